Context: an optimization exercise on an open-source flow, tuned for small area. The choices shown serve that exercise and are no tape-out recipe. Where RTL was checked, it was by simulation tests only, not by an equivalence proof against the original. Runs are listed by start time; runs that overlapped did not see each other's results, and the first one shown may already differ from the original design. The series may have gaps, and a smaller design here may also do less where the tests do not look. Function not checked in run 1: the RTL went through the layout flow alone. Power figures rest on the tool's default switching activity, not on a simulated workload.

<file path="design/flow/design.v">
`timescale 1ns / 1ns
module flash_driver#(
    parameter                                   BLOCK_SIZE         = 64*1024,     
    parameter                                   PAGE_SIZE          = 256   ,     
    parameter                                   BLCOK_WIDTH        = $clog2(BLOCK_SIZE) 
)
(
    input                                       clk                 ,
    input                                       rst                 ,
    output reg                                  spi_cs              ,
    output                                      spi_sdo             ,
    input                                       spi_sdi             ,
    input                                       flash_start         ,
    input                                       flash_wr_rd         , 
    input              [BLCOK_WIDTH-1: 0]       flash_length        , 
    input              [23: 0]                  flash_addr          , 
    input              [7: 0]                   flash_wr_data       ,
    output reg                                  flash_wr_req        , 
    output reg         [7: 0]                   flash_rd_data       ,
    output reg                                  flash_rd_vld        ,
    output                                      flash_busy
);
    localparam                                  WR_EN_CMD          = 8'h06 ; 
    localparam                                  RD_STATUS_CMD      = 8'h05 ; 
    localparam                                  RD_DATA_CMD        = 8'h03 ; 
    localparam                                  PP_WR_CMD          = 8'h02 ; 
    localparam                                  BERASE_CMD         = 8'hd8 ; 
    localparam                                  IDLE               = 6'b000000;
    localparam                                  RD_STATUS          = 6'b000001;
    localparam                                  WR_EN              = 6'b000010;
    localparam                                  BERASE             = 6'b000100;
    localparam                                  PP_WR              = 6'b001000;
    localparam                                  RD_DATA            = 6'b010000;
    localparam                                  END                = 6'b100000;
    reg                [5: 0]                   cur_state           ;
    reg                [5: 0]                   next_state          ;
    reg                [23: 0]                  flash_addr_d0       ;
    reg                [23: 0]                  flash_wr_addr       ;
    reg                [BLCOK_WIDTH-1: 0]       flash_length_d0     ;
    reg                [3: 0]                   bit_cnt             ;
    reg                [BLCOK_WIDTH: 0]       byte_cnt            ;
    reg                [31: 0]                  wr_data             ;
    reg                                         wr_busy             ;
    reg                                         rd_busy             ;
    reg                                         block_erase_done    ; 
    reg                                         flash_wr_req_r      ;
    reg                [BLCOK_WIDTH-1: 0]       wr_length           ;
    reg                                         spi_cs_down         ;
    always @(posedge clk )
        begin
            if(flash_start) begin
                flash_addr_d0 <= flash_addr;
                flash_length_d0 <= flash_length;
        end
            else begin
                flash_addr_d0 <= flash_addr_d0;
                flash_length_d0 <= flash_length_d0;
        end
        end
    always @(posedge clk )
        begin
            if(rst) begin
                bit_cnt <= 0;
        end
            else if(bit_cnt == 7) begin
                bit_cnt <= 0;
        end
            else if(spi_cs) begin
                bit_cnt <= 0;
        end
            else begin
                bit_cnt <= bit_cnt +1;
        end
        end
    always @(posedge clk )
        begin
            if(rst) begin
                byte_cnt <= 0;
        end
            else if(cur_state != next_state) begin
                byte_cnt <= 0;
        end
            else if(bit_cnt == 7) begin
                byte_cnt <= byte_cnt +1;
        end
            else begin
                byte_cnt <= byte_cnt;
        end
        end
    assign                                      spi_sdo            = wr_data[31];
    always @(posedge clk )
        begin
            if(rst) begin
                wr_busy <= 0;
                rd_busy <= 0;
        end
        else if(cur_state == IDLE) begin
                wr_busy <= 0;
                rd_busy <= 0;
        end
            else if(flash_wr_rd) begin
                wr_busy <= 0;
                rd_busy <= 1;
        end
            else if(~flash_wr_rd) begin
                wr_busy <= 1;
                rd_busy <= 0;
        end
            else begin
                wr_busy <= wr_busy;
                rd_busy <= rd_busy;
        end
        end
    assign                                      flash_busy         = (cur_state != IDLE);
    always @(posedge clk )
        begin
            if(rst)
                cur_state <= IDLE;
            else
                cur_state <= next_state;
        end
    always @( * ) begin
            case(cur_state)
                IDLE:
        begin
            if(flash_start)
                next_state = RD_STATUS        ;
            else
                next_state = IDLE;
        end
                RD_STATUS:
        begin
            if(byte_cnt >= 1 && bit_cnt == 7 && ~spi_sdi && wr_busy) begin
                next_state = WR_EN;
        end
            else if(byte_cnt >= 1 && bit_cnt == 7 && ~spi_sdi && rd_busy) begin
                next_state = RD_DATA;
        end
            else
                next_state = cur_state;
        end
                WR_EN:
        begin
            if(bit_cnt == 7 && ~block_erase_done) begin
                next_state = BERASE;
        end
            else if(bit_cnt == 7 && block_erase_done) begin
                next_state = PP_WR;
        end
            else
                next_state = cur_state;
        end
                BERASE:
        begin
            if(byte_cnt == 3 && bit_cnt == 7) begin
                next_state = RD_STATUS;
        end
            else
                next_state = cur_state;
        end
                PP_WR:
        begin
            if(byte_cnt == wr_length + 3 && bit_cnt == 7) begin
                next_state = END;
        end
            else if(byte_cnt == PAGE_SIZE +3 && bit_cnt == 7) begin
                next_state = RD_STATUS;
        end
            else
                next_state = cur_state;
        end
                RD_DATA:
        begin
            if(byte_cnt == flash_length_d0 +3 && bit_cnt == 7) begin
                next_state = END;
        end
            else
                next_state = cur_state;
        end
                END:
        begin
                next_state = IDLE;
        end
                default: next_state = IDLE;
        endcase
        end
    always @(posedge clk) begin
            if(cur_state != next_state)
                spi_cs_down <= 1;
            else
                spi_cs_down <= 0;
        end
    always @(posedge clk) begin
            if(rst)
                spi_cs <= 1;
            else if(cur_state == IDLE || cur_state == END)
                spi_cs <= 1;
            else if(cur_state != next_state)
                spi_cs <= 1;
            else if(spi_cs_down)
                spi_cs <= 0;
        end
    always @(posedge clk )
        begin
            if(rst) begin
                block_erase_done <= 0;
        end
            else if(cur_state == BERASE && byte_cnt==3 && bit_cnt == 7) begin
                block_erase_done <= 1;
        end
            else if(cur_state == IDLE || cur_state == END) begin
                block_erase_done <= 0;
        end
            else begin
                block_erase_done <= block_erase_done;
        end
        end
    always @(posedge clk )
        begin
            if(rst) begin
                wr_length <= 0;
                flash_wr_addr <= 0;
        end
            else if(flash_start) begin
                wr_length <= flash_length;
                flash_wr_addr <= flash_addr;
        end
            else if(cur_state == PP_WR && byte_cnt == PAGE_SIZE +3 && bit_cnt == 7) begin
                wr_length <= wr_length -PAGE_SIZE;
                flash_wr_addr <= flash_wr_addr + PAGE_SIZE;
        end
            else begin
                wr_length <= wr_length;
                flash_wr_addr <= flash_wr_addr;
        end
        end
    always @(posedge clk )
        begin
            if(rst) begin
                wr_data <= 0;
        end
            else if(cur_state == RD_STATUS && spi_cs) begin
                wr_data <= {RD_STATUS_CMD,24'b0};
        end
            else if(cur_state == WR_EN && spi_cs) begin
                wr_data <= {WR_EN_CMD,24'b0};
        end
            else if(cur_state == BERASE && spi_cs) begin
                wr_data <= {BERASE_CMD,flash_addr_d0};
        end
            else if(cur_state == PP_WR && spi_cs) begin
                wr_data <= {PP_WR_CMD,flash_wr_addr};
        end
            else if(cur_state == RD_DATA && spi_cs) begin
                wr_data <= {RD_DATA_CMD,flash_addr_d0};
        end
            else if(flash_wr_req_r) begin
                wr_data <= {flash_wr_data,24'b0};
        end
            else if(~spi_cs)begin
                wr_data <= wr_data<<1;
        end
            else
                wr_data <= wr_data;
        end
    always @(posedge clk )
        begin
            if(rst) begin
                flash_wr_req <= 0;
        end
            else if(cur_state == PP_WR && byte_cnt >=3 && bit_cnt == 5
                                        && byte_cnt != PAGE_SIZE+3 && byte_cnt != wr_length +3) begin
                flash_wr_req <= 1;
        end
            else begin
                flash_wr_req <= 0;
        end
        end
    always @(posedge clk )
        begin
                flash_wr_req_r <= flash_wr_req;
        end
    always @(posedge clk) begin
            if(~spi_cs)
                flash_rd_data <= {flash_rd_data[6:0],spi_sdi};
            else
                flash_rd_data <= flash_rd_data;
        end
    always @(posedge clk) begin
            if(cur_state == RD_DATA && bit_cnt == 7 && byte_cnt > 3)
                flash_rd_vld <= 1'b1;
            else
                flash_rd_vld <= 0;
        end
endmodule
</file>
<file path="design/flow/run.sh">
#!/bin/bash
# synth_recipe.tcl (not shown) runs the flow's synth.tcl, then flattens the netlist and writes it again
# the make line also repeats each setting of config.mk as NAME=value (left out here)
make -C /OpenROAD-flow-scripts/flow DESIGN_CONFIG=/design/flow/config.mk WORK_HOME=/design/flow/orfs CLKGATE_MAP_FILE= SYNTH_SCRIPT=/design/flow/synth_recipe.tcl finish
</file>
<file path="design/flow/config.mk">
export PLATFORM = sky130hd
export DESIGN_NAME = flash_driver
export DESIGN_NICKNAME = flash_driver
export VERILOG_FILES = /design/flow/design.v
export SDC_FILE = /design/flow/constraint.sdc
export NUM_CORES = 4
export LEC_CHECK = 0
export CAP_MARGIN = 20
export CORE_MARGIN = 2
export CORE_UTILIZATION = 40
export SLEW_MARGIN = 20
</file>
<file path="design/flow/constraint.sdc">
create_clock -name core_clock -period 10.0 [get_ports {clk}]
set_input_delay 2.0000 -clock core_clock [delete_from_list [all_inputs] [get_ports {clk}]]
set_output_delay 2.0000 -clock core_clock [all_outputs]
set_load 0.01 [all_outputs]
</file>
==> results of run 1 <==
-- state kept, by name, summed over array words and instances, names as in the netlist --
| name | cells |
|---|---|
| bit_cnt | 4 |
| block_erase_done | 1 |
| byte_cnt | 17 |
| cur_state | 6 |
| flash_addr_d0 | 24 |
| flash_length_d0 | 16 |
| flash_rd_data | 8 |
| flash_rd_vld | 1 |
| flash_wr_addr | 24 |
| flash_wr_req | 1 |
| flash_wr_req_r | 1 |
| rd_busy | 1 |
| spi_cs | 1 |
| spi_cs_down | 1 |
| wr_busy | 1 |
| wr_data | 32 |
| wr_length | 16 |
-- synth_stat cells (21+ instances only) --
cell type,n,area [sq um]
sky130_fd_sc_hd__xor2_1,32,280.3
sky130_fd_sc_hd__o21ai_0,22,110.1
sky130_fd_sc_hd__nor2_1,137,514.2
sky130_fd_sc_hd__clkbuf_1,29,108.9
sky130_fd_sc_hd__nand4_1,21,131.4
sky130_fd_sc_hd__nor4_1,21,131.4
sky130_fd_sc_hd__mux2i_1,27,270.3
sky130_fd_sc_hd__a211oi_1,30,225.2
sky130_fd_sc_hd__xnor2_1,43,376.6
sky130_fd_sc_hd__nand2_1,75,281.5
sky130_fd_sc_hd__edfxtp_1,48,1441
sky130_fd_sc_hd__a21oi_1,27,135.1
sky130_fd_sc_hd__nor3_1,52,260.3
sky130_fd_sc_hd__a22oi_1,26,195.2
sky130_fd_sc_hd__inv_1,28,105.1
sky130_fd_sc_hd__dfxtp_1,107,2142
-- worst max path at each step --
stage	from	end	slack [ps]	cells past startpoint
after floorplan	spi_sdi	spi_cs	6510	7
after global placement	spi_sdi	spi_cs	5580	7
after detailed placement	spi_sdi	spi_cs	5570	7
after CTS	cur_state[3]	flash_busy	5840	4
after global routing	cur_state[3]	flash_busy	5720	4
final	cur_state[3]	flash_busy	5860	4
-- per-layer routing --
layer	vias to the layer above	wire, microns
li1	3481	-
met4	0	284
met5	-	0
met1	3395	10760
met3	21	841
met2	156	9578
-- final cells by class --
cell class                 count  area share
timing repair buffer          73     0.07300
multi-input combinational    699      0.4584
sequential                   155      0.3617
clock buffer                  19     0.04799
clock inverter                13     0.01351
inverter                      28     0.01061
tap                          275     0.03473
-- metrics by stage --
| step | instance area, sq um | setup slack [ps] | cells | utilization |
|---|---|---|---|---|
| final | 9907 | 5858 | 1262 | 0.4698 |
| after global routing | 9907 | 5721 | 1262 | 0.4698 |
| after CTS | 9872 | 5845 | 1261 | 0.4681 |
| after detailed placement | 9263 | 5572 | 1229 | 0.4392 |
| after global placement | 9263 | 5583 | 1229 | 0.4392 |
| after floorplan | 8627 | 6512 | 953 | - |
-- cell families (layout without fill, tap and decap cells) --
kind of cell,count (synthesis),after routing,synth area share
AO/OA/AOI/OAI,165,165,0.1391
XOR/XNOR,75,75,0.07614
adder cells (fa/ha/maj),9,9,0.01305
buffers and inverters,99,133,0.05903
flip-flops,155,155,0.4154
multiplexers,28,28,0.03263
AND/OR/NAND/NOR,422,422,0.2647
-- critical path, stage by stage, from the launching register on --
cell                              delay (ps)
sky130_fd_sc_hd__dfxtp_1                 390
sky130_fd_sc_hd__or3_1                   470
sky130_fd_sc_hd__nor2b_1                 300
sky130_fd_sc_hd__inv_1                    70
sky130_fd_sc_hd__clkdlybuf4s50_1         480
-- power groups by stage --
| stage | Sequential (uW) | Combinational, uW | Clock [uW] |
|---|---|---|---|
| after floorplan | 711 | 98.9 | 0 |
| after global placement | 724 | 137 | 0 |
| after detailed placement | 724 | 139 | 0 |
| after CTS | 710 | 139 | 678 |
| after global routing | 715 | 154 | 703 |
| final | 711 | 139 | 664 |
==> out/summary.md, run 1 <==
The flow ran to the end and the layout has no timing, DRC or antenna violations. Entering global routing, the biggest net connects 75 pins. The tools report the remaining max-slew budget at the tightest pin as 0.2862. Setup repair after global routing left no endpoint under its margin. The ratio of final minimum period to clock period is 0.4142, and the count of maximum capacitance violations is 0.

The tools report the number of cells produced by synthesis as 953. For the power after layout, the log shows 1513 uW. Fill cells in the final layout number 2029. The synthesized netlist contains 90 unique library cells. Cell internal power was estimated by the tool at 1108 uW. The number of hold violations in the final report was 0; the peak ir drop on the vdd network was 0.09939 mV. The logs give 0.470 for the sequential group share of total power and 155 for the total number of clock tree sinks. The tools report the startpoint of the most critical register-to-register path as wr_length[0].

In the final layout, flip-flops and latches occupy 3583 sq um. Data on the critical path is required at its endpoint by 8000 ps. Setup violations remaining at the end of the flow were counted as 0.

The worst path in the final design needs a cycle of 4142 ps, including I/O delays and setup. Buffers placed on the I/O ports in this run total 65. The count of antenna-violating nets left after detailed routing is 0, and the number of cells traversed by the worst register-to-register path is 9. The tools report the leakage power total as 0.003492 uW. After global routing, the most crowded layer is met2.

The first global-routing pass estimated 35220 microns of wire. The logs give 0 ps for the total negative slack for setup checks and 241.4 MHz for the maximum clock rate. Counting along the longest clock path gives a buffer depth of 2. For the routing usage on met1, the log shows 0.2798.

In this run the core area contains 53 standard-cell rows. At the later pin of the worst-skew pair, clock insertion delay measures 430 ps. Worst hold margin: 359.9 ps. The launch point of the worst hold path is flash_wr_req.

The final max-slew violation count was 0; the reg-to-reg setup timing slack was 6350 ps. The portion of total power attributed to the clock network is 0.438, and the transition time at the pin with the least slew margin is 1070 ps. The tools report the net count of the finished layout as 1036. The initial antenna violation count is 0, and the total track usage is 0.1946.

The number of vias in the routed layout came out at 7053. The most common flop cell mapped by yosys was sky130_fd_sc_hd__dfxtp_1. In this run the standard cell core region covers 21090 sq um. In this run the horizontal extent of the chip is 150.9 microns.

For the data arrival time of the critical path, the log shows 2140 ps. The tools report the critical path capture point type as an output pin. Mean cell area of the mapped netlist: 9.052 sq um. The clock root buffer master is sky130_fd_sc_hd__clkbuf_16.

Along the worst path, the maximum fanout reaches 8. For this run, design rule violations remaining after detail routing come to 0. Dividing total power by cell area gives a power density of 152.8 nW/um^2. Clock skew on the completed layout was measured at 12.55 ps.

The hold path depth came out at 0. The type of element launching the critical path is a flip-flop. The library cell used most frequently in the layout, excluding fill and tap cells, is sky130_fd_sc_hd__nor2_1.

In the layout the commonest cells are sky130_fd_sc_hd__nor2_1 (137), sky130_fd_sc_hd__dfxtp_1 (107), sky130_fd_sc_hd__nand2_1 (75). Routability-driven placement finished with a final weighted congestion of 0.8654. The share of the yosys chip area belonging to registers came out at 0.4154. Terminating pin of the worst hold path: flash_wr_req_r. For the met3 usage in global routing, the log shows 0.02801. After global routing the overflow that remains totals 0. Counting flops with a built-in enable in the synthesized netlist gives 48.

The H-tree level count came out at 4. Synthesis inferred 155 register bits. By startpoint and endpoint, the worst setup path is classified as reg -> out. The summed instance area of the synthesized netlist was 8627 sq um.

The detail-routed net length per standard cell was 17.00 microns; the die area was 22760 sq um. Buffers added to address setup during post-CTS repair amount to 0. The logs give 524 for the violation count after the first detailed-route iteration and 0.092 for the relative contribution of combinational cells to total power. Hold repair after CTS inserted 0 buffers.

The first-pass iteration count of the detailed router came out at 5. The fraction of layout cells with a size suffix above 1 is 0.08409. Via count of the first global-routing pass: 6617.

Switching fraction of total power: 0.2679. The CTS buffer count is 17, and the number of top-level pins is 66. For the number of instances resized during post-cts repair, the log shows 0.

The met2 routing resource usage after global routing is 0.3064, and the switching power summed over all nets is 405.5 uW. The initial core utilization came out at 0.4091. The layout overhead on the synthesized area works out to 14.84%. Net count after synthesis: 1015. For the count of synthesis-stage warnings from yosys, the log shows 1. The tightest min-delay check is of the reg -> reg type. The wire length after detailed routing is 21460 microns, and the clock-pin slew on the worst setup and hold paths is 70 ps.

Capture point of the worst reg-to-reg path: byte_cnt[1]. The vertical extent of the die was 150.9 microns. The share of synthesized flip-flops with an asynchronous set or reset is 0. The total inserted antenna cells came out at 0. TritonCTS built the clock tree. The area of the multi-input gates is 4542 sq um. The wire-length estimate of the detail-placed layout is 14300 microns. Dividing the detail-routed via count by the number of cells gives 5.589.
==> run 2: changes to the inputs <==
==> design/flow/design.v (replaced) <==
`timescale 1ns / 1ns
module flash_driver#(
    parameter                                   BLOCK_SIZE         = 64*1024,
    parameter                                   PAGE_SIZE          = 256   ,
    parameter                                   BLCOK_WIDTH        = $clog2(BLOCK_SIZE)
)
(
    input                                       clk                 ,
    input                                       rst                 ,
    output reg                                  spi_cs              ,
    output                                      spi_sdo             ,
    input                                       spi_sdi             ,
    input                                       flash_start         ,
    input                                       flash_wr_rd         , 
    input              [BLCOK_WIDTH-1: 0]       flash_length        ,
    input              [23: 0]                  flash_addr          ,
    input              [7: 0]                   flash_wr_data       ,
    output reg                                  flash_wr_req        ,
    output reg         [7: 0]                   flash_rd_data       ,
    output reg                                  flash_rd_vld        ,
    output                                      flash_busy
);
    localparam [2:0] IDLE   = 3'd0,
                     STAT   = 3'd1,
                     WREN   = 3'd2,
                     BERASE = 3'd3,
                     PP     = 3'd4,
                     RD     = 3'd5,
                     FIN    = 3'd6;
    reg  [2:0]  st;
    reg  [2:0]  nst;
    reg         erased;      
    reg  [2:0]  bcnt;        
    reg  [2:0]  ph;          
    reg  [23:0] a;
    reg  [15:0] len;
    wire s_idle = (st == IDLE);
    wire s_stat = (st == STAT);
    wire s_wren = (st == WREN);
    wire s_ber  = (st == BERASE);
    wire s_pp   = (st == PP);
    wire s_rd   = (st == RD);
    wire s_fin  = (st == FIN);
    wire bit7   = (bcnt == 3'd7);
    wire p0     = (ph == 3'd0);
    wire p3     = (ph == 3'd3);
    wire pdat   = ph[2];
    wire paddr  = ~ph[2] & (ph[1:0] != 2'd0);
    wire p3d    = p3 | pdat;
    wire eq     = (a[15:0] == len);
    wire pgend  = (a[7:0] == 8'd0);
    assign flash_busy = ~s_idle;
    always @(*) begin
        nst = st;
        case (st)
            IDLE:   if (flash_start) nst = STAT;
            STAT:   if (bit7 && !p0 && !spi_sdi) nst = flash_wr_rd ? RD : WREN;
            WREN:   if (bit7) nst = erased ? PP : BERASE;
            BERASE: if (bit7 && p3) nst = STAT;
            PP:     if (bit7 && p3d && eq) nst = FIN;
                    else if (bit7 && pdat && pgend) nst = STAT;
            RD:     if (bit7 && p3d && eq) nst = FIN;
            FIN:    nst = IDLE;
            default: nst = IDLE;
        endcase
    end
    always @(posedge clk) begin
        if (rst) st <= IDLE;
        else     st <= nst;
    end
    always @(posedge clk) begin
        spi_cs <= rst | s_idle | s_fin | (nst != st);
    end
    always @(posedge clk) begin
        erased <= ~s_idle & (erased | s_ber);
    end
    always @(posedge clk) begin
        if (spi_cs) begin
            bcnt <= 3'd0;
            ph   <= 3'd0;
        end else begin
            bcnt <= bcnt + 3'd1;
            if (bit7 && !ph[2]) ph <= ph + 3'd1;
        end
    end
    wire shift_hi = ~spi_cs & paddr & (s_ber | s_pp | s_rd) & (s_rd | ~p3);
    wire shift_lo = ~spi_cs & paddr & s_rd;
    wire inc      = ~spi_cs & pdat & (bcnt == 3'd0) & (s_pp | s_rd);
    always @(posedge clk) begin
        if (flash_start) begin
            a   <= flash_addr;
            len <= flash_length;
        end else begin
            if (shift_hi) a[23:8] <= {a[22:8], s_rd ? a[7] : a[23]};
            if (shift_lo) a[7:0]  <= {a[6:0], 1'b0};
            if (inc)      a[15:0] <= a[15:0] + 16'd1;
        end
    end
    always @(posedge clk) begin
        if (s_pp && bit7) flash_rd_data <= flash_wr_data;
        else              flash_rd_data <= {flash_rd_data[6:0], spi_sdi};
    end
    always @(posedge clk) begin
        flash_wr_req <= ~rst & s_pp & (bcnt == 3'd5) & p3d & ~eq & (p3 | ~pgend);
        flash_rd_vld <= s_rd & pdat & bit7;
    end
    reg cmd_bit;
    always @(*) begin
        case (st)
            STAT:    cmd_bit = (bcnt == 3'd5) | (bcnt == 3'd7);                     
            WREN:    cmd_bit = (bcnt == 3'd5) | (bcnt == 3'd6);                     
            BERASE:  cmd_bit = (bcnt == 3'd0) | (bcnt == 3'd1) | (bcnt == 3'd3)
                             | (bcnt == 3'd4);                                       
            PP:      cmd_bit = (bcnt == 3'd6);                                       
            RD:      cmd_bit = (bcnt == 3'd6) | (bcnt == 3'd7);                     
            default: cmd_bit = 1'b0;
        endcase
    end
    assign spi_sdo = p0    ? cmd_bit :
                     paddr ? (a[23] & (s_ber | s_pp | s_rd) & (s_rd | ~p3)) :
                             (flash_rd_data[7] & s_pp);
endmodule
==> run 2 against run 1 <==
Effect of this change: largest power group unchanged; first-iteration DRC count fell by 73%; sequential power fell by 58%; non-clock buffer count fell by 5; utilization rose by 4.0 points; synthesized cell count fell by 65%; sequential cell count fell by 94; worst hold slack improved by 120 ps; synthesized area fell by 59%; largest cell class unchanged; fmax fell by 13%; clock-buffer cell count fell by 7; combinational power fell by 53%.
==> out/summary.md, run 2 <==
The tools report the first-pass iteration count of the detailed router as 4. Registers take 1622 sq um. After the first detailed-routing iteration, the DRC count stood at 141.

Setup repair after global routing left no endpoint under its margin. The number of inserted filler cells in the final layout is 805, and the ratio of final minimum period to clock period is 0.4753. The post-synthesis xor/xnor area fraction came out at 0.04995. Kind of cell with the highest combined delay on the critical path: simple AND/OR/NAND/NOR gates. VDD sags by at most 0.06123 mV. The synthesized-area fraction occupied by ao, oa, aoi and oai cells is 0.1459, and the deepest clock path buffer count is 2. The initial core utilization was 0.4081; the half-perimeter wire length after detailed placement was 5334 microns.

The number of clock buffers added by TritonCTS is 9. On the final layout, the worst hold slack is 484.0 ps. For the clock insertion delay at the later pin of the skew report, the log shows 340 ps.

The repair_antennas step left the layout with diodes totalling 0. The count of synthesis-stage warnings from yosys is 1. Number of top-level pins: 66. The critical path in this run is classified as reg -> out. Leaving out fill and tap cells, the most frequent cell in the layout is sky130_fd_sc_hd__clkdlybuf4s50_1. The mean cell area of the mapped netlist works out to 10.44 sq um. TritonCTS built the clock tree.

The floorplan step set the die width to 97.64 microns. The share of synthesized flip-flops with an asynchronous set or reset was 0. The tools report the die area as 9533 sq um.

Summed over all layers, the global routing overflow is 0. In the final layout, the registers with the most flip-flops are a (24), len (16), flash_rd_data (8). The count of maximum capacitance violations came out at 0.

The number of hold violations in the final report was 0; the summed instance area of the synthesized netlist was 3507 sq um. The share of Yosys cell area claimed by the top area cell type came out at 0.3425. The tools report the type of element launching the critical path as a flip-flop.

The design draws 603.8 uW. The worst hold path belongs to the class reg -> reg. Once the clock tree was built, the setup fixing pass inserted 0 buffers. The logs give 4158 sq um for the placed standard-cell area and 2625 for the number of vias in the routed layout. The worst path buffer plus inverter count was 1; the ratio of total power to cell area was 137.9 nW/um^2. The number of hold buffers added after CTS was 0. Summed over all failing endpoints, the final setup total negative slack is 0 ps.

The maximum net fanout on the critical path works out to 21. The register with the most flip-flops in the layout has 24 of them. STA classifies the critical path endpoint as an output pin. Area share of fa/ha/maj cells after synthesis: 0.03924.

In the post-synthesis netlist, the biggest area contributors are sky130_fd_sc_hd__edfxtp_1 (34%), sky130_fd_sc_hd__dfxtp_1 (12%), sky130_fd_sc_hd__mux2_2 (5.1%), sky130_fd_sc_hd__xor2_1 (4.5%), sky130_fd_sc_hd__ha_1 (3.9%). By count the netlist is led by sky130_fd_sc_hd__edfxtp_1 (40), sky130_fd_sc_hd__nand2_1 (24), sky130_fd_sc_hd__nor2_1 (22), sky130_fd_sc_hd__dfxtp_1 (21), sky130_fd_sc_hd__a21oi_1 (20). Data on the critical path arrives at its endpoint at 2750 ps. Buffers placed on the I/O ports in this run total 65. The initial antenna violation count is 0.

The leading area contributor after synthesis is sky130_fd_sc_hd__edfxtp_1. In this run the vertical extent of the chip is 97.64 microns. Library cell contributing the largest single delay on the critical path: sky130_fd_sc_hd__dfxtp_1. From synthesis to final layout, the design area changed by 24.87%. The number of cells produced by synthesis is 336, and the final max-slew violation count is 0.

The final layout contains 454 nets. The run gives 0.4624 as the share of the yosys chip area belonging to registers. After synthesis, the largest family of logic cells by area is simple AND/OR/NAND/NOR gates.

The via count of the first global-routing pass is 2579, and the count of antenna-violating nets left after detailed routing is 0. The signal on the critical path passes through nand3b_1 > a21oi_1 > nor2_1 > or4b_2 > nand3_1 > clkdlybuf4s50_1. Setup slack closes at 5247 ps. For the wire length of the first global-routing pass, the log shows 12460 microns. The clock arrives with 8.426 ps of skew. The number of gates resized after CTS was 0. The remaining max-slew budget at the tightest pin is 0.5492, and the detail-routed net length per standard cell is 14.86 microns.

Worst setup slack after placement: 5648 ps. The area of the multi-input gates is 1669 sq um, and the transition time at the pin with the least slew margin is 675.2 ps. At the end of routability-driven placement, the weighted congestion stood at 0.8030.

Clock-pin slew was measured on the worst setup and hold paths at 80 ps. Row generation in the floorplan step produced 34 rows. With fillers left out, the area of the finished cells amounts to 4379 sq um. In this design, the stage delay of the slowest critical-path cell is 760 ps. The multiplexer area fraction after synthesis came out at 0.08027.

The area of the core region came out at 8593 sq um. The number of different library cells in the post-synthesis netlist is 58, and the detailed-route DRC error count is 0. The library cells used most frequently in the layout, excluding fill and tap cells, are sky130_fd_sc_hd__clkdlybuf4s50_1 (64), sky130_fd_sc_hd__edfxtp_1 (40), sky130_fd_sc_hd__nand2_1 (24). The flow ran to the end and the layout has no timing, DRC or antenna violations.

The tools report the total number of clock tree sinks as 61. In this run the static leakage power is 0.001592 uW. Derived from the worst setup path, the maximum achievable clock frequency is 210.4 MHz. Flop and latch count out of synthesis: 61. The clock tree synthesis step divided the H-tree into 3 levels.

The register with the most flip-flops in the final layout is a. The total track usage is 0.1631. Among all flip-flop cells after synthesis, the most frequent one is sky130_fd_sc_hd__edfxtp_1. The synthesized design contains 40 enable-type register cells. Entering global routing, the biggest net connects 56 pins. The net count after synthesis is 400. The simple-gate share of the synthesized area was 0.1605; the count of endpoints failing setup in the final report was 0. The clock period minus worst slack is 4753 ps, and the required time at the worst-slack endpoint is 8000 ps. In the post-synthesis netlist, the cell with the most instances is sky130_fd_sc_hd__edfxtp_1.

The tree is rooted in a sky130_fd_sc_hd__clkbuf_8. Wires add up to 7475 microns. Dividing the detail-routed via count by the number of cells gives 5.219. The fraction of layout cells with a size suffix above 1 came out at 0.1241.
run 2: changes by cell type in the layout (fill, tap and decap cells not counted), moves of 18 or more:
cell,previous run,this run
sky130_fd_sc_hd__nor2_1,137,22
sky130_fd_sc_hd__dfxtp_1,107,21
sky130_fd_sc_hd__nand2_1,75,24
sky130_fd_sc_hd__nor3_1,52,2
sky130_fd_sc_hd__xnor2_1,43,2
sky130_fd_sc_hd__a211oi_1,30,4
sky130_fd_sc_hd__a22oi_1,26,0
sky130_fd_sc_hd__mux2i_1,27,9
sky130_fd_sc_hd__nand4_1,21,3
run 2: worst register-to-register path: cells and delay by family (launching register included):
family	cells	cell delay, ps
simple gates	2	1000
flops	1	620
compound gates	2	520
run 2: path summary, 6_finish.rpt:
path | start | endpoint | slack [ps] | cells past startpoint
max reg2reg | st[2] | a[4] | 7580 | 4
min reg2reg | flash_rd_data[5] | flash_rd_data[6] | 480 | 1
min | flash_rd_data[5] | flash_rd_data[6] | 480 | 1
max | st[0] | spi_sdo | 5250 | 6
run 2: cell families (layout without fill, tap and decap cells):
group	count (synthesis)	count (layout)
xor+xnor	20	20
flops	61	61
buf+inv	42	101
fa+ha+maj	11	11
simple gates	101	101
compound gates	75	75
mux	26	26
run 2: final cells by class:
class                   count  share of cell area
inverters                  17             0.01457
well taps                 108             0.03086
multi-input cells         233              0.3811
flip-flops and latches     61              0.3703
clock buffers              12             0.04286
repair buffers             68              0.1526
clock inverters             4            0.007714
run 2: power breakdown:
part	switching, uW	total, uW	internal (uW)
sequential	16.0	302	286
clock	107	236	129
combinational	25.5	65.6	40.1
run 2: routing by layer:
metal	vias to the layer above	track usage	part of all wire
met5	-	0	0
met2	69	0.2504	0.46
met4	0	0.05449	0.012
met1	1215	0.2260	0.48
li1	1332	-	-
met3	9	0.04029	0.044
run 2: stage by stage:
step,util,cells
floorplan,-,336
global placement,0.4838,487
detailed placement,0.4838,487
CTS,0.5096,503
global route,0.5096,503
finish,0.5096,503
==> run 3: changes to the inputs <==
--- a/design/flow/design.v
+++ b/design/flow/design.v
@@ -15,7 +15,7 @@
     input              [BLCOK_WIDTH-1: 0]       flash_length        ,
     input              [23: 0]                  flash_addr          ,
     input              [7: 0]                   flash_wr_data       ,
-    output reg                                  flash_wr_req        ,
+    output                                      flash_wr_req        ,
     output reg         [7: 0]                   flash_rd_data       ,
     output reg                                  flash_rd_vld        ,
     output                                      flash_busy
@@ -47,7 +47,9 @@
     wire pdat   = ph[2];
     wire paddr  = ~ph[2] & (ph[1:0] != 2'd0);
     wire p3d    = p3 | pdat;
-    wire eq     = (a[15:0] == len);
+    reg         eqf;         
+    reg         cy;          
+    wire eq     = eqf;
     wire pgend  = (a[7:0] == 8'd0);
     assign flash_busy = ~s_idle;
     always @(*) begin
@@ -69,7 +71,9 @@
         else     st <= nst;
     end
     always @(posedge clk) begin
-        spi_cs <= rst | s_idle | s_fin | (nst != st);
+        spi_cs <= rst | s_idle | s_fin
+                | (bit7 & ((s_stat & ~p0 & ~spi_sdi) | s_wren | (s_ber & p3)
+                           | ((s_pp | s_rd) & p3d & eq) | (s_pp & pdat & pgend)));
     end
     always @(posedge clk) begin
         erased <= ~s_idle & (erased | s_ber);
@@ -85,7 +89,23 @@
     end
     wire shift_hi = ~spi_cs & paddr & (s_ber | s_pp | s_rd) & (s_rd | ~p3);
     wire shift_lo = ~spi_cs & paddr & s_rd;
-    wire inc      = ~spi_cs & pdat & (bcnt == 3'd0) & (s_pp | s_rd);
+    wire rot      = ~spi_cs & pdat & ~bcnt[2] & (s_pp | s_rd);
+    wire       first = (bcnt[1:0] == 2'd0);
+    wire [4:0] sum   = {1'b0, a[3:0]} + {4'd0, first | cy};
+    reg  [3:0] lnib;
+    always @(*) begin
+        case (bcnt[1:0])
+            2'd0: lnib = len[3:0];
+            2'd1: lnib = len[7:4];
+            2'd2: lnib = len[11:8];
+            default: lnib = len[15:12];
+        endcase
+    end
+    wire [3:0] cmpv = pdat ? sum[3:0] : 4'd0;
+    always @(posedge clk) begin
+        cy <= sum[4];
+        if (!bcnt[2]) eqf <= (first | eqf) & (cmpv == lnib);
+    end
     always @(posedge clk) begin
         if (flash_start) begin
             a   <= flash_addr;
@@ -93,7 +113,7 @@
         end else begin
             if (shift_hi) a[23:8] <= {a[22:8], s_rd ? a[7] : a[23]};
             if (shift_lo) a[7:0]  <= {a[6:0], 1'b0};
-            if (inc)      a[15:0] <= a[15:0] + 16'd1;
+            if (rot)      a[15:0] <= {sum[3:0], a[15:4]};
         end
     end
     always @(posedge clk) begin
@@ -101,9 +121,9 @@
         else              flash_rd_data <= {flash_rd_data[6:0], spi_sdi};
     end
     always @(posedge clk) begin
-        flash_wr_req <= ~rst & s_pp & (bcnt == 3'd5) & p3d & ~eq & (p3 | ~pgend);
         flash_rd_vld <= s_rd & pdat & bit7;
     end
+    assign flash_wr_req = s_pp & (bcnt == 3'd6) & p3d & ~eq & (p3 | ~pgend);
     reg cmd_bit;
     always @(*) begin
         case (st)
==> design/flow/flow/run.sh (new file) <==
#!/bin/bash
# Standard synthesis and layout, with small port buffers and a small clock tree
# (clkbuf_4 buffers, no dummy loads). Each step's output goes to its own log here.
set -euo pipefail
bash standard.sh synth > synth.log 2>&1
bash standard.sh \
  "BUFFER_PORTS_ARGS=-buffer_cell sky130_fd_sc_hd__buf_1" \
  "CTS_ARGS=-repair_clock_nets -dont_use_dummy_load -sink_clustering_enable -buf_list sky130_fd_sc_hd__clkbuf_4" \
  finish > layout.log 2>&1
==> design/flow/standard.sh (new file) <==
#!/bin/bash
# synth_recipe.tcl (not shown) runs the flow's synth.tcl, then flattens the netlist and writes it again
# the make line also repeats each setting of config.mk as NAME=value (left out here)
make -C /OpenROAD-flow-scripts/flow DESIGN_CONFIG=/design/flow/config.mk WORK_HOME=/design/flow/orfs CLKGATE_MAP_FILE= SYNTH_SCRIPT=/design/flow/synth_recipe.tcl "${@:-finish}"
removed: design/flow/run.sh
==> run 3 against run 2 <==
Effect of this change: synthesized area is 9.3% lower; cell count fell by 12%; sequential share of layout area increased by 9.4 points; total power grew 0.75%; critical path type unchanged; largest cell class is now registers; largest power group unchanged.
==> out/summary.md, run 3 <==
The net count of the finished layout is 411, and the synthesized-area fraction occupied by ao, oa, aoi and oai cells is 0.1133. The mean cell area of the mapped netlist was 11.32 sq um. Hold repair after CTS inserted 0 buffers. At the worst endpoint, the required time is 8000 ps. The detail-routed net length per standard cell is 14.12 microns, and the design internal power is 413.0 uW. For the final database, setup skew stands at 38.51 ps.

The area of the multi-input gates was 1395 sq um. For this run, the detailed router's first-pass iteration total came to 4. The flop and latch count out of synthesis works out to 62. Cell with the most instances after synthesis: sky130_fd_sc_hd__edfxtp_1. In this run the most critical hold path is launched from flash_rd_data[0]. Share of Yosys cell area claimed by the top area cell type: 0.3869. The signal on the critical path passes through nor3b_2 > nand3_1 > nor4_1 > buf_1. The final max-slew violation count was 0. The number of nets in the synthesized netlist is 347. The total track usage came out at 0.1505. The post-synthesis xor/xnor area fraction was 0.01652; the wire length of the first global-routing pass was 9998 microns. Across all register-to-register paths, the minimum setup slack is 7610 ps. The clock period minus worst slack is 4129 ps. For the initial core utilization, the log shows 0.4118.

Most common library cell in the layout ignoring fill and taps: sky130_fd_sc_hd__buf_1. The largest registers in the layout are a (24), len (16), flash_rd_data (8). Summing over every cut layer, the via total after detailed routing is 2264.

The worst register-to-register path ends at eqf. The flow ran to the end and the layout has no timing, DRC or antenna violations. For this design, the sink count on the clock tree is 62.

Ratio of total power to cell area: 171.1 nW/um^2. The tools report the die area as 8684 sq um. The worst setup path is captured at an output pin. The count of synthesis-stage warnings from yosys was 1.

The area share of fa/ha/maj cells after synthesis was 0.05112. The count of cells in the finished layout, fillers not included, comes to 445. Across the run, the number of max-cap violations was 0. The tools report the maximum clock rate as 242.2 MHz. The sequential group share of total power is 0.554. Data on the critical path arrives at its endpoint at 2130 ps. The repair_antennas step left the layout with diodes totalling 0.

Setup repair after global routing left no endpoint under its margin. The relative contribution of combinational cells to total power came out at 0.247. The count of endpoints failing setup in the final report was 0; the transition time at the pin with the least slew margin was 590.4 ps. The maximum net fanout on the critical path is 17. The tree is rooted in a sky130_fd_sc_hd__clkbuf_4. The worst path buffer plus inverter count is 1, and the layout overhead on the synthesized area is 11.76%. The vertical extent of the die is 93.19 microns, and the detailed-route DRC error count is 0.

The run gives 2076 as the via count of the first global-routing pass. The main combinational cell family by area after synthesis is simple AND/OR/NAND/NOR gates. The H-tree generated during clock tree synthesis spans 3 levels. The global placer's final weighted congestion was 0.8453; the longest individual stage delay on the worst path was 660 ps. The number of inserted filler cells in the final layout was 757.

The overall die width is 93.19 microns. The commonest cells after synthesis are sky130_fd_sc_hd__edfxtp_1 (41), sky130_fd_sc_hd__nand2_1 (28), sky130_fd_sc_hd__dfxtp_1 (21), sky130_fd_sc_hd__o21ai_1 (21), sky130_fd_sc_hd__mux2i_1 (19). Grouping stages by cell kind, the critical path spends the most delay in simple AND/OR/NAND/NOR gates. The number of cells produced by synthesis was 281. The count of nets left with antenna violations once routing finished came out at 0. Port buffering added 65 buffers. The ratio of final minimum period to clock period was 0.4129; the pin count of the biggest net entering global routing was 61. VDD sags by at most 0.07964 mV. Once placement completed, the tool counted placed cells totaling 436. The row count is 32. Of all cell types, the one taking the most synthesized area is sky130_fd_sc_hd__edfxtp_1. Registers take 1652 sq um. TritonCTS built the clock tree. The hold path depth is 1. The fraction of layout cells with a size suffix above 1 was 0.09913; the wire length after detailed routing was 6283 microns. Counting cells, the worst reg-to-reg path comes to 9.

The remaining max-slew budget at the tightest pin is 0.6064. In this run the worst hold path is classified as reg -> reg. The tools report the initial antenna violation count as 0. The type of the worst setup path is reg -> out. Number of hold violations in the final report: 0. The logs give 6381 ps for the worst setup slack after placement and 0 for the remaining global-route overflow.

The CTS buffer count was 9; the share of synthesized flip-flops with an asynchronous set or reset was 0. Once detailed placement completed, the half-perimeter wirelength came to 4563 microns. The clock insertion delay at the later pin of the skew report came out at 410 ps. The simple-gate share of the synthesized area was 0.1412. After layout, the worst setup slack is 5871 ps.

Summed over all nets, the switching power comes to 195.3 uW. In this run the count of I/O pins placed on the die edge is 66. After clock tree synthesis, the clock-pin slew on the worst setup and hold paths is 100 ps. The library cell contributing the largest single delay on the critical path was sky130_fd_sc_hd__dfxtp_1. The core region is 7727 sq um. No sink is reached through more buffers than the 2 on the longest clock path. More flip-flops sit in one register than any other, and that register is a. The number of instances resized during post-cts repair was 0. The most used flip-flop cell after synthesis is sky130_fd_sc_hd__edfxtp_1. The total negative slack for setup checks was 0 ps.

The synthesized netlist occupies a cell area of 3182 sq um. Leaving out fill and tap cells, the most frequent cells in the layout are sky130_fd_sc_hd__buf_1 (64), sky130_fd_sc_hd__edfxtp_1 (41), sky130_fd_sc_hd__nand2_1 (28). Multiplexer area fraction after synthesis: 0.1164.

The number of synthesized flops with an enable pin is 41, and the switching fraction of total power is 0.3210. The path with the worst hold slack has its endpoint at flash_rd_data[1]. The synthesized netlist contains 54 unique library cells. The portion of total power attributed to the clock network came out at 0.199. The type of element launching the critical path is a flip-flop.

In this run the static leakage power is 0.001380 uW. The flip-flop count of the largest register after layout works out to 24. Yosys attributes the largest share of cell area to sky130_fd_sc_hd__edfxtp_1 (39%), sky130_fd_sc_hd__dfxtp_1 (13%), sky130_fd_sc_hd__mux2i_1 (6.0%), sky130_fd_sc_hd__ha_1 (5.1%), sky130_fd_sc_hd__nand2_1 (3.3%). The number of setup buffers added after CTS is 0.

The startpoint identified for the worst register-to-register timing path is bcnt[0]. For the share of the yosys chip area belonging to registers, the log shows 0.5191. The mean number of vias per cell was 5.088.

The run gives 139 as the violation count after the first detailed-route iteration.
run 3: cell count changes after synthesis, moves of 5 or more:
| cell | previous run | this run |
|---|---|---|
| sky130_fd_sc_hd__o21ai_1 | 1 | 21 |
| sky130_fd_sc_hd__nor2_1 | 22 | 7 |
| sky130_fd_sc_hd__xor2_1 | 18 | 3 |
| sky130_fd_sc_hd__a21oi_1 | 20 | 10 |
| sky130_fd_sc_hd__buf_4 | 10 | 0 |
| sky130_fd_sc_hd__mux2i_1 | 9 | 19 |
| sky130_fd_sc_hd__mux2_2 | 16 | 8 |
| sky130_fd_sc_hd__mux2_1 | 1 | 8 |
| sky130_fd_sc_hd__nand3_1 | 12 | 5 |
| sky130_fd_sc_hd__o21ai_0 | 15 | 8 |
| sky130_fd_sc_hd__a31oi_1 | 7 | 1 |
| sky130_fd_sc_hd__nor4_1 | 7 | 2 |
run 3: cells by family (layout without fill, tap and decap cells):
logic type                 count (synthesis)  after routing
adders and majority gates                 13             13
DFF                                       62             62
and+or+nand+nor                           80             80
xor gates and xnor gates                   6              6
AOI/OAI and AO/OA                         57             57
muxes                                     35             35
buffers and inverters                     28             90
run 3: routing by layer:
layer / GRT usage / part of all wire / up-vias
met2: 0.2192 / 0.45 / 64
met3: 0.04754 / 0.046 / 10
met4: 0.05392 / 0.011 / 0
li1: - / - / 1150
met5: 0 / 0 / -
met1: 0.2110 / 0.49 / 1040
run 3: per-stage QoR:
stage / hold slack [ps] / area (sq um) / util / total power (uW)
6_report: 448.2 / 3556 / 0.4602 / 608.3
2_1_floorplan: 454.0 / 3182 / - / 445.9
3_3_place_gp: 443.2 / 3488 / 0.4514 / 491.1
4_1_cts: 444.3 / 3556 / 0.4602 / 614.2
3_5_place_dp: 448.7 / 3488 / 0.4514 / 493.9
5_1_grt: 452.5 / 3556 / 0.4602 / 648.5
run 3: cell type report:
class | instances | area share
multi-input combinational | 191 | 0.3923
timing repair buffer | 66 | 0.07108
sequential | 62 | 0.4645
tap | 102 | 0.03589
inverter | 15 | 0.01724
clock buffer | 9 | 0.01900
run 3: how the worst max path moves through the flow:
| stage | startpoint | to | depth (start not counted) |
|---|---|---|---|
| 6_report | st[2] | flash_wr_req | 4 |
| 5_1_grt | st[2] | flash_wr_req | 4 |
| 4_1_cts | st[2] | flash_wr_req | 4 |
| 3_5_place_dp | st[2] | flash_wr_req | 4 |
| 3_3_place_gp | st[1] | spi_sdo | 6 |
| 2_1_floorplan | st[1] | spi_sdo | 6 |
run 3: power by group through the flow:
stage | registers, uW | clock network [uW] | logic, uW
floorplan | 326 | 0 | 120
global placement | 341 | 0 | 150
detailed placement | 342 | 0 | 152
CTS | 337 | 125 | 152
global route | 342 | 135 | 172
finish | 337 | 121 | 150
==> run 4: changes to the inputs <==
--- a/design/flow/design.v
+++ b/design/flow/design.v
@@ -22,11 +22,11 @@
 );
     localparam [2:0] IDLE   = 3'd0,
                      STAT   = 3'd1,
-                     WREN   = 3'd2,
-                     BERASE = 3'd3,
-                     PP     = 3'd4,
-                     RD     = 3'd5,
-                     FIN    = 3'd6;
+                     WREN   = 3'd5,
+                     BERASE = 3'd2,
+                     PP     = 3'd6,
+                     RD     = 3'd4,
+                     FIN    = 3'd7;
     reg  [2:0]  st;
     reg  [2:0]  nst;
     reg         erased;      
@@ -87,8 +87,7 @@
             if (bit7 && !ph[2]) ph <= ph + 3'd1;
         end
     end
-    wire shift_hi = ~spi_cs & paddr & (s_ber | s_pp | s_rd) & (s_rd | ~p3);
-    wire shift_lo = ~spi_cs & paddr & s_rd;
+    wire shift    = ~spi_cs & paddr & ~s_stat;
     wire rot      = ~spi_cs & pdat & ~bcnt[2] & (s_pp | s_rd);
     wire       first = (bcnt[1:0] == 2'd0);
     wire [4:0] sum   = {1'b0, a[3:0]} + {4'd0, first | cy};
@@ -111,8 +110,7 @@
             a   <= flash_addr;
             len <= flash_length;
         end else begin
-            if (shift_hi) a[23:8] <= {a[22:8], s_rd ? a[7] : a[23]};
-            if (shift_lo) a[7:0]  <= {a[6:0], 1'b0};
+            if (shift)    a       <= {a[22:0], a[23] & ~s_rd};
             if (rot)      a[15:0] <= {sum[3:0], a[15:4]};
         end
     end
@@ -137,6 +135,6 @@
         endcase
     end
     assign spi_sdo = p0    ? cmd_bit :
-                     paddr ? (a[23] & (s_ber | s_pp | s_rd) & (s_rd | ~p3)) :
+                     paddr ? (a[23] & ~s_stat) :
                              (flash_rd_data[7] & s_pp);
 endmodule
==> run 4 against run 3 <==
Effect of this change: sequential cell count is the same; utilization shrank 0.10 points; highest routed layer unchanged; worst hold slack gained 33 ps; via count shrank 3.1%; worst setup slack lost 140 ps; total power grew 3.5%; sequential power grew 3%; cell area shrank 0.74%; largest cell class unchanged; critical path depth grew 1; still clean on timing, DRC and antenna.
==> out/summary.md, run 4 <==
The tools report the startpoint of the most critical register-to-register path as st[2]. The share of synthesized flip-flops with an asynchronous set or reset is 0. The area of the core region was 7687 sq um; the initial antenna violation count was 0.

After detailed routing, the total wire length is 6030 microns. The layout overhead on the synthesized area works out to 12.08%. Share of Yosys cell area claimed by the top area cell type: 0.3909.

The reg-to-reg setup timing slack is 7120 ps, and the clock period minus worst slack is 4268 ps. The class of the tightest hold or removal check was reg -> reg. STA puts the critical path data arrival time at 2270 ps.

At the worst endpoint, the required time is 8000 ps. The tools report the count of synthesis-stage warnings from yosys as 1. The top cell types in the final layout, fill and taps aside, are sky130_fd_sc_hd__buf_1 (64), sky130_fd_sc_hd__edfxtp_1 (41), sky130_fd_sc_hd__nand2_1 (30).

The initial core utilization was 0.4097. After the first detailed-routing iteration, the DRC count stood at 121. Setup violations remaining at the end of the flow were counted as 0. The half-perimeter wire length after detailed placement is 4332 microns, and the via count of the first global-routing pass is 2125. CTS placed an instance of sky130_fd_sc_hd__clkbuf_4 at the clock tree root. The final max-slew violation count came out at 0.

Sorting the synthesized cells by how often they occur yields sky130_fd_sc_hd__edfxtp_1 (41), sky130_fd_sc_hd__nand2_1 (30), sky130_fd_sc_hd__dfxtp_1 (21), sky130_fd_sc_hd__mux2i_1 (19), sky130_fd_sc_hd__mux2_2 (17). The number of hold buffers added after CTS is 0. Leading area contributor after synthesis: sky130_fd_sc_hd__edfxtp_1. Type of the worst setup path: reg -> out. Post-CTS setup buffer count: 0.

Setup repair after global routing left no endpoint under its margin. The row count was 32. The fraction of layout cells with a size suffix above 1 works out to 0.1231.

The worst setup path is launched from a flip-flop. TritonCTS built the clock tree. The worst setup path is captured at an output pin.

After the last flow step, the layout net total stands at 401. The summed instance area of the synthesized netlist was 3149 sq um. Across the run, the number of max-cap violations was 0. For the met3 usage in global routing, the log shows 0.04312. The cell with the most instances after synthesis is sky130_fd_sc_hd__edfxtp_1. The overall die width came out at 92.73 microns. The ratio of total power to cell area came out at 178.3 nW/um^2.

Counting flops with a built-in enable in the synthesized netlist gives 41. The met2 routing resource usage after global routing came out at 0.2311. The mean cell area of the mapped netlist is 11.58 sq um, and the detailed-route DRC error count is 0. The largest registers in the layout are a (24), len (16), flash_rd_data (8).

In the synthesized netlist the dominant register cell turns out to be sky130_fd_sc_hd__edfxtp_1. Once the clock tree was built, the resizer swapped 0 gates to a different size. The run gives 2193 as the number of vias in the routed layout. The capture point of the worst reg-to-reg path was a[15]. The repair_antennas step left the layout with diodes totalling 0. The number of cells produced by synthesis was 272. IR analysis of the VDD net gives a maximum drop of 0.06680 mV. The run finished with no timing, DRC or antenna violations.

The H-tree level count was 3. The startpoint identified for the worst hold timing path is flash_rd_data[3]. The ratio of final minimum period to clock period was 0.4268. No sink is reached through more buffers than the 2 on the longest clock path. For this design the static power due to leakage is 0.001216 uW. The die area is 8599 sq um, and the count of antenna-violating nets left after detailed routing is 0. The mean number of vias per cell is 5.041, and the CTS buffer count is 9. The terminating pin of the worst hold path is flash_rd_data[4]. By area the synthesized netlist is led by sky130_fd_sc_hd__edfxtp_1 (39%), sky130_fd_sc_hd__dfxtp_1 (13%), sky130_fd_sc_hd__mux2_2 (6.1%), sky130_fd_sc_hd__mux2i_1 (6.0%), sky130_fd_sc_hd__ha_1 (5.2%).

At the end of routability-driven placement, the weighted congestion stood at 0.8504. The hold path depth came out at 1. Derived from the worst setup path, the maximum achievable clock frequency is 234.3 MHz.

In this run the cell area measured after placement is 3462 sq um. Clock-pin slew on the worst setup and hold paths: 90 ps. Design area: 3530 sq um. The later pin in the worst-skew pair is clocked with a latency of 400 ps. Along the worst path, the maximum fanout reaches 21. The detail-routed net length per standard cell was 13.86 microns; the total number of clock tree sinks was 62. Synthesis inferred 62 register bits.

The register with the most flip-flops in the layout has 24 of them. The pin count of the biggest net entering global routing came out at 59. The run gives 0.2010 as the routing usage on met1. The total track usage came out at 0.1520.

The transition time at the pin with the least slew margin works out to 921.3 ps. Clock skew on the completed layout was measured at 23.12 ps. The number of nets in the synthesized netlist is 338.

The global routing stage identified its most utilized layer as met2. For this design the top-level I/O count stands at 66. Before antenna repair, the detailed router went through 4 iterations. The count of buffers added on input and output ports is 65. The register with the highest flop count is a. The first global-routing pass estimated 10030 microns of wire. The number of hold violations in the final report is 0. The worst register-to-register path has a depth of 3. The tools report the share of the yosys chip area belonging to registers as 0.5244. For this run the aggregate overflow at the end of global routing stands at 0. The run gives 0.3791 as the remaining max-slew budget at the tightest pin. The most common library cell in the layout ignoring fill and taps was sky130_fd_sc_hd__buf_1. The floorplan step set the die height to 92.73 microns. The run gives 49 as the number of different library cells in the post-synthesis netlist. After routing, the total negative slack on setup checks comes to 0 ps.
[run 4: cell type report]
type | count | area, sq um
Inverter | 14 | 52.55
Multi-Input combinational cell | 181 | 1370
Fill cell | 770 | 4158
Timing Repair Buffer | 67 | 260.3
Sequential cell | 62 | 1652
Clock buffer | 9 | 67.56
Tap cell | 102 | 127.6
[run 4: worst max-delay path by stage]
stage / startpoint / endpoint / slack (ps) / cells past startpoint
6_report: st[2] / spi_sdo / 5730 / 5
5_1_grt: st[2] / spi_sdo / 5580 / 5
4_1_cts: st[2] / spi_sdo / 5730 / 5
3_5_place_dp: flash_start / a[13] / 6040 / 5
3_3_place_gp: flash_start / a[11] / 6070 / 5
2_1_floorplan: bcnt[0] / spi_sdo / 6550 / 6
[run 4: cells by family (layout without fill, tap and decap cells)]
kind of cell | count (synthesis) | after routing | synth area share
simple gates | 76 | 76 | 0.1343
xor+xnor | 6 | 6 | 0.01669
fa+ha+maj | 13 | 13 | 0.05165
compound gates | 50 | 50 | 0.1061
mux | 36 | 36 | 0.1212
buf+inv | 29 | 90 | 0.04569
flops | 62 | 62 | 0.5244
[run 4: per-stage QoR]
stage            util  setup WS, ps  cells  hold slack (ps)  total power, uW
3_3_place_gp   0.4504          6073    426            463.5            514.6
2_1_floorplan       -          6553    272            456.5            470.0
4_1_cts        0.4591          5733    435            474.2            635.5
3_5_place_dp   0.4504          6038    426            469.1            515.4
6_report       0.4591          5732    435            481.1            629.4
5_1_grt        0.4591          5576    435            484.0            672.8
[run 4: critical path: stages (launching register included)]
cell                      delay [ps]
sky130_fd_sc_hd__dfxtp_1         810
sky130_fd_sc_hd__nor2_1          240
sky130_fd_sc_hd__or4b_1          520
sky130_fd_sc_hd__nand2_1          80
sky130_fd_sc_hd__a21o_1           80
sky130_fd_sc_hd__buf_1           150
[run 4: layer usage]
metal / up-vias / wire length (microns)
met5: - / 0
met4: 0 / 109
met3: 9 / 298
met2: 54 / 2716
met1: 1017 / 2906
li1: 1113 / -
[run 4: where the power goes]
group          switching, uW  internal [uW]
clock                   77.9           41.8
sequential              44.2            303
combinational           85.9           76.9
total                    208            421
==> run 5: changes to the inputs <==
--- a/design/flow/design.v
+++ b/design/flow/design.v
@@ -7,7 +7,7 @@
 (
     input                                       clk                 ,
     input                                       rst                 ,
-    output reg                                  spi_cs              ,
+    output                                      spi_cs              ,
     output                                      spi_sdo             ,
     input                                       spi_sdi             ,
     input                                       flash_start         ,
@@ -44,11 +44,11 @@
     wire bit7   = (bcnt == 3'd7);
     wire p0     = (ph == 3'd0);
     wire p3     = (ph == 3'd3);
-    wire pdat   = ph[2];
+    wire pdat   = ph[2] & ~ph[1];
+    wire pre    = ph[2] & ph[1];
     wire paddr  = ~ph[2] & (ph[1:0] != 2'd0);
     wire p3d    = p3 | pdat;
     reg         eqf;         
-    reg         cy;          
     wire eq     = eqf;
     wire pgend  = (a[7:0] == 8'd0);
     assign flash_busy = ~s_idle;
@@ -70,16 +70,17 @@
         if (rst) st <= IDLE;
         else     st <= nst;
     end
-    always @(posedge clk) begin
-        spi_cs <= rst | s_idle | s_fin
-                | (bit7 & ((s_stat & ~p0 & ~spi_sdi) | s_wren | (s_ber & p3)
-                           | ((s_pp | s_rd) & p3d & eq) | (s_pp & pdat & pgend)));
-    end
+    wire leave = bit7 & ((s_stat & ~p0 & ~spi_sdi) | s_wren | (s_ber & p3)
+                         | ((s_pp | s_rd) & p3d & eq) | (s_pp & pdat & pgend));
+    assign spi_cs = s_idle | s_fin | pre;
     always @(posedge clk) begin
         erased <= ~s_idle & (erased | s_ber);
     end
     always @(posedge clk) begin
-        if (spi_cs) begin
+        if (leave | s_idle | s_fin) begin
+            bcnt <= 3'd0;
+            ph   <= 3'd6;
+        end else if (pre) begin
             bcnt <= 3'd0;
             ph   <= 3'd0;
         end else begin
@@ -87,10 +88,19 @@
             if (bit7 && !ph[2]) ph <= ph + 3'd1;
         end
     end
-    wire shift    = ~spi_cs & paddr & ~s_stat;
-    wire rot      = ~spi_cs & pdat & ~bcnt[2] & (s_pp | s_rd);
+    wire shift    = paddr & ~s_stat;
+    wire rot      = pdat & ~bcnt[2] & (s_pp | s_rd);
     wire       first = (bcnt[1:0] == 2'd0);
-    wire [4:0] sum   = {1'b0, a[3:0]} + {4'd0, first | cy};
+    reg        cin;          
+    always @(*) begin
+        case (bcnt[1:0])
+            2'd0: cin = 1'b1;
+            2'd1: cin = (a[15:12] == 4'd0);
+            2'd2: cin = (a[15:8] == 8'd0);
+            default: cin = (a[15:4] == 12'd0);
+        endcase
+    end
+    wire [4:0] sum   = {1'b0, a[3:0]} + {4'd0, cin};
     reg  [3:0] lnib;
     always @(*) begin
         case (bcnt[1:0])
@@ -102,7 +112,6 @@
     end
     wire [3:0] cmpv = pdat ? sum[3:0] : 4'd0;
     always @(posedge clk) begin
-        cy <= sum[4];
         if (!bcnt[2]) eqf <= (first | eqf) & (cmpv == lnib);
     end
     always @(posedge clk) begin
==> design/flow/flow/run.sh (replaced) <==
#!/bin/bash
# Standard synthesis, then the standard layout with:
#  - every combinational cell set to its smallest drive before floorplan (downsize.tcl);
#    repair_design upsizes again where slew or capacitance needs it,
#  - buf_1 port buffers,
#  - clkbuf_4 clock tree without dummy loads,
#  - power recovery (downsizing off the critical paths) after global routing.
# Each step's output goes to its own log here.
set -euo pipefail
here=$(pwd)
bash standard.sh synth > synth.log 2>&1
bash standard.sh \
  "PRE_FLOORPLAN_TCL=$here/flow/downsize.tcl" \
  "BUFFER_PORTS_ARGS=-buffer_cell sky130_fd_sc_hd__buf_1" \
  "CTS_ARGS=-repair_clock_nets -dont_use_dummy_load -sink_clustering_enable -buf_list sky130_fd_sc_hd__clkbuf_4" \
  RECOVER_POWER=100 \
  finish > layout.log 2>&1
==> design/flow/flow/downsize.tcl (new file) <==
# Set every combinational cell to the smallest drive strength of its function; the
# flow's repair_design upsizes again wherever slew or capacitance needs it. Registers
# keep the cell synthesis gave them.
set db [ord::get_db]
set block [ord::get_db_block]
set dont_use [expr {[info exists ::env(DONT_USE_CELLS)] ? $::env(DONT_USE_CELLS) : ""}]
proc ds_dont_use {name pats} {
  foreach p $pats { if {[string match $p $name]} { return 1 } }
  return 0
}
set n 0
foreach inst [$block getInsts] {
  set m [[$inst getMaster] getName]
  if {![regexp {^(sky130_fd_sc_hd__[a-z0-9]+)_([0-9]+)$} $m -> base drv]} { continue }
  if {[regexp {df|dl|sdf|conb|tap|fill|decap|clkbuf|clkinv|probe} $base]} { continue }
  foreach d {0 1 2} {
    if {$d >= $drv} { break }
    set cand ${base}_$d
    set nm [$db findMaster $cand]
    if {$nm == "NULL" || [ds_dont_use $cand $dont_use]} { continue }
    replace_cell [$inst getName] $cand
    incr n
    break
  }
}
puts "downsize: $n cells set to a smaller drive"
==> run 5 against run 4 <==
Effect of this change: the layout now fails its checks (capacitance limit, slew limit); synthesized cell count increased by 0.37%; die area decreased by 4.6%; sequential share of layout area increased by 0.56 points; total power increased by 5.9%; via count increased by 2.2%; worst hold slack got worse by 24 ps; register-to-register slack improved by 240 ps; global-route usage increased by 0.70 points.
==> out/summary.md, run 5 <==
The remaining global-route overflow is 0, and the data arrival time of the critical path is 4630 ps. The logs give 2 for the deepest clock path buffer count and 60 for the final max-slew violation count. Clock skew on the completed layout was measured at 33.80 ps. The via count of the first global-routing pass came out at 2206. Ratio of final minimum period to clock period: 0.4623. Placed standard-cell area: 3339 sq um.

The filler cells instantiated in the layout total 744. The launch point of the worst hold path was flash_rd_data[3]. The total number of clock tree sinks is 60.

Capture point of the worst reg-to-reg path: eqf. The remaining max-slew budget at the tightest pin is -0.6650, and the hold path depth is 1. Counting I/O delays and the setup requirement, the final critical path takes 4623 ps. The maximum clock rate is 216.3 MHz, and the number of cells traversed by the worst register-to-register path is 10.

The run gives 66 as the number of top-level pins. The register with the most flip-flops in the layout has 24 of them. For the CTS buffer count, the log shows 9. The flow ran to the end, but the layout failed its checks. After the last flow step, the layout net total stands at 401. The count of maximum capacitance violations is 1, and the relative contribution of combinational cells to total power is 0.283. The worst setup path is launched from an input port. The core region is 7253 sq um.

Clock root buffer master: sky130_fd_sc_hd__clkbuf_4. The detailed router placed 2241 vias in this run. The critical path in this run is classified as in -> reg. The path with the worst hold slack has its endpoint at flash_rd_data[4]. The run gives 8207 sq um as the die area.

The die is 90.59 microns tall. Once layout is complete, the cells apart from fillers number 435. Clock-pin slew was measured on the worst setup and hold paths at 100 ps.

When the netlist entered floorplanning its net count stood at 336. The total track usage came out at 0.1590. The peak ir drop on the vdd network was 0.07086 mV; the violation count after the first detailed-route iteration was 94. Post-CTS repair changed the size of 0 cells. Leaving out fill and tap cells, the most frequent cells in the layout are sky130_fd_sc_hd__buf_1 (64), sky130_fd_sc_hd__edfxtp_1 (41), sky130_fd_sc_hd__nand2_1 (29). The global placer's final weighted congestion is 0.8016, and the design internal power is 444.2 uW. The first global-routing pass estimated 10440 microns of wire. Detailed-route DRC error count: 0. Setup repair after global routing left no endpoint under its margin. Summed over all cells, the static leakage comes to 0.001168 uW. Dividing the detail-routed wire length by the instance count gives 14.39 microns. For the final routed database, the setup TNS stands at 0 ps. Class of the tightest hold or removal check: reg -> reg. Traced cell by cell, the critical path runs through clkbuf_2 > clkbuf_1 > or3_1.

The design draws 666.7 uW. The clock insertion delay at the later pin of the skew report is 390 ps. Dividing total power by cell area gives a power density of 195.9 nW/um^2. The run gives 0 as the post-CTS setup buffer count. Input and output buffers added on the ports amount to 65.

Initial core utilization: 0.4135. The clock tree synthesis step divided the H-tree into 3 levels. The worst register-to-register path begins at a[11].

The transition time at the pin with the least slew margin works out to 2498 ps. For the design area, the log shows 3403 sq um. The first TritonRoute pass finished after 4 iterations. STA puts the critical path data required time at 10000 ps. Setup violations remaining at the end of the flow were counted as 0. In this run the horizontal extent of the chip is 90.59 microns. TritonCTS built the clock tree. Row generation in the floorplan step produced 31 rows. Switching power summed over all nets: 222.4 uW.

The largest single stage delay on the critical path is 1760 ps. The layout checks failed on capacitance limit, slew limit. The most common library cell in the layout ignoring fill and taps was sky130_fd_sc_hd__buf_1. The fraction of layout cells with a size suffix above 1 came out at 0.03571. 0 antenna diodes ended up in the layout.

Entering global routing, the biggest net connects 60 pins. The count of antenna-violating nets left after detailed routing is 0, and the count of synthesis-stage warnings from yosys is 1. For the portion of total power attributed to the clock network, the log shows 0.172. The worst setup path is captured at a flip-flop. Using the TritonRoute via totals, the vias-per-cell ratio works out to 5.152. The number of hold violations in the final report was 0; the wire length after detailed routing was 6260 microns. The largest registers in the layout are a (24), len (16), flash_rd_data (8). After clock tree synthesis, the flow added hold-fix buffers numbering 0. The run gives 273 as the number of cells produced by synthesis. The run gives 0 as the initial antenna violation count. Ranked by flip-flop count, first place goes to a. The slowest stage of the critical path is the sky130_fd_sc_hd__clkbuf_1 cell.

Sequential group share of total power: 0.545. The switching fraction of total power is 0.3337. The maximum net fanout on the critical path came out at 59. The reg-to-reg setup timing slack came out at 7360 ps.

The tools report the number of placed instances with taps included as 426. Detailed placement finished with a half-perimeter wire length of 4534 microns.
[run 5: worst max-delay path by stage]
stage / start / to / slack [ps] / cells past startpoint
2_1_floorplan: bcnt[0] / spi_sdo / 6300 / 8
3_3_place_gp: bcnt[0] / spi_sdo / 6110 / 8
3_5_place_dp: bcnt[0] / spi_sdo / 6020 / 8
4_1_cts: bcnt[0] / spi_sdo / 5610 / 8
5_1_grt: flash_start / a[8] / 5030 / 3
6_report: flash_start / a[8] / 5380 / 3
[run 5: metrics by stage]
stage	hold WS, ps	worst slack (ps)	util
4_1_cts	464.2	5615	0.4697
6_report	457.5	5377	0.4692
3_3_place_gp	445.9	6115	0.4604
5_1_grt	490.0	5028	0.4692
2_1_floorplan	435.3	6299	-
3_5_place_dp	453.5	6019	0.4604
[run 5: routing by layer]
metal / wire (microns) / vias up / GRT usage
met5: 0 / - / 0
met4: 94 / 0 / 0.06538
met3: 252 / 8 / 0.03923
met2: 2926 / 50 / 0.2500
met1: 2987 / 1041 / 0.2099
li1: - / 1142 / -
[run 5: final cells by class]
cell class,count,area (sq um),share of cell area
clock buffer,9,67.56,0.01985
inverter,11,41.29,0.01213
multi-input combinational,189,1303,0.3827
sequential,60,1612,0.4735
tap,99,123.9,0.03640
timing repair buffer,67,256.5,0.07537
[run 5: power by group through the flow]
stage	clock network [uW]	logic [uW]	registers, uW
3_5_place_dp	0	190	368
5_1_grt	129	217	371
3_3_place_gp	0	189	368
6_report	115	188	363
4_1_cts	121	191	363
2_1_floorplan	0	152	346
[run 5: critical path: cells and delay by family]
kind	cells	cell delay, ps
buf+inv	2	1830
simple gates	1	760
==> run 6: changes to the inputs <==
==> design/flow/flow/run.sh (replaced) <==
#!/bin/bash
# Standard synthesis, then the standard layout with:
#  - every combinational cell set to its smallest drive before floorplan (downsize.tcl);
#    repair_design upsizes again where slew or capacitance needs it,
#  - buf_1 port buffers,
#  - clkbuf_4 clock tree without dummy loads.
# Each step's output goes to its own log here.
set -euo pipefail
here=$(pwd)
bash standard.sh synth > synth.log 2>&1
bash standard.sh \
  "PRE_FLOORPLAN_TCL=$here/flow/downsize.tcl" \
  "BUFFER_PORTS_ARGS=-buffer_cell sky130_fd_sc_hd__buf_1" \
  "CTS_ARGS=-repair_clock_nets -dont_use_dummy_load -sink_clustering_enable -buf_list sky130_fd_sc_hd__clkbuf_4" \
  finish > layout.log 2>&1
==> run 6 against run 5 <==
Effect of this change: now clean on timing, DRC and antenna; worst setup slack improved by 270 ps; utilization up 0.052 points; synthesized cell count did not move; fmax grew 6.2%; clock power barely moved; global-route usage unchanged; critical path depth grew 5; sequential cell count stayed put; clock skew hardly changed; die area did not move; critical path type is now reg -> out; largest cell class unchanged.
==> out/summary.md, run 6 <==
The count of nets left with antenna violations once routing finished came out at 0. Across all layers, the routed design uses 2243 vias. The tree built by TritonCTS fans out to 60 sinks. The run gives 1303 sq um as the area of the multi-input gates. For this run, the number of standard cells in the final layout without fillers is 435.

The total track usage is 0.1590, and the final design utilization is 0.4697. The logs give 0.07105 mV for the peak ir drop on the vdd network and 0 for the post-CTS setup buffer count. After clock tree synthesis, the repair step resized 0 gates. The register with the highest flop count was a.

The clock period minus worst slack is 4353 ps. The logs give 0.5329 for the remaining max-slew budget at the tightest pin and 0 for the count of endpoints failing setup in the final report. After detailed placement, the design holds a cell count of 426.

For the final routed database, the setup TNS stands at 0 ps. TritonCTS built the clock tree. Initial core utilization: 0.4135. Kind of cell with the highest combined delay on the critical path: adder cells. In this run the worst path has a maximum fanout of 11. The detail-routed net length per standard cell is 14.46 microns. Fraction of layout cells with a size suffix above 1: 0.03869. The remaining global-route overflow was 0; the wire length after detailed routing was 6288 microns.

Entering global routing, the biggest net connects 60 pins. Setup repair after global routing left no endpoint under its margin. Max-cap violations in this run came to 0.

The clock-pin slew on the worst setup and hold paths works out to 100 ps. Cell with the most instances on the worst path: sky130_fd_sc_hd__ha_1. STA classifies the critical path startpoint as a flip-flop. The floorplan step set the die width to 90.59 microns. The H-tree level count was 3; the global placer's final weighted congestion was 0.8016.

Count of synthesis-stage warnings from yosys: 1. The tightest hold path in the finished design has a slack of 453.3 ps. The run gives 336 as the net count after synthesis. The initial antenna violation count is 0. The run finished with no timing, DRC or antenna violations. The wire length of the first global-routing pass is 10440 microns. The longest clock path from root to sink contains 2 buffers. In the layout the commonest cells are sky130_fd_sc_hd__buf_1 (64), sky130_fd_sc_hd__edfxtp_1 (41), sky130_fd_sc_hd__nand2_1 (29). The critical path contains buffers and inverters numbering 2 combined.

The first-pass iteration count of the detailed router came out at 4. The ratio of final minimum period to clock period was 0.4353; the design area was 3407 sq um. Data arrival time of the critical path: 2350 ps. The maximum clock rate was 229.7 MHz.

The largest registers in the layout are a (24), len (16), flash_rd_data (8). At the pin with the least slew margin, the transition time is 700.6 ps. On the worst path, the slowest cell contributes a delay of 450 ps. The number of hold violations in the final report came out at 0. Port buffering added 65 buffers. 0 antenna diodes ended up in the layout. In this run the core area contains 31 standard-cell rows. The later pin in the worst-skew pair is clocked with a latency of 390 ps. On the critical path, the stage with the largest delay is an instance of sky130_fd_sc_hd__dfxtp_1. Summing all placed instances gives a cell area of 3339 sq um. The detailed router finished its first iteration with 98 violations.

Fill cells in the final layout number 744. For the required time at the worst-slack endpoint, the log shows 8000 ps. The logs give 0 for the final max-slew violation count and 2206 for the via count of the first global-routing pass. The core region is 7253 sq um. Between clock sinks in the finished design, the worst skew comes to 33.84 ps. The final layout contains 401 nets.

Buffers inserted during clock tree synthesis total 9. The tools report the half-perimeter wire length after detailed placement as 4534 microns. The area of all sequential standard cells is 1612 sq um. Clock root buffer master: sky130_fd_sc_hd__clkbuf_4. The register with the most flip-flops in the layout has 24 of them. For this design, the CTS-stage hold fixing added 0 buffers. Critical path capture point type: an output pin. The mean number of vias per cell works out to 5.156.

Walking the worst path, the cells encountered are ha_1 > ha_1 > inv_1 > o22ai_1 > nand3b_1 > o211ai_1 > a41o_1 > buf_1. The type of the worst setup path was reg -> out. Leaving out fill and tap cells, the most frequent cell in the layout is sky130_fd_sc_hd__buf_1. In this run the vertical extent of the chip is 90.59 microns. The detailed-route DRC error count is 0, and the die area is 8207 sq um.

The ratio of total power to cell area was 195.8 nW/um^2; the number of top-level pins was 66. Summed over all cells, the static leakage comes to 0.001171 uW. The number of cells produced by synthesis is 273. The min-delay analysis places its worst path in the category reg -> reg.
==> run 6: routing by layer <==
| metal | up-vias | part of all wire | global-route usage |
|---|---|---|---|
| met3 | 8 | 0.042 | 0.03923 |
| met5 | - | 0 | 0 |
| met1 | 1039 | 0.48 | 0.2099 |
| li1 | 1141 | - | - |
| met2 | 55 | 0.46 | 0.2500 |
| met4 | 0 | 0.015 | 0.06538 |
==> run 6: power by group <==
part	internal (uW)	switching (uW)
registers	319	44.7
logic	82.8	106
clock network	41.8	72.4
==> run 6: metrics by stage <==
stage / worst slack, ps / total power, uW
after floorplan: 6299 / 498.0
after global placement: 6115 / 556.7
after detailed placement: 6019 / 558.5
after CTS: 5615 / 674.9
after global routing: 5505 / 715.8
final: 5647 / 666.9
==> run 6: final cells by class <==
class / instances / area share
flip-flops and latches: 60 / 0.4730
multi-input cells: 189 / 0.3823
repair buffers: 67 / 0.07639
well taps: 99 / 0.03636
clock buffers: 9 / 0.01983
inverters: 11 / 0.01212
==> run 6: path summary, 6_finish.rpt <==
| path | startpoint | cells after the start | end | slack, ps |
|---|---|---|---|---|
| worst max-delay path | bcnt[0] | 8 | spi_sdo | 5650 |
| worst min-delay path | flash_rd_data[3] | 1 | flash_rd_data[4] | 450 |
| worst max register to register | a[11] | 10 | eqf | 7370 |
| worst min register to register | flash_rd_data[3] | 1 | flash_rd_data[4] | 450 |
==> run 7: changes to the inputs <==
--- a/design/flow/design.v
+++ b/design/flow/design.v
@@ -52,26 +52,22 @@
     wire eq     = eqf;
     wire pgend  = (a[7:0] == 8'd0);
     assign flash_busy = ~s_idle;
+    wire leave = bit7 & ((s_stat & ~p0 & ~spi_sdi) | s_wren | (s_ber & p3)
+                         | ((s_pp | s_rd) & p3d & eq) | (s_pp & pdat & pgend));
     always @(*) begin
-        nst = st;
         case (st)
-            IDLE:   if (flash_start) nst = STAT;
-            STAT:   if (bit7 && !p0 && !spi_sdi) nst = flash_wr_rd ? RD : WREN;
-            WREN:   if (bit7) nst = erased ? PP : BERASE;
-            BERASE: if (bit7 && p3) nst = STAT;
-            PP:     if (bit7 && p3d && eq) nst = FIN;
-                    else if (bit7 && pdat && pgend) nst = STAT;
-            RD:     if (bit7 && p3d && eq) nst = FIN;
-            FIN:    nst = IDLE;
-            default: nst = IDLE;
+            STAT:    nst = flash_wr_rd ? RD : WREN;
+            WREN:    nst = erased ? PP : BERASE;
+            BERASE:  nst = STAT;
+            PP:      nst = eq ? FIN : STAT;
+            default: nst = FIN;
         endcase
     end
     always @(posedge clk) begin
-        if (rst) st <= IDLE;
-        else     st <= nst;
+        if (rst | s_fin)  st <= IDLE;
+        else if (s_idle)  begin if (flash_start) st <= STAT; end
+        else if (leave)   st <= nst;
     end
-    wire leave = bit7 & ((s_stat & ~p0 & ~spi_sdi) | s_wren | (s_ber & p3)
-                         | ((s_pp | s_rd) & p3d & eq) | (s_pp & pdat & pgend));
     assign spi_cs = s_idle | s_fin | pre;
     always @(posedge clk) begin
         erased <= ~s_idle & (erased | s_ber);
@@ -100,7 +96,7 @@
             default: cin = (a[15:4] == 12'd0);
         endcase
     end
-    wire [4:0] sum   = {1'b0, a[3:0]} + {4'd0, cin};
+    wire [3:0] sum   = a[3:0] + {3'd0, cin};
     reg  [3:0] lnib;
     always @(*) begin
         case (bcnt[1:0])
==> run 7 against run 6 <==
Effect of this change: largest power group unchanged; via count is 0.36% higher; worst setup slack better by 49 ps; clock power up 4%; critical path type unchanged.
==> out/summary.md, run 7 <==
The tools report the post-CTS setup buffer count as 0. The H-tree was split into 3 levels. The library cell used most frequently in the layout, excluding fill and tap cells, is sky130_fd_sc_hd__buf_1. Total negative slack for setup checks: 0 ps. The tools report the remaining max-slew budget at the tightest pin as 0.2915. Measured along the y axis, the die boundary spans 91.44 microns. The number of hold violations in the final report was 0. The required time at the worst-slack endpoint was 8000 ps; the fraction of layout cells with a size suffix above 1 was 0.03824.

The maximum net fanout on the critical path works out to 10. The routed design could run at a clock period as short as 4303 ps. The analysis attributes to cell leakage a power of 0.001348 uW. The number of vias in the routed layout was 2251.

The die area was 8360 sq um; the count of port buffers added during placement was 65. The run finished with no timing, DRC or antenna violations. The ratio of final minimum period to clock period was 0.4303. Setup violations remaining at the end of the flow were counted as 0. The transition time at the pin with the least slew margin is 1056 ps. In this run the critical register-to-register path is launched from st[1]. a holds more flip-flops than any other register. The tools report the number of inserted filler cells in the final layout as 717. The uppermost layer routed was met4. VDD sags by at most 0.08206 mV. The via count of the first global-routing pass is 2250. Deepest clock path buffer count: 2. The floorplan step defined a core boundary enclosing 7331 sq um. Using the TritonRoute via totals, the vias-per-cell ratio works out to 5.128. The number of cells produced by synthesis was 279; the initial antenna violation count was 0. Setup repair after global routing left no endpoint under its margin. In the detailed route, the total length drawn on met3 is 310 microns. The clock skew after layout came out at 13.97 ps.

The tools report the critical path capture point type as an output pin. The floorplan has 31 rows. In this run the clock root is driven by a sky130_fd_sc_hd__clkbuf_4. The clock reaches the later pin of the worst-skew pair after 390 ps.

The violation count after the first detailed-route iteration was 161. Entering global routing, the biggest net connects 60 pins. For this run, the post-layout net count is 410. The routed wire length on met2 is 2910 microns. The congestion estimate from routability-driven global placement came to 0.8192.

The run gives 430 as the number of placed instances with taps included. The initial core utilization is 0.4171, and the worst hold margin is 468.7 ps. The number of non-filler instances in the completed layout is 439, and the total inserted antenna cells is 0.

For the total track usage, the log shows 0.1646. STA classifies the critical path startpoint as a flip-flop. 66 I/O pins were placed. Final max-slew violation count: 0. The class of the tightest hold or removal check was reg -> reg. Counting every net in the synthesized netlist gives 347. In the layout the commonest cells are sky130_fd_sc_hd__buf_1 (64), sky130_fd_sc_hd__edfxtp_1 (41), sky130_fd_sc_hd__nand2_1 (28). The tools report the wire length after detailed routing as 6377 microns. The data arrival time of the critical path came out at 2300 ps.

Timing would allow up to 232.4 MHz. The number of hold buffers added after CTS is 0. Dividing the detail-routed wire length by the instance count gives 14.53 microns. TritonCTS built the clock tree. For the first-pass iteration count of the detailed router, the log shows 4. The flip-flop count of the largest register after layout works out to 24.

The number of gates resized after CTS was 0. The largest registers in the layout are a (24), len (16), flash_rd_data (8). Tracing the worst setup path back leads to its startpoint at st[0]. The type of the worst setup path is reg -> out. The detailed-route DRC error count is 0. The detail route stage leaves a number of antenna-violating nets equal to 0. The total number of clock tree sinks is 60, and the count of synthesis-stage warnings from yosys is 1. In this run the horizontal extent of the chip is 91.44 microns.

Summed over all layers, the global routing overflow is 0. In this run the most critical hold path is launched from flash_rd_data[5]. The half-perimeter wire length after detailed placement is 4682 microns. Max-cap violations in this run came to 0. After clock tree synthesis, the clock-pin slew on the worst setup and hold paths is 80 ps. TritonCTS created 9 clock buffers. The ratio of total power to cell area works out to 143.5 nW/um^2. For the total routed wire length on the met1 layer, the log shows 3056 microns.

The first global-routing pass estimated 10840 microns of wire.
## run 7: final timing paths
check	to	slack, ps	cells after the start
max reg2reg	a[1]	7080	6
min reg2reg	flash_rd_data[6]	470	1
max	spi_sdo	5700	8
min	flash_rd_data[6]	470	1
## run 7: final cells by class
class / instances / area, sq um / share of cell area
Multi-Input combinational cell: 186 / 1329 / 0.3841
Clock buffer: 9 / 67.56 / 0.01953
Timing Repair Buffer: 67 / 260.3 / 0.07523
Sequential cell: 60 / 1612 / 0.4658
Tap cell: 99 / 123.9 / 0.03580
Inverter: 18 / 67.56 / 0.01953
## run 7: critical path, cell delays in order, from the launching register on
cell and delay (ps):
sky130_fd_sc_hd__dfxtp_1 350, sky130_fd_sc_hd__inv_1 120, sky130_fd_sc_hd__ha_1 400, sky130_fd_sc_hd__inv_1 140
sky130_fd_sc_hd__a21o_1 200, sky130_fd_sc_hd__a32oi_1 180, sky130_fd_sc_hd__o221ai_1 150, sky130_fd_sc_hd__a31o_1 250
sky130_fd_sc_hd__buf_1 120
## run 7: per-layer routing
layer / track usage / vias to the layer above
met2: 0.2506 / 53
met4: 0.07323 / 0
met5: 0 / -
li1: - / 1136
met3: 0.04398 / 9
met1: 0.2191 / 1053
## run 7: power by group
group	total, uW	switching, uW	internal, uW
clock network	118	76.4	41.8
logic	72.9	41.6	31.3
registers	305	14.8	291
total	497	133	364
## run 7: metrics by stage
stage	power (uW)	util	setup slack [ps]	area, sq um
CTS	503.4	0.4719	5706	3460
global placement	383.3	0.4627	5807	3392
global route	526.2	0.4719	5510	3460
detailed placement	384.9	0.4627	5728	3392
finish	496.6	0.4719	5697	3460
floorplan	356.0	-	6367	3058
==> run 8: changes to the inputs <==
--- a/design/flow/design.v
+++ b/design/flow/design.v
@@ -20,13 +20,13 @@
     output reg                                  flash_rd_vld        ,
     output                                      flash_busy
 );
-    localparam [2:0] IDLE   = 3'd0,
-                     STAT   = 3'd1,
-                     WREN   = 3'd5,
-                     BERASE = 3'd2,
-                     PP     = 3'd6,
+    localparam [2:0] IDLE   = 3'd7,
+                     STAT   = 3'd2,
+                     WREN   = 3'd0,
+                     BERASE = 3'd1,
+                     PP     = 3'd5,
                      RD     = 3'd4,
-                     FIN    = 3'd7;
+                     FIN    = 3'd6;
     reg  [2:0]  st;
     reg  [2:0]  nst;
     reg         erased;      
==> run 8 against run 7 <==
Effect of this change: highest routed layer unchanged; register-to-register slack got worse by 210 ps; sequential power about the same; sequential cell count did not move; worst setup slack lost 55 ps; via count down 3.8%; sequential share of layout area up 1.4 points; wire length shrank 7.5%; combinational power fell by 12%; clock-buffer cell count is the same; non-clock buffer count unchanged.
==> out/summary.md, run 8 <==
The run finished with no timing, DRC or antenna violations. The design area was 3358 sq um; the placed standard-cell area was 3291 sq um. For this run, the post-layout net count is 392. The run gives 2 as the deepest clock path buffer count.

Setup violations remaining at the end of the flow were counted as 0. In the final layout, flip-flops and latches occupy 1612 sq um. Fraction of layout cells with a size suffix above 1: 0.03976. The count of port buffers added during placement works out to 65. TritonCTS built the clock tree.

In the layout the commonest cells are sky130_fd_sc_hd__buf_1 (64), sky130_fd_sc_hd__edfxtp_1 (41), sky130_fd_sc_hd__nand2_1 (33). The clock-pin slew on the worst setup and hold paths is 90 ps. The die covers 8076 sq um. On the final layout, the worst hold slack is 477.2 ps. The routing usage on met1 came out at 0.2135. The area of the core region is 7214 sq um, and the final max-slew violation count is 0. In the final timing run, aggregate negative setup slack is 0 ps. The ratio of final minimum period to clock period is 0.4359. Summed over all layers, the routed wires come to 5901 microns. The cell with the most instances on the worst path was sky130_fd_sc_hd__ha_1. The longest individual stage delay on the worst path works out to 450 ps.

OpenSTA, run right after detailed placement, puts the worst setup slack at 6069 ps. In the final layout, the registers with the most flip-flops are a (24), len (16), flash_rd_data (8). In the synthesized netlist, the number of instances is 264. When the netlist entered floorplanning its net count stood at 327. Class of the tightest hold or removal check: reg -> reg. The total track usage was 0.1566; the transition time at the pin with the least slew margin was 1032 ps. The worst path buffer plus inverter count is 1, and the initial core utilization is 0.4088. The worst hold path begins at flash_rd_data[6].

The run gives 0 as the number of hold violations in the final report. The multi-input combinational cells in the finished layout cover a total of 1246 sq um. a holds more flip-flops than any other register. The H-tree level count is 3.

Mean number of vias per cell: 5.082. Setup repair after global routing left no endpoint under its margin. For this design the ratio of total power to cell area is 145.8 nW/um^2. The tools report the via count of the first global-routing pass as 2081.

Dividing the detail-routed wire length by the instance count gives 13.85 microns. The pin count of the biggest net entering global routing is 60, and the remaining global-route overflow is 0. After layout, the worst setup slack is 5641 ps. For the met3 usage in global routing, the log shows 0.05365. Detailed routing inserted a total of 2165 vias. For this run, design rule violations remaining after detail routing come to 0.

The tools report the met2 routing resource usage after global routing as 0.2317. The clock insertion delay at the later pin of the skew report was 410 ps; the leakage power total was 0.001171 uW. The number of cells traversed by the worst register-to-register path came out at 7. For the remaining max-slew budget at the tightest pin, the log shows 0.3070.

The run gives 9977 microns as the wire length of the first global-routing pass. VDD sags by at most 0.06214 mV. The pre-antenna-repair detailed-routing pass consisted of 4 iterations. Timing would allow up to 229.4 MHz. Terminating pin of the worst hold path: flash_rd_data[7]. For this run, the number of standard cells in the final layout without fillers is 426. The tools report the CTS buffer count as 9.

On the critical path the largest part of the delay comes from adder cells. The count of synthesis-stage warnings from yosys is 1. The number of hold buffers added after CTS was 0. The type of element launching the critical path was a flip-flop.

The hold path depth came out at 1. The repair_antennas step left the layout with diodes totalling 0. The setup check on the worst reg-to-reg path leaves a slack of 6870 ps. Between clock sinks in the finished design, the worst skew comes to 12.99 ps. Post-CTS repair changed the size of 0 cells.

The half-perimeter wire length after detailed placement is 4201 microns, and the maximum net fanout on the critical path is 8. The capture point of the worst reg-to-reg path is st[2]. The row count is 31.

At the end of routability-driven placement, the weighted congestion stood at 0.8509. The critical path capture point type was an output pin. The clock root buffer master was sky130_fd_sc_hd__clkbuf_4. The logs give 0 for the count of antenna-violating nets left after detailed routing and 66 for the number of top-level pins. Counting tap cells, the placed design contains a total of 417 instances. Initial antenna violation count: 0. The most common library cell in the layout ignoring fill and taps is sky130_fd_sc_hd__buf_1. The logs give 153 for the violation count after the first detailed-route iteration and 700 for the number of inserted filler cells in the final layout. The critical path goes through ha_1 > ha_1 > nand3_1 > a21oi_1 > a311oi_1 > o21ai_0 > buf_1. The required time at the worst-slack endpoint was 8000 ps. In this run the vertical extent of the chip is 89.87 microns. The flip-flop count of the largest register after layout came out at 24. The setup path with the least slack is of type reg -> out. Counting every sink on the clock net gives 60.

Counting I/O delays and the setup requirement, the final critical path takes 4359 ps. In this run the critical register-to-register path is launched from bcnt[0]. The count of maximum capacitance violations is 0, and the overall die width is 89.87 microns. The layer with the highest usage was met2. For the worst setup path, the data arrival time is 2360 ps. Post-CTS timing repair inserted 0 buffers for setup. Library cell contributing the largest single delay on the critical path: sky130_fd_sc_hd__dfxtp_1.
## run 8: report_power, final
part | switching, uW | total (uW) | internal, uW | leakage, uW
sequential | 16.6 | 307 | 291 | 0.000567
combinational | 36.2 | 64.5 | 28.3 | 0.000563
clock | 76.0 | 118 | 41.7 | 0.0000414
## run 8: how the worst max path moves through the flow
| stage | start | cells after the start | to |
|---|---|---|---|
| final | bcnt[0] | 7 | spi_sdo |
| after global routing | bcnt[0] | 7 | spi_sdo |
| after CTS | bcnt[0] | 7 | spi_sdo |
| after detailed placement | bcnt[0] | 7 | spi_sdo |
| after global placement | bcnt[0] | 7 | spi_sdo |
| after floorplan | bcnt[0] | 7 | spi_sdo |
## run 8: final cells by class
class,instances,area share
inverters,13,0.01453
clock buffers,9,0.02012
flip-flops and latches,60,0.4799
repair buffers,67,0.07750
well taps,99,0.03689
multi-input cells,178,0.3711
## run 8: metal layers
metal,up-vias,share of wire
met5,-,0
li1,1097,-
met4,0,0.014
met3,9,0.071
met1,973,0.48
met2,86,0.44
## run 8: per-stage QoR
stage,util,power [uW]
5_1_grt,0.4655,517.9
4_1_cts,0.4655,495.0
6_report,0.4655,489.7
3_3_place_gp,0.4561,378.0
3_5_place_dp,0.4561,378.9
2_1_floorplan,-,352.1

-- afterwards: timing with drivers on the ports --
No port has a modelled driver above. Below, the same layouts with a new extraction and two added sets of constraints.
Step 1 (the two cells are an assumption about what drives the block):
set clk [get_ports {clk}]
set_driving_cell -lib_cell sky130_fd_sc_hd__clkbuf_16 $clk
set_driving_cell -lib_cell sky130_fd_sc_hd__buf_2 [delete_from_list [all_inputs] $clk]
Step 2 adds t to the input delays and takes it off the output delays; t is the mean of the earliest and latest rising clock arrival at the registers after step 1. Input paths then give back, and output paths get back, about the clock's delay inside the block.
Three values: ideal, step 1, step 2; two values: the first two.
| run | t, ns | setup WS [ns] | worst setup path at the end | pins driven straight from the clock port |
|---|---|---|---|---|
| run 1 | 0.468 | 5.858 / 5.816 / 5.517 | input to register | 1 |
| run 2 | 0.367 | 5.247 / 5.216 / 5.583 | register to output | 1 |
| run 3 | 0.414 | 5.871 / 5.845 / 6.259 | register to output | 1 |
| run 4 | 0.420 | 5.732 / 5.704 / 6.021 | input to register | 1 |
| run 5 | 0.406 | 5.377 / 5.385 / 4.979 | input to register | 1 |
| run 6 | 0.406 | 5.647 / 5.617 / 6.023 | register to output | 1 |
| run 7 | 0.412 | 5.697 / 5.670 / 5.778 | input to register | 1 |
| run 8 | 0.425 | 5.641 / 5.614 / 6.039 | register to output | 1 |
For run 5, which loses most, drivers alone change the setup slack by +0.008 ns; drivers and shift together by -0.398 ns.
